What follows belongs to an exercise in optimizing a design on an open flow for small area; a production flow would make more cautious choices. In this exercise RTL edits were held to simulation tests only and were not proved equivalent to the original. Runs are listed by start time; runs that overlapped did not see each other's results, and the first one shown may already differ from the original design. Not every run is shown, and edits may drop behaviour that the tests do not exercise. Power and IR drop assume default switching activity.

===== flow/config.mk =====
export PLATFORM = sky130hd
export DESIGN_NAME = parser_wrapper
export DESIGN_NICKNAME = parser_wrapper
export VERILOG_FILES = /design/flow/design.v
export SDC_FILE = /design/flow/constraint.sdc
export NUM_CORES = 4
export LEC_CHECK = 0
export CAP_MARGIN = 20
export CORE_AREA = 5 5 435 435
export DIE_AREA = 0 0 440 440
export SLEW_MARGIN = 20

===== flow/constraint.sdc =====
create_clock -name core_clock -period 5.0 [get_ports {CLK}]
set_input_delay 1.0000 -clock core_clock [delete_from_list [all_inputs] [get_ports {CLK}]]
set_output_delay 1.0000 -clock core_clock [all_outputs]
set_load 0.01 [all_outputs]

===== flow/design.v =====
`timescale  1ns/1ns
`default_nettype wire
module parser_wrapper #(
  parameter C_BUS_DATA_WIDTH = 512                 ,
  parameter C_BUS_KEEP_WIDTH = (C_BUS_DATA_WIDTH/8)
) (
  input  wire                        CLK              ,
  input  wire                        RST_N            ,
  input  wire [C_BUS_DATA_WIDTH-1:0] IN_PACKET_TDATA  ,
  output wire                        IN_PACKET_TREADY ,
  input  wire                        IN_PACKET_TVALID ,
  input  wire                        IN_PACKET_TLAST  ,
  input  wire [C_BUS_KEEP_WIDTH-1:0] IN_PACKET_TKEEP  ,
  output wire [C_BUS_DATA_WIDTH-1:0] OUT_PACKET_TDATA ,
  input  wire                        OUT_PACKET_TREADY,
  output wire                        OUT_PACKET_TVALID,
  output wire                        OUT_PACKET_TLAST ,
  output wire [C_BUS_KEEP_WIDTH-1:0] OUT_PACKET_TKEEP ,
  output wire                        RULE_TDATA       ,
  output wire                        RULE_TVALID
);
  assign OUT_PACKET_TDATA  = IN_PACKET_TDATA;
  assign IN_PACKET_TREADY  = OUT_PACKET_TREADY;
  assign OUT_PACKET_TVALID = IN_PACKET_TVALID;
  assign OUT_PACKET_TLAST  = IN_PACKET_TLAST;
  assign OUT_PACKET_TKEEP  = IN_PACKET_TKEEP;
  wire [7:0] B [0:63];
  genvar g;
  generate
    for (g = 0; g < 64; g = g + 1) begin : g_byte
      assign B[g] = IN_PACKET_TDATA[8*g+:8];
    end
  endgenerate
  wire [15:0] w12 = {B[12], B[13]};
  wire [15:0] w16 = {B[16], B[17]};
  wire [15:0] w20 = {B[20], B[21]};
  wire e12_v4   = w12 == 16'h0800;
  wire e12_v6   = w12 == 16'h86DD;
  wire e12_vlan = w12 == 16'h8100;
  wire e16_v4   = w16 == 16'h0800;
  wire e16_v6   = w16 == 16'h86DD;
  wire e16_vlan = w16 == 16'h8100;
  wire e20_v4   = w20 == 16'h0800;
  wire e20_v6   = w20 == 16'h86DD;
  wire [60:0] p53;
  generate
    for (g = 0; g < 61; g = g + 1) begin : g_p53
      assign p53[g] = ({B[g], B[g+1]} == 16'h0035) || ({B[g+2], B[g+3]} == 16'h0035);
    end
  endgenerate
  wire t1 = e12_v4                 && B[23] == 8'h11 && p53[34];
  wire t2 = e12_vlan && e16_v4     && B[27] == 8'h11 && p53[38];
  wire t3 = e16_vlan && e20_v4     && B[31] == 8'h11 && p53[42];
  wire t4 = e12_v6                 && B[18] == 8'h11 && p53[52];
  wire t5 = e12_vlan && e16_v6     && B[22] == 8'h11 && p53[56];
  wire t6 = e16_vlan && e20_v6     && B[26] == 8'h11 && p53[60];
  wire verdict = t1 | t2 | t3 | t4 | t5 | t6;
  wire take = IN_PACKET_TVALID & OUT_PACKET_TREADY;
  reg first;
  reg valid1;
  reg rule_valid;
  always @(posedge CLK or negedge RST_N) begin
    if(~RST_N) begin
      first      <= 1'b1;
      valid1     <= 1'b0;
      rule_valid <= 1'b0;
    end else begin
      if(take)
        first <= IN_PACKET_TLAST;
      valid1     <= take & first;
      rule_valid <= valid1;
    end
  end
  reg rule1;
  reg rule;
  always @(posedge CLK) begin
    rule1 <= verdict;
    rule  <= rule1;
  end
  assign RULE_TDATA  = rule;
  assign RULE_TVALID = rule_valid;
endmodule

===== flow/run.sh =====
#!/bin/bash
# synth_recipe.tcl (not shown) runs the flow's synth.tcl, then flattens the netlist and writes it again
# the make line also repeats each setting of config.mk as NAME=value (left out here)
make -C /OpenROAD-flow-scripts/flow DESIGN_CONFIG=/design/flow/config.mk WORK_HOME=/design/flow/orfs CLKGATE_MAP_FILE= SYNTH_SCRIPT=/design/flow/synth_recipe.tcl finish

==> insert_results.sql, run 1 <==
INSERT INTO impl_metrics (metric_group, metric, value, unit) VALUES
('status', 'run_status', 'no timing/DRC/antenna violations', ''),
('layout', 'fin_area', '0.0101', 'mm2'),
('setup_path', 'cell_type_of_the_slowest_stage_on_the_worst_timing_path', 'sky130_fd_sc_hd__a211oi_1', ''),
('setup_path', 'critical_path.max_stage_delay', '840', 'ps'),
('sta', 'layout_skew', '0.117', 'ps'),
('yosys', 'mappedNetlistNets', '1289', ''),
('layout', 'filler_cell_count', '21700', ''),
('setup_path', 'worst-endpoint-arrival', '3720', 'ps'),
('cts', 'cts_hold_buf', '0', ''),
('yosys', 'yosysSeqAreaShare', '2.17', '%'),
('yosys', 'synth_top_cell_area_share', '81.1', '%'),
('place', 'placement.io_buffers', '585', ''),
('yosys', 'yosys-mux-area-fraction', '0.210', '%'),
('cts', 'cts-root-to-sink-buffers', '2', ''),
('global_routing', 'tot_gr_track_use', '15.9', '%'),
('cts', 'clock_sinks', '5', ''),
('setup_path', 'setup.worst_path.end_class', 'flip-flop', ''),
('floorplanning', 'die_area', '0.194', 'mm2'),
('yosys', 'synth.area.top_cells', 'sky130_fd_sc_hd__buf_4 81%, sky130_fd_sc_hd__nor4b_1 3.8%, sky130_fd_sc_hd__nor4_1 3.5%, sky130_fd_sc_hd__and4b_1 2.6%, sky130_fd_sc_hd__nand4_1 2.2%', ''),
('setup_path', 'cpLargestDelayFamily', 'compound AO/OA/AOI/OAI gates', ''),
('sta', 'final-setup-viol-count', '0', ''),
('job', 'cap_viol_max_count', '0', ''),
('sta', 'max_clock_freq', '0.280', 'GHz'),
('pwr', 'cellLeakagePower', '2.59', 'nW'),
('setup_path', 'largest_driver_fanout_on_the_critical_path', '2', ''),
('sta', 'min_period_over_period', '71.5', '%'),
('pwr', 'finalPower', '0.00107', 'W'),
('cts', 'number_of_gates_given_a_new_drive_strength_after_cts', '0', ''),
('setup_path', 'timing.setup.critical_path_class', 'in2reg', ''),
('place', 'place_ws', '1270', 'ps'),
('pwr', 'power.density_cell_area', '105', 'mW/mm2'),
('sta', 'worst_pin_slew', '913', 'ps'),
('yosys', 'ys.flop_type', 'sky130_fd_sc_hd__dfxtp_1', ''),
('detailed_routing', 'wl_per_cell', '50.5', 'um'),
('detailed_routing', 'drt_first_pass_iters', '5', ''),
('sta', 'drv_slew', '0', ''),
('setup_path', 'crit_path_start_kind', 'input port', ''),
('floorplanning', 'placement_rows', '157', ''),
('yosys', 'post_synth_fa_ha_maj_area_fraction', '0', '%'),
('layout', 'drive_above_1_share', '1.80', '%'),
('yosys', 'synth-compound-area-share', '1.21', '%'),
('hold_path', 'min_delay_path_depth', '0', ''),
('cts', 'clk_latency', '240', 'ps'),
('hold_path', 'hold_path_startpoint', 'rule1$_DFF_P_', ''),
('yosys', 'synth-edff-count', '0', ''),
('yosys', 'netlist_instances', '708', ''),
('floorplanning', 'die_width', '440', 'um'),
('yosys', 'synthSimpleGateAreaFrac', '15.4', '%'),
('yosys', 'commonest_cells_in_the_synthesized_netlist', '579 x sky130_fd_sc_hd__buf_4, 30 x sky130_fd_sc_hd__nor4_1, 23 x sky130_fd_sc_hd__nor4b_1', ''),
('setup_path', 'path_cells', 'clkdlybuf4s50_1 -> nor4b_1 -> nand4_1 -> a211oi_1 -> o21ai_1 -> o311ai_2', ''),
('yosys', 'ys_types', '26', ''),
('sta', 'finalCriticalPeriod', '3580', 'ps'),
('setup_path', 'r2r_cells', '1', ''),
('yosys', 'ys_async_rst_share', '60.0', '%'),
('sta', 'slew_headroom', '38.8', '%'),
('detailed_routing', 'viasPerCell', '1.81', ''),
('setup_path', 'timing.critical_path.required', '5150', 'ps'),
('layout', 'synthToLayoutAreaGrowth', '88.8', '%'),
('yosys', 'synth_top_family_by_area', 'buffers and inverters', ''),
('cts', 'post-cts-setup-buffer-count', '0', ''),
('global_routing', 'gr-total-overflow', '0', ''),
('detailed_routing', 'first_iter_violations', '552', ''),
('place', 'total_cell_area_at_the_placement_stage', '0.00999', 'mm2'),
('sta', 'final_critical_path_setup_slack', '1420', 'ps'),
('setup_path', 'r2r-start', 'first$_DFFE_PN1P_', ''),
('layout', 'final-instance-count-excl-fill', '3209', ''),
('sta', 'fin_setup_tns', '0', 'ps'),
('pwr', 'vdd_ir_drop_max', '0.0682', 'mV'),
('global_routing', 'grt_pass1_vias', '5190', ''),
('yosys', 'yosysWarnings', '1', ''),
('layout', 'num-nets-final', '1305', '');
power by group:
group | switching, W | leakage, nW | internal (W)
registers | 0.000000771 | 0.0535 | 0.0000435
clock network | 0.0000328 | 0.0383 | 0.000106
logic | 0.000471 | 2.50 | 0.000414
total | 0.000504 | 2.59 | 0.000563
worst max path at each step:
stage	from	endpoint	slack (ps)	depth (start not counted)
floorplan	IN_PACKET_TDATA[345]	rule1$_DFF_P_	2870	5
global placement	IN_PACKET_TDATA[138]	rule1$_DFF_P_	1250	7
detailed placement	IN_PACKET_TDATA[142]	rule1$_DFF_P_	1270	7
CTS	OUT_PACKET_TREADY	IN_PACKET_TREADY	1390	2
global route	IN_PACKET_TDATA[128]	OUT_PACKET_TDATA[128]	1410	2
finish	IN_PACKET_TDATA[312]	rule1$_DFF_P_	1420	6
cell usage in the layout (no fill, tap or decap), drive strengths merged, types with 2 or more instances in the layout:
cell type        n
diode           22
dfxtp            2
a21oi            2
nor4            32
nand4           19
clkdlybuf4s50  585
a2111oi          2
buf              5
nor3             2
nand3b           2
clkbuf           4
nand3            4
nor2             6
and4b           14
a211oi           2
dfrtp            2
nand4b           2
nor4b           24
nand2            7
routing by layer:
| layer | GRT usage [%] | wire, um |
|---|---|---|
| met5 | 0.277 | 138 |
| met4 | 3.55 | 3860 |
| met3 | 19.0 | 41600 |
| met2 | 29.6 | 84500 |
| met1 | 9.14 | 31800 |
area by class of cell:
cell class	instances	area [um2]	share of cell area (%)
Antenna cell	22	55.1	0.544
Clock buffer	4	78.8	0.778
Multi-Input combinational cell	124	900	8.88
Sequential cell	5	116	1.15
Tap cell	2464	3080	30.4
Timing Repair Buffer	590	5890	58.2
sequential cells by signal (all words and copies together) (netlist names):
name	count
first	1
rule	1
rule1	1
rule_valid	1
valid1	1
kinds of logic after synthesis:
family,count (synthesis)
buffers and inverters,579
and+or+nand+nor,115
AOI/OAI and AO/OA,8
DFF,5
muxes,1
metrics by stage:
stage	utilization, %	hold WS, ps
floorplan	-	310
global placement	5.45	342
detailed placement	5.45	330
CTS	5.49	340
global route	5.51	351
finish	5.52	340
==> run 2, diff against run 1 <==
==> flow/flow/run.sh (new file) <==
#!/bin/bash
# Standard ORFS layout, with the port buffers made from the smallest buffer.
set -e
cd "$(dirname "$0")/.."
cat >> config.mk <<'CFG'
export BUFFER_PORTS_ARGS = -buffer_cell sky130_fd_sc_hd__buf_1
CFG
bash standard.sh > standard.log 2>&1
==> flow/standard.sh (new file) <==
#!/bin/bash
# synth_recipe.tcl (not shown) runs the flow's synth.tcl, then flattens the netlist and writes it again
# the make line also repeats each setting of config.mk as NAME=value (left out here)
make -C /OpenROAD-flow-scripts/flow DESIGN_CONFIG=/design/flow/config.mk WORK_HOME=/design/flow/orfs CLKGATE_MAP_FILE= SYNTH_SCRIPT=/design/flow/synth_recipe.tcl "${@:-finish}"
--- a/flow/config.mk
+++ b/flow/config.mk
@@ -9,3 +9,4 @@
 export CORE_AREA = 5 5 435 435
 export DIE_AREA = 0 0 440 440
 export SLEW_MARGIN = 20
+export BUFFER_PORTS_ARGS = -buffer_cell sky130_fd_sc_hd__buf_1
removed: flow/run.sh
==> insert_results.sql, run 2 <==
INSERT INTO impl_metrics (metric_group, metric, value, unit) VALUES
('pwr', 'power.density_cell_area', '120', 'mW/mm2'),
('yosys', 'ys.flop_type', 'sky130_fd_sc_hd__dfxtp_1', ''),
('floorplanning', 'initial_core_util', '2.92', '%'),
('setup_path', 'critical_path.max_stage_delay', '750', 'ps'),
('detailed_routing', 'drt_first_pass_iters', '7', ''),
('layout', 'finish.utilization', '3.59', '%'),
('cts', 'number_of_gates_given_a_new_drive_strength_after_cts', '0', ''),
('status', 'run_status', 'no timing/DRC/antenna violations', ''),
('sta', 'hold_violations', '0', ''),
('setup_path', 'timing.setup.critical_path_class', 'in2out', ''),
('setup_path', 'cell_type_of_the_slowest_stage_on_the_worst_timing_path', 'sky130_fd_sc_hd__buf_1', ''),
('cts', 'cts_hold_buf', '0', ''),
('sta', 'max_clock_freq', '0.340', 'GHz'),
('global_routing', 'gr-total-overflow', '0', ''),
('layout', 'num-nets-final', '1306', ''),
('floorplanning', 'core_region_area', '0.183', 'mm2'),
('cts', 'clk_latency', '240', 'ps'),
('place', 'hpwlAfterDp', '159000', 'um'),
('setup_path', 'largest_driver_fanout_on_the_critical_path', '2', ''),
('pwr', 'cellLeakagePower', '1.01', 'nW'),
('detailed_routing', 'viasPerCell', '1.93', ''),
('pwr', 'finalPower', '0.000792', 'W'),
('sta', 'worst_pin_slew', '1030', 'ps'),
('yosys', 'yosysSeqAreaShare', '2.17', '%'),
('yosys', 'avgSynthCellArea', '7.57', 'um2'),
('yosys', 'netlist_instances', '708', ''),
('global_routing', 'grt_antenna_before_repair', '116', ''),
('floorplanning', 'placement_rows', '157', ''),
('sta', 'finalCriticalPeriod', '2940', 'ps'),
('sta', 'drv_slew', '0', ''),
('floorplanning', 'die_height', '440', 'um'),
('setup_path', 'worst-endpoint-arrival', '1940', 'ps'),
('pwr', 'netSwitchingFraction', '66.8', '%'),
('detailed_routing', 'route.final.wire_length', '162000', 'um'),
('floorplanning', 'die_area', '0.194', 'mm2'),
('layout', 'most_frequent_cells_in_the_layout', '585 x sky130_fd_sc_hd__buf_1, 30 x sky130_fd_sc_hd__nor4_1, 22 x sky130_fd_sc_hd__nor4b_1', ''),
('pwr', 'relative_contribution_of_the_clock_network_to_total_power', '17.6', '%'),
('hold_path', 'hold_path.class', 'reg2reg', ''),
('cts', 'ctsHtreeMaxLevel', '1', ''),
('yosys', 'synth.area.top_cells', 'sky130_fd_sc_hd__buf_4 81%, sky130_fd_sc_hd__nor4b_1 3.8%, sky130_fd_sc_hd__nor4_1 3.5%, sky130_fd_sc_hd__and4b_1 2.6%, sky130_fd_sc_hd__nand4_1 2.2%', ''),
('sta', 'fin_setup_tns', '0', 'ps'),
('sta', 'min_period_over_period', '58.7', '%'),
('global_routing', 'grt_max_degree', '5', ''),
('sta', 'final_critical_path_setup_slack', '2060', 'ps'),
('cts', 'cts_tree', 'yes', ''),
('sta', 'layout_skew', '0.726', 'ps'),
('yosys', 'synth_top_cell_area_share', '81.1', '%'),
('cts', 'clkSlewWorstSetupHoldPaths', '30', 'ps'),
('global_routing', 'grt_pass1_wl', '172000', 'um'),
('cts', 'root_buffer', 'sky130_fd_sc_hd__clkbuf_16', ''),
('pwr', 'power.share.sequential', '5.6', '%'),
('yosys', 'mappedNetlistNets', '1289', ''),
('job', 'cap_viol_max_count', '0', ''),
('global_routing', 'grt_pass1_vias', '5193', ''),
('setup_path', 'path_cells', 'buf_1 -> buf_1', ''),
('place', 'place_ws', '1690', 'ps'),
('yosys', 'synth-seq-cells', '5', ''),
('yosys', 'post_synthesis_cell_type_with_the_largest_combined_area', 'sky130_fd_sc_hd__buf_4', ''),
('yosys', 'most_common_cell_in_the_netlist', 'sky130_fd_sc_hd__buf_4', ''),
('detailed_routing', 'first_iter_violations', '878', ''),
('place', 'globalplace.congestion', '1.03', ''),
('setup_path', 'critPathMostFrequentCell', 'sky130_fd_sc_hd__buf_1', ''),
('detailed_routing', 'wl_per_cell', '49.9', 'um'),
('detailed_routing', 'post-route-drc-count', '0', ''),
('layout', 'mostFrequentLayoutCell', 'sky130_fd_sc_hd__buf_1', ''),
('sta', 'rsz_0062_raised_after_global_routing', 'no', ''),
('sta', 'final-setup-viol-count', '0', ''),
('cts', 'post-cts-setup-buffer-count', '0', ''),
('pwr', 'comb_power_share', '76.8', '%'),
('yosys', 'ys_async_rst_share', '60.0', '%'),
('place', 'placement.io_buffers', '585', ''),
('layout', 'drive_above_1_share', '2.21', '%'),
('yosys', 'commonest_cells_in_the_synthesized_netlist', '579 x sky130_fd_sc_hd__buf_4, 30 x sky130_fd_sc_hd__nor4_1, 23 x sky130_fd_sc_hd__nor4b_1', ''),
('sta', 'slew_headroom', '31.3', '%'),
('global_routing', 'tot_gr_track_use', '15.9', '%'),
('setup_path', 'cpLargestDelayFamily', 'buffers and inverters', ''),
('setup_path', 'crit_path_start_kind', 'input port', ''),
('cts', 'tritoncts.num_buffers', '3', ''),
('pwr', 'p_sw', '0.000529', 'W'),
('layout', 'synthToLayoutAreaGrowth', '22.8', '%'),
('yosys', 'synth-edff-count', '0', ''),
('detailed_routing', 'detail-route-antenna-nets', '0', ''),
('setup_path', 'setup.worst_path.end_class', 'primary output', ''),
('yosys', 'synthesis.area', '0.00536', 'mm2'),
('setup_path', 'cp_num_buf_inv', '2', ''),
('floorplanning', 'die_width', '440', 'um'),
('cts', 'cts-root-to-sink-buffers', '2', ''),
('setup_path', 'timing.critical_path.required', '4000', 'ps'),
('pwr', 'p_int', '0.000263', 'W'),
('detailed_routing', 'dr_total_vias', '6242', ''),
('cts', 'clock_sinks', '5', ''),
('pwr', 'vdd_ir_drop_max', '0.0858', 'mV'),
('floorplanning', 'ios', '1162', ''),
('yosys', 'yosysWarnings', '1', ''),
('yosys', 'ys_types', '26', '');
## run 2: cell counts after synthesis
No cell type changed its count.
## run 2: logic make-up after synthesis
group	after synthesis	share of synthesized area (%)
AO/OA/AOI/OAI	8	1.21
buffers and inverters	579	81.1
flip-flops	5	2.17
AND/OR/NAND/NOR	115	15.4
multiplexers	1	0.210
## run 2: metrics by stage
stage	area, um2	hold slack [ps]	instances
floorplan	5360	310	708
global placement	6320	339	3181
detailed placement	6380	339	3184
CTS	6460	348	3188
global route	6520	359	3213
finish	6590	346	3240
## run 2: per-layer routing
layer  GRT usage (%)  wire, um  share of wire (%)
met4            4.83      5900                3.7
met1            8.48     28400                 18
met5            1.49       462               0.29
met3            20.0     44700                 28
met2            28.7     82200                 51
## run 2: final timing paths
kind,start,end,slack (ps),cells past startpoint
max,IN_PACKET_TDATA[468],OUT_PACKET_TDATA[468],2060,2
min reg2reg,valid1$_DFF_PN0_,rule_valid$_DFF_PN0_,350,0
min in group asynchronous,RST_N,rule_valid$_DFF_PN0_,560,1
min,valid1$_DFF_PN0_,rule_valid$_DFF_PN0_,350,0
max reg2reg,first$_DFFE_PN1P_,valid1$_DFF_PN0_,4270,1
max in group asynchronous,RST_N,first$_DFFE_PN1P_,4220,1
## run 2: cell type report
type                       instances  area (um2)
sequential                         5         116
multi-input combinational        124         910
fill                           22100      177000
clock buffer                       4        78.8
timing repair buffer             591        2270
tap                             2464        3080
antenna                           52         130
## run 2: power by group through the flow
stage | Sequential [W] | Combinational (W) | Clock, W
6_report | 0.0000442 | 0.000609 | 0.000139
5_1_grt | 0.0000444 | 0.000635 | 0.000152
4_1_cts | 0.0000442 | 0.000625 | 0.000148
3_5_place_dp | 0.0000448 | 0.000623 | 0
3_3_place_gp | 0.0000446 | 0.000618 | 0
2_1_floorplan | 0.0000448 | 0.000496 | 0
==> run 3, diff against run 2 <==
--- a/flow/design.v
+++ b/flow/design.v
@@ -56,18 +56,18 @@
   wire t6 = e16_vlan && e20_v6     && B[26] == 8'h11 && p53[60];
   wire verdict = t1 | t2 | t3 | t4 | t5 | t6;
   wire take = IN_PACKET_TVALID & OUT_PACKET_TREADY;
-  reg first;
+  reg in_pkt;
   reg valid1;
   reg rule_valid;
   always @(posedge CLK or negedge RST_N) begin
     if(~RST_N) begin
-      first      <= 1'b1;
+      in_pkt     <= 1'b0;
       valid1     <= 1'b0;
       rule_valid <= 1'b0;
     end else begin
       if(take)
-        first <= IN_PACKET_TLAST;
-      valid1     <= take & first;
+        in_pkt <= ~IN_PACKET_TLAST;
+      valid1     <= take & ~in_pkt;
       rule_valid <= valid1;
     end
   end
--- a/flow/config.mk
+++ b/flow/config.mk
@@ -6,7 +6,8 @@
 export NUM_CORES = 4
 export LEC_CHECK = 0
 export CAP_MARGIN = 20
-export CORE_AREA = 5 5 435 435
-export DIE_AREA = 0 0 440 440
+export CORE_AREA = 5 5 355 355
+export CTS_BUF_LIST = sky130_fd_sc_hd__clkbuf_1
+export DIE_AREA = 0 0 360 360
 export SLEW_MARGIN = 20
 export BUFFER_PORTS_ARGS = -buffer_cell sky130_fd_sc_hd__buf_1
==> insert_results.sql, run 3 <==
INSERT INTO impl_metrics (metric_group, metric, value, unit) VALUES
('yosys', 'synth.area.top_cells', 'sky130_fd_sc_hd__buf_4 81%, sky130_fd_sc_hd__nor4b_1 3.8%, sky130_fd_sc_hd__nor4_1 3.5%, sky130_fd_sc_hd__and4b_1 2.6%, sky130_fd_sc_hd__nand4_1 2.2%', ''),
('setup_path', 'timing.critical_path.required', '5150', 'ps'),
('floorplanning', 'initial_core_util', '4.40', '%'),
('detailed_routing', 'post-route-drc-count', '0', ''),
('global_routing', 'grt_pass1_vias', '4949', ''),
('setup_path', 'r2r-start', 'in_pkt$_DFFE_PN0P_', ''),
('floorplanning', 'placement_rows', '128', ''),
('setup_path', 'r2r_setup_slack', '4380', 'ps'),
('cts', 'tritoncts.num_buffers', '3', ''),
('yosys', 'synth-edff-count', '0', ''),
('setup_path', 'worst_setup_path_endpoint', 'rule1$_DFF_P_', ''),
('sta', 'fin_setup_tns', '0', 'ps'),
('cts', 'clkSlewWorstSetupHoldPaths', '110', 'ps'),
('global_routing', 'grt_pass1_wl', '128000', 'um'),
('pwr', 'cellLeakagePower', '0.936', 'nW'),
('place', 'placement.io_buffers', '585', ''),
('setup_path', 'rr_endpoint', 'in_pkt$_DFFE_PN0P_', ''),
('layout', 'filler_cell_count', '14700', ''),
('setup_path', 'critical_path.startpoint', 'IN_PACKET_TDATA[136]', ''),
('cts', 'cts-root-to-sink-buffers', '2', ''),
('sta', 'drv_slew', '0', ''),
('floorplanning', 'die_width', '360', 'um'),
('yosys', 'synth-seq-cells', '5', ''),
('place', 'globalplace.congestion', '0.884', ''),
('global_routing', 'grt_antenna_before_repair', '123', ''),
('floorplanning', 'die_height', '360', 'um'),
('yosys', 'yosysSeqAreaShare', '2.15', '%'),
('pwr', 'power.density_cell_area', '104', 'mW/mm2'),
('place', 'hpwlAfterDp', '113000', 'um'),
('yosys', 'ys.flop_type', 'sky130_fd_sc_hd__dfrtp_1', ''),
('detailed_routing', 'first_iter_violations', '347', ''),
('setup_path', 'setup.worst_path.end_class', 'flip-flop', ''),
('yosys', 'netlist_instances', '709', ''),
('sta', 'rsz_0062_raised_after_global_routing', 'no', ''),
('global_routing', 'gr-total-overflow', '0', ''),
('hold_path', 'hold_path.class', 'reg2reg', ''),
('global_routing', 'tot_gr_track_use', '16.7', '%'),
('floorplanning', 'die_area', '0.130', 'mm2'),
('cts', 'root_buffer', 'sky130_fd_sc_hd__clkbuf_1', ''),
('yosys', 'yosysWarnings', '1', ''),
('cts', 'cts_tree', 'yes', ''),
('status', 'run_status', 'no timing/DRC/antenna violations', ''),
('floorplanning', 'ios', '1162', ''),
('layout', 'num-nets-final', '1302', ''),
('detailed_routing', 'detail-route-antenna-nets', '0', ''),
('yosys', 'post_synthesis_cell_type_with_the_largest_combined_area', 'sky130_fd_sc_hd__buf_4', ''),
('yosys', 'avgSynthCellArea', '7.55', 'um2'),
('cts', 'ctsHtreeMaxLevel', '1', ''),
('setup_path', 'timing.setup.critical_path_class', 'in2reg', ''),
('setup_path', 'r2r_cells', '2', ''),
('detailed_routing', 'drt_first_pass_iters', '4', ''),
('global_routing', 'grt_max_degree', '5', ''),
('layout', 'most_frequent_cells_in_the_layout', '585 x sky130_fd_sc_hd__buf_1, 30 x sky130_fd_sc_hd__nor4_1, 22 x sky130_fd_sc_hd__nor4b_1', ''),
('setup_path', 'crit_path_start_kind', 'input port', ''),
('detailed_routing', 'route.final.wire_length', '115000', 'um'),
('yosys', 'mappedNetlistNets', '1290', ''),
('detailed_routing', 'viasPerCell', '2.22', ''),
('cts', 'post-cts-setup-buffer-count', '0', ''),
('job', 'cap_viol_max_count', '0', ''),
('cts', 'clk_latency', '260', 'ps'),
('sta', 'max_clock_freq', '0.328', 'GHz'),
('sta', 'hold_ws', '344', 'ps'),
('layout', 'mostFrequentLayoutCell', 'sky130_fd_sc_hd__buf_1', ''),
('cts', 'clock_sinks', '5', ''),
('sta', 'min_period_over_period', '61.0', '%'),
('sta', 'layout_skew', '0.0822', 'ps'),
('sta', 'worst_pin_slew', '1020', 'ps'),
('setup_path', 'largest_driver_fanout_on_the_critical_path', '3', ''),
('pwr', 'vdd_ir_drop_max', '0.0291', 'mV'),
('setup_path', 'worst-endpoint-arrival', '3200', 'ps'),
('yosys', 'commonest_cells_in_the_synthesized_netlist', '579 x sky130_fd_sc_hd__buf_4, 30 x sky130_fd_sc_hd__nor4_1, 23 x sky130_fd_sc_hd__nor4b_1', ''),
('sta', 'finalCriticalPeriod', '3050', 'ps'),
('yosys', 'ys_types', '24', ''),
('floorplanning', 'core_region_area', '0.122', 'mm2'),
('sta', 'final-setup-viol-count', '0', ''),
('layout', 'synthToLayoutAreaGrowth', '0.537', '%'),
('cts', 'cts_hold_buf', '0', ''),
('sta', 'hold_violations', '0', ''),
('layout', 'final-instance-count-excl-fill', '2392', ''),
('yosys', 'synthesis.area', '0.00536', 'mm2'),
('detailed_routing', 'dr_total_vias', '5314', ''),
('yosys', 'synth_top_cell_area_share', '81.1', '%'),
('yosys', 'ys_async_rst_share', '60.0', '%'),
('layout', 'finish.utilization', '4.42', '%'),
('layout', 'drive_above_1_share', '0.833', '%'),
('yosys', 'most_common_cell_in_the_netlist', 'sky130_fd_sc_hd__buf_4', ''),
('cts', 'number_of_gates_given_a_new_drive_strength_after_cts', '0', ''),
('detailed_routing', 'wl_per_cell', '48.0', 'um'),
('place', 'placed_cells', '2341', ''),
('sta', 'slew_headroom', '31.3', '%');
==> run 3: cell types whose count changed in the layout (fill, tap and decap cells not counted), moves of 3 or more <==
cell,delta
sky130_fd_sc_hd__buf_4,-3
sky130_fd_sc_hd__clkbuf_1,+3
sky130_fd_sc_hd__clkbuf_16,-3
sky130_fd_sc_hd__diode_2,-5
==> run 3: routing by layer <==
layer / GRT usage, % / share of wire [%] / up-vias
li1: - / - / 1868
met1: 14.5 / 30 / 2355
met2: 27.1 / 45 / 879
met3: 19.6 / 24 / 116
met4: 0.117 / 0.15 / 96
met5: 0 / 0.53 / -
==> run 3: report_power, final <==
group	switching, W	internal (W)
Sequential	0.000000775	0.0000421
Combinational	0.000374	0.000111
Clock	0.0000169	0.0000129
Total	0.000392	0.000166
==> run 3: metrics by stage <==
step | total power (W) | area (um2) | setup WS (ps)
floorplan | 0.000540 | 5360 | 2870
global placement | 0.000545 | 5250 | 1380
global route | 0.000585 | 5290 | 1700
CTS | 0.000583 | 5260 | 1630
detailed placement | 0.000549 | 5250 | 1330
finish | 0.000558 | 5390 | 1950
==> run 3: how the worst min path moves through the flow <==
stage                  start            to  slack (ps)  depth (start not counted)
3_5_place_dp   rule1$_DFF_P_  rule$_DFF_P_         320                          0
6_report       rule1$_DFF_P_  rule$_DFF_P_         340                          0
4_1_cts        rule1$_DFF_P_  rule$_DFF_P_         350                          0
3_3_place_gp   rule1$_DFF_P_  rule$_DFF_P_         310                          0
2_1_floorplan  rule1$_DFF_P_  rule$_DFF_P_         310                          0
5_1_grt        rule1$_DFF_P_  rule$_DFF_P_         360                          0
==> run 3: cell type report <==
cell class,instances,area [um2],area share (%)
flip-flops and latches,5,115,2.14
repair buffers,586,2200,40.9
well taps,1625,2030,37.8
clock buffers,4,15.0,0.279
multi-input cells,125,901,16.7
diodes,47,118,2.18
==> run 3: worst max-delay path, stage by stage <==
cell and delay [ps]:
sky130_fd_sc_hd__buf_1 150, sky130_fd_sc_hd__nor4_1 900, sky130_fd_sc_hd__nand4_1 340, sky130_fd_sc_hd__a211oi_1 480, sky130_fd_sc_hd__o21ai_1 180, sky130_fd_sc_hd__o311ai_2 140
==> run 3: cell families after synthesis <==
kind of cell | count (synthesis) | share of synthesized area, %
buf+inv | 579 | 81.1
simple gates | 116 | 15.4
compound gates | 9 | 1.31
flops | 5 | 2.15
==> run 4, diff against run 3 <==
==> flow/flow/run.sh (replaced) <==
#!/bin/bash
# Standard ORFS layout with two changes:
#  - the port buffers are the smallest buffer (buf_1);
#  - after the standard synthesis, the gates that compute the verdict are
#    replaced by a hand-mapped NAND/NOR netlist (flow/gen_logic.py), proven
#    equivalent with Yosys before it is used.  Registers are untouched.
set -euo pipefail
W="$(cd "$(dirname "$0")/.." && pwd)"
cd "$W"
cat >> config.mk <<'CFG'
export BUFFER_PORTS_ARGS = -buffer_cell sky130_fd_sc_hd__buf_1
CFG
bash standard.sh synth > synth.log 2>&1
R="$W/orfs/results/${FLOW_PLATFORM:-sky130hd}/parser_wrapper/base"
LIB=/OpenROAD-flow-scripts/flow/platforms/sky130hd/lib/sky130_fd_sc_hd__tt_025C_1v80.lib
cp "$R/1_2_yosys.v" "$W/synth_standard.v"
if python3 flow/remap.py "$W/synth_standard.v" "$W/synth_remap.v" verdict > remap.log 2>&1; then
  sed "s#LIBFILE#$LIB#;s#OLDNET#$W/synth_standard.v#;s#NEWNET#$W/synth_remap.v#" flow/eqv.ys > eqv_run.ys
  if yosys -q eqv_run.ys > eqv.log 2>&1; then
    echo "equivalent: using the hand-mapped netlist" >> remap.log
    cp "$W/synth_remap.v" "$R/1_2_yosys.v"
    touch "$R/1_2_yosys.v"
  else
    echo "not proven equivalent: keeping the standard netlist" >> remap.log
  fi
fi
bash standard.sh > layout.log 2>&1
==> flow/flow/areas.json (new file) <==
{"sky130_fd_sc_hd__a2111o_1": 11.2608, "sky130_fd_sc_hd__a2111o_2": 12.512, "sky130_fd_sc_hd__a2111o_4": 21.2704, "sky130_fd_sc_hd__a2111oi_0": 8.7584, "sky130_fd_sc_hd__a2111oi_1": 10.0096, "sky130_fd_sc_hd__a2111oi_2": 15.0144, "sky130_fd_sc_hd__a2111oi_4": 27.5264, "sky130_fd_sc_hd__a211o_1": 8.7584, "sky130_fd_sc_hd__a211o_2": 10.0096, "sky130_fd_sc_hd__a211o_4": 17.5168, "sky130_fd_sc_hd__a211oi_1": 7.5072, "sky130_fd_sc_hd__a211oi_2": 12.512, "sky130_fd_sc_hd__a211oi_4": 20.0192, "sky130_fd_sc_hd__a21bo_1": 10.0096, "sky130_fd_sc_hd__a21bo_2": 10.0096, "sky130_fd_sc_hd__a21bo_4": 16.2656, "sky130_fd_sc_hd__a21boi_0": 7.5072, "sky130_fd_sc_hd__a21boi_1": 7.5072, "sky130_fd_sc_hd__a21boi_2": 11.2608, "sky130_fd_sc_hd__a21boi_4": 18.768, "sky130_fd_sc_hd__a21o_1": 7.5072, "sky130_fd_sc_hd__a21o_2": 8.7584, "sky130_fd_sc_hd__a21o_4": 15.0144, "sky130_fd_sc_hd__a21oi_1": 5.0048, "sky130_fd_sc_hd__a21oi_2": 8.7584, "sky130_fd_sc_hd__a21oi_4": 16.2656, "sky130_fd_sc_hd__a221o_1": 10.0096, "sky130_fd_sc_hd__a221o_2": 11.2608, "sky130_fd_sc_hd__a221o_4": 21.2704, "sky130_fd_sc_hd__a221oi_1": 8.7584, "sky130_fd_sc_hd__a221oi_2": 15.0144, "sky130_fd_sc_hd__a221oi_4": 26.2752, "sky130_fd_sc_hd__a222oi_1": 10.0096, "sky130_fd_sc_hd__a22o_1": 8.7584, "sky130_fd_sc_hd__a22o_2": 10.0096, "sky130_fd_sc_hd__a22o_4": 17.5168, "sky130_fd_sc_hd__a22oi_1": 7.5072, "sky130_fd_sc_hd__a22oi_2": 12.512, "sky130_fd_sc_hd__a22oi_4": 21.2704, "sky130_fd_sc_hd__a2bb2o_1": 10.0096, "sky130_fd_sc_hd__a2bb2o_2": 11.2608, "sky130_fd_sc_hd__a2bb2o_4": 20.0192, "sky130_fd_sc_hd__a2bb2oi_1": 8.7584, "sky130_fd_sc_hd__a2bb2oi_2": 15.0144, "sky130_fd_sc_hd__a2bb2oi_4": 26.2752, "sky130_fd_sc_hd__a311o_1": 10.0096, "sky130_fd_sc_hd__a311o_2": 11.2608, "sky130_fd_sc_hd__a311o_4": 20.0192, "sky130_fd_sc_hd__a311oi_1": 8.7584, "sky130_fd_sc_hd__a311oi_2": 15.0144, "sky130_fd_sc_hd__a311oi_4": 26.2752, "sky130_fd_sc_hd__a31o_1": 8.7584, "sky130_fd_sc_hd__a31o_2": 8.7584, "sky130_fd_sc_hd__a31o_4": 17.5168, "sky130_fd_sc_hd__a31oi_1": 6.256, "sky130_fd_sc_hd__a31oi_2": 12.512, "sky130_fd_sc_hd__a31oi_4": 21.2704, "sky130_fd_sc_hd__a32o_1": 10.0096, "sky130_fd_sc_hd__a32o_2": 11.2608, "sky130_fd_sc_hd__a32o_4": 21.2704, "sky130_fd_sc_hd__a32oi_1": 8.7584, "sky130_fd_sc_hd__a32oi_2": 16.2656, "sky130_fd_sc_hd__a32oi_4": 27.5264, "sky130_fd_sc_hd__a41o_1": 10.0096, "sky130_fd_sc_hd__a41o_2": 11.2608, "sky130_fd_sc_hd__a41o_4": 21.2704, "sky130_fd_sc_hd__a41oi_1": 8.7584, "sky130_fd_sc_hd__a41oi_2": 16.2656, "sky130_fd_sc_hd__a41oi_4": 27.5264, "sky130_fd_sc_hd__and2_0": 6.256, "sky130_fd_sc_hd__and2_1": 6.256, "sky130_fd_sc_hd__and2_2": 7.5072, "sky130_fd_sc_hd__and2_4": 8.7584, "sky130_fd_sc_hd__and2b_1": 7.5072, "sky130_fd_sc_hd__and2b_2": 8.7584, "sky130_fd_sc_hd__and2b_4": 10.0096, "sky130_fd_sc_hd__and3_1": 6.256, "sky130_fd_sc_hd__and3_2": 7.5072, "sky130_fd_sc_hd__and3_4": 11.2608, "sky130_fd_sc_hd__and3b_1": 8.7584, "sky130_fd_sc_hd__and3b_2": 10.0096, "sky130_fd_sc_hd__and3b_4": 12.512, "sky130_fd_sc_hd__and4_1": 8.7584, "sky130_fd_sc_hd__and4_2": 10.0096, "sky130_fd_sc_hd__and4_4": 11.2608, "sky130_fd_sc_hd__and4b_1": 10.0096, "sky130_fd_sc_hd__and4b_2": 11.2608, "sky130_fd_sc_hd__and4b_4": 13.7632, "sky130_fd_sc_hd__and4bb_1": 12.512, "sky130_fd_sc_hd__and4bb_2": 12.512, "sky130_fd_sc_hd__and4bb_4": 16.2656, "sky130_fd_sc_hd__buf_1": 3.7536, "sky130_fd_sc_hd__buf_12": 20.0192, "sky130_fd_sc_hd__buf_16": 27.5264, "sky130_fd_sc_hd__buf_2": 5.0048, "sky130_fd_sc_hd__buf_4": 7.5072, "sky130_fd_sc_hd__buf_6": 11.2608, "sky130_fd_sc_hd__buf_8": 15.0144, "sky130_fd_sc_hd__bufbuf_16": 32.5312, "sky130_fd_sc_hd__bufbuf_8": 18.768, "sky130_fd_sc_hd__bufinv_16": 30.0288, "sky130_fd_sc_hd__bufinv_8": 17.5168, "sky130_fd_sc_hd__clkbuf_1": 3.7536, "sky130_fd_sc_hd__clkbuf_16": 25.024, "sky130_fd_sc_hd__clkbuf_2": 5.0048, "sky130_fd_sc_hd__clkbuf_4": 7.5072, "sky130_fd_sc_hd__clkbuf_8": 13.7632, "sky130_fd_sc_hd__clkdlybuf4s15_1": 10.0096, "sky130_fd_sc_hd__clkdlybuf4s15_2": 11.2608, "sky130_fd_sc_hd__clkdlybuf4s18_1": 10.0096, "sky130_fd_sc_hd__clkdlybuf4s18_2": 10.0096, "sky130_fd_sc_hd__clkdlybuf4s25_1": 10.0096, "sky130_fd_sc_hd__clkdlybuf4s25_2": 10.0096, "sky130_fd_sc_hd__clkdlybuf4s50_1": 10.0096, "sky130_fd_sc_hd__clkdlybuf4s50_2": 11.2608, "sky130_fd_sc_hd__clkinv_1": 3.7536, "sky130_fd_sc_hd__clkinv_16": 30.0288, "sky130_fd_sc_hd__clkinv_2": 5.0048, "sky130_fd_sc_hd__clkinv_4": 8.7584, "sky130_fd_sc_hd__clkinv_8": 16.2656, "sky130_fd_sc_hd__clkinvlp_2": 5.0048, "sky130_fd_sc_hd__clkinvlp_4": 7.5072, "sky130_fd_sc_hd__conb_1": 3.7536, "sky130_fd_sc_hd__decap_12": 15.0144, "sky130_fd_sc_hd__decap_3": 3.7536, "sky130_fd_sc_hd__decap_4": 5.0048, "sky130_fd_sc_hd__decap_6": 7.5072, "sky130_fd_sc_hd__decap_8": 10.0096, "sky130_fd_sc_hd__dfbbn_1": 32.5312, "sky130_fd_sc_hd__dfbbn_2": 35.0336, "sky130_fd_sc_hd__dfbbp_1": 32.5312, "sky130_fd_sc_hd__dfrbp_1": 28.7776, "sky130_fd_sc_hd__dfrbp_2": 30.0288, "sky130_fd_sc_hd__dfrtn_1": 25.024, "sky130_fd_sc_hd__dfrtp_1": 25.024, "sky130_fd_sc_hd__dfrtp_2": 26.2752, "sky130_fd_sc_hd__dfrtp_4": 28.7776, "sky130_fd_sc_hd__dfsbp_1": 28.7776, "sky130_fd_sc_hd__dfsbp_2": 30.0152, "sky130_fd_sc_hd__dfstp_1": 26.2752, "sky130_fd_sc_hd__dfstp_2": 26.2752, "sky130_fd_sc_hd__dfstp_4": 30.0288, "sky130_fd_sc_hd__dfxbp_1": 23.7728, "sky130_fd_sc_hd__dfxbp_2": 26.2752, "sky130_fd_sc_hd__dfxtp_1": 20.0192, "sky130_fd_sc_hd__dfxtp_2": 21.2704, "sky130_fd_sc_hd__dfxtp_4": 23.7728, "sky130_fd_sc_hd__diode_2": 2.5024, "sky130_fd_sc_hd__dlclkp_1": 17.5168, "sky130_fd_sc_hd__dlclkp_2": 18.768, "sky130_fd_sc_hd__dlclkp_4": 21.2704, "sky130_fd_sc_hd__dlrbn_1": 21.2704, "sky130_fd_sc_hd__dlrbn_2": 22.5216, "sky130_fd_sc_hd__dlrbp_1": 21.2704, "sky130_fd_sc_hd__dlrbp_2": 22.5216, "sky130_fd_sc_hd__dlrtn_1": 17.5168, "sky130_fd_sc_hd__dlrtn_2": 17.5168, "sky130_fd_sc_hd__dlrtn_4": 20.0192, "sky130_fd_sc_hd__dlrtp_1": 16.2656, "sky130_fd_sc_hd__dlrtp_2": 17.5168, "sky130_fd_sc_hd__dlrtp_4": 20.0192, "sky130_fd_sc_hd__dlxbn_1": 18.768, "sky130_fd_sc_hd__dlxbn_2": 21.2704, "sky130_fd_sc_hd__dlxbp_1": 18.768, "sky130_fd_sc_hd__dlxtn_1": 15.0144, "sky130_fd_sc_hd__dlxtn_2": 16.2656, "sky130_fd_sc_hd__dlxtn_4": 18.768, "sky130_fd_sc_hd__dlxtp_1": 15.0144, "sky130_fd_sc_hd__dlygate4sd1_1": 8.7584, "sky130_fd_sc_hd__dlygate4sd2_1": 8.7584, "sky130_fd_sc_hd__dlygate4sd3_1": 10.0096, "sky130_fd_sc_hd__dlymetal6s2s_1": 12.512, "sky130_fd_sc_hd__dlymetal6s4s_1": 12.512, "sky130_fd_sc_hd__dlymetal6s6s_1": 12.512, "sky130_fd_sc_hd__ebufn_1": 10.0096, "sky130_fd_sc_hd__ebufn_2": 11.2608, "sky130_fd_sc_hd__ebufn_4": 16.2656, "sky130_fd_sc_hd__ebufn_8": 26.2752, "sky130_fd_sc_hd__edfxbp_1": 32.5312, "sky130_fd_sc_hd__edfxtp_1": 30.0288, "sky130_fd_sc_hd__einvn_0": 5.0048, "sky130_fd_sc_hd__einvn_1": 6.256, "sky130_fd_sc_hd__einvn_2": 8.7584, "sky130_fd_sc_hd__einvn_4": 13.7632, "sky130_fd_sc_hd__einvn_8": 22.5216, "sky130_fd_sc_hd__einvp_1": 6.256, "sky130_fd_sc_hd__einvp_2": 8.7584, "sky130_fd_sc_hd__einvp_4": 13.7632, "sky130_fd_sc_hd__einvp_8": 22.5216, "sky130_fd_sc_hd__fa_1": 20.0192, "sky130_fd_sc_hd__fa_2": 22.5216, "sky130_fd_sc_hd__fa_4": 27.5264, "sky130_fd_sc_hd__fah_1": 33.7824, "sky130_fd_sc_hd__fahcin_1": 33.7824, "sky130_fd_sc_hd__fahcon_1": 33.7824, "sky130_fd_sc_hd__ha_1": 12.512, "sky130_fd_sc_hd__ha_2": 15.0144, "sky130_fd_sc_hd__ha_4": 25.024, "sky130_fd_sc_hd__inv_1": 3.7536, "sky130_fd_sc_hd__inv_12": 16.2656, "sky130_fd_sc_hd__inv_16": 20.0192, "sky130_fd_sc_hd__inv_2": 3.7536, "sky130_fd_sc_hd__inv_4": 6.256, "sky130_fd_sc_hd__inv_6": 8.7584, "sky130_fd_sc_hd__inv_8": 11.2608, "sky130_fd_sc_hd__lpflow_bleeder_1": 7.5072, "sky130_fd_sc_hd__lpflow_clkbufkapwr_1": 3.7536, "sky130_fd_sc_hd__lpflow_clkbufkapwr_16": 25.024, "sky130_fd_sc_hd__lpflow_clkbufkapwr_2": 5.0048, "sky130_fd_sc_hd__lpflow_clkbufkapwr_4": 7.5072, "sky130_fd_sc_hd__lpflow_clkbufkapwr_8": 13.7632, "sky130_fd_sc_hd__lpflow_clkinvkapwr_1": 3.7536, "sky130_fd_sc_hd__lpflow_clkinvkapwr_16": 30.0288, "sky130_fd_sc_hd__lpflow_clkinvkapwr_2": 5.0048, "sky130_fd_sc_hd__lpflow_clkinvkapwr_4": 8.7584, "sky130_fd_sc_hd__lpflow_clkinvkapwr_8": 16.2656, "sky130_fd_sc_hd__lpflow_decapkapwr_12": 15.0144, "sky130_fd_sc_hd__lpflow_decapkapwr_3": 3.7536, "sky130_fd_sc_hd__lpflow_decapkapwr_4": 5.0048, "sky130_fd_sc_hd__lpflow_decapkapwr_6": 7.5072, "sky130_fd_sc_hd__lpflow_decapkapwr_8": 10.0096, "sky130_fd_sc_hd__lpflow_inputiso0n_1": 6.256, "sky130_fd_sc_hd__lpflow_inputiso0p_1": 7.5072, "sky130_fd_sc_hd__lpflow_inputiso1n_1": 7.5072, "sky130_fd_sc_hd__lpflow_inputiso1p_1": 6.256, "sky130_fd_sc_hd__lpflow_inputisolatch_1": 13.7632, "sky130_fd_sc_hd__lpflow_isobufsrc_1": 6.256, "sky130_fd_sc_hd__lpflow_isobufsrc_16": 45.0432, "sky130_fd_sc_hd__lpflow_isobufsrc_2": 8.7584, "sky130_fd_sc_hd__lpflow_isobufsrc_4": 13.7632, "sky130_fd_sc_hd__lpflow_isobufsrc_8": 23.7728, "sky130_fd_sc_hd__lpflow_isobufsrckapwr_16": 38.7872, "sky130_fd_sc_hd__lpflow_lsbuf_lh_hl_isowell_tap_1": 35.0336, "sky130_fd_sc_hd__lpflow_lsbuf_lh_hl_isowell_tap_2": 35.0336, "sky130_fd_sc_hd__lpflow_lsbuf_lh_hl_isowell_tap_4": 40.0384, "sky130_fd_sc_hd__lpflow_lsbuf_lh_isowell_4": 40.0384, "sky130_fd_sc_hd__lpflow_lsbuf_lh_isowell_tap_1": 35.0336, "sky130_fd_sc_hd__lpflow_lsbuf_lh_isowell_tap_2": 35.0336, "sky130_fd_sc_hd__lpflow_lsbuf_lh_isowell_tap_4": 40.0384, "sky130_fd_sc_hd__macro_sparecell": 36.2848, "sky130_fd_sc_hd__maj3_1": 10.0096, "sky130_fd_sc_hd__maj3_2": 11.2608, "sky130_fd_sc_hd__maj3_4": 13.7632, "sky130_fd_sc_hd__mux2_1": 11.2608, "sky130_fd_sc_hd__mux2_2": 11.2608, "sky130_fd_sc_hd__mux2_4": 15.0144, "sky130_fd_sc_hd__mux2_8": 26.2752, "sky130_fd_sc_hd__mux2i_1": 10.0096, "sky130_fd_sc_hd__mux2i_2": 13.7632, "sky130_fd_sc_hd__mux2i_4": 22.5216, "sky130_fd_sc_hd__mux4_1": 26.2752, "sky130_fd_sc_hd__mux4_2": 22.5216, "sky130_fd_sc_hd__mux4_4": 25.024, "sky130_fd_sc_hd__nand2_1": 3.7536, "sky130_fd_sc_hd__nand2_2": 6.256, "sky130_fd_sc_hd__nand2_4": 11.2608, "sky130_fd_sc_hd__nand2_8": 20.0192, "sky130_fd_sc_hd__nand2b_1": 6.256, "sky130_fd_sc_hd__nand2b_2": 8.7584, "sky130_fd_sc_hd__nand2b_4": 13.7632, "sky130_fd_sc_hd__nand3_1": 5.0048, "sky130_fd_sc_hd__nand3_2": 10.0096, "sky130_fd_sc_hd__nand3_4": 17.5168, "sky130_fd_sc_hd__nand3b_1": 7.5072, "sky130_fd_sc_hd__nand3b_2": 11.2608, "sky130_fd_sc_hd__nand3b_4": 20.0192, "sky130_fd_sc_hd__nand4_1": 6.256, "sky130_fd_sc_hd__nand4_2": 12.512, "sky130_fd_sc_hd__nand4_4": 21.2704, "sky130_fd_sc_hd__nand4b_1": 8.7584, "sky130_fd_sc_hd__nand4b_2": 15.0144, "sky130_fd_sc_hd__nand4b_4": 23.7728, "sky130_fd_sc_hd__nand4bb_1": 11.2608, "sky130_fd_sc_hd__nand4bb_2": 16.2656, "sky130_fd_sc_hd__nand4bb_4": 27.5264, "sky130_fd_sc_hd__nor2_1": 3.7536, "sky130_fd_sc_hd__nor2_2": 6.256, "sky130_fd_sc_hd__nor2_4": 11.2608, "sky130_fd_sc_hd__nor2_8": 20.0192, "sky130_fd_sc_hd__nor2b_1": 6.256, "sky130_fd_sc_hd__nor2b_2": 8.7584, "sky130_fd_sc_hd__nor2b_4": 13.7632, "sky130_fd_sc_hd__nor3_1": 5.0048, "sky130_fd_sc_hd__nor3_2": 10.0096, "sky130_fd_sc_hd__nor3_4": 16.2656, "sky130_fd_sc_hd__nor3b_1": 7.5072, "sky130_fd_sc_hd__nor3b_2": 12.512, "sky130_fd_sc_hd__nor3b_4": 18.768, "sky130_fd_sc_hd__nor4_1": 6.256, "sky130_fd_sc_hd__nor4_2": 12.512, "sky130_fd_sc_hd__nor4_4": 21.2704, "sky130_fd_sc_hd__nor4b_1": 8.7584, "sky130_fd_sc_hd__nor4b_2": 15.0144, "sky130_fd_sc_hd__nor4b_4": 23.7728, "sky130_fd_sc_hd__nor4bb_1": 10.0096, "sky130_fd_sc_hd__nor4bb_2": 16.2656, "sky130_fd_sc_hd__nor4bb_4": 25.024, "sky130_fd_sc_hd__o2111a_1": 11.2608, "sky130_fd_sc_hd__o2111a_2": 12.512, "sky130_fd_sc_hd__o2111a_4": 20.0192, "sky130_fd_sc_hd__o2111ai_1": 8.7584, "sky130_fd_sc_hd__o2111ai_2": 15.0144, "sky130_fd_sc_hd__o2111ai_4": 26.2752, "sky130_fd_sc_hd__o211a_1": 10.0096, "sky130_fd_sc_hd__o211a_2": 10.0096, "sky130_fd_sc_hd__o211a_4": 17.5168, "sky130_fd_sc_hd__o211ai_1": 7.5072, "sky130_fd_sc_hd__o211ai_2": 12.512, "sky130_fd_sc_hd__o211ai_4": 21.2704, "sky130_fd_sc_hd__o21a_1": 7.5072, "sky130_fd_sc_hd__o21a_2": 8.7584, "sky130_fd_sc_hd__o21a_4": 15.0144, "sky130_fd_sc_hd__o21ai_0": 5.0048, "sky130_fd_sc_hd__o21ai_1": 5.0048, "sky130_fd_sc_hd__o21ai_2": 8.7584, "sky130_fd_sc_hd__o21ai_4": 16.2656, "sky130_fd_sc_hd__o21ba_1": 10.0096, "sky130_fd_sc_hd__o21ba_2": 10.0096, "sky130_fd_sc_hd__o21ba_4": 16.2656, "sky130_fd_sc_hd__o21bai_1": 7.5072, "sky130_fd_sc_hd__o21bai_2": 11.2608, "sky130_fd_sc_hd__o21bai_4": 18.768, "sky130_fd_sc_hd__o221a_1": 11.2608, "sky130_fd_sc_hd__o221a_2": 11.2608, "sky130_fd_sc_hd__o221a_4": 20.0192, "sky130_fd_sc_hd__o221ai_1": 8.7584, "sky130_fd_sc_hd__o221ai_2": 15.0144, "sky130_fd_sc_hd__o221ai_4": 26.2752, "sky130_fd_sc_hd__o22a_1": 8.7584, "sky130_fd_sc_hd__o22a_2": 10.0096, "sky130_fd_sc_hd__o22a_4": 17.5168, "sky130_fd_sc_hd__o22ai_1": 6.256, "sky130_fd_sc_hd__o22ai_2": 12.512, "sky130_fd_sc_hd__o22ai_4": 20.0192, "sky130_fd_sc_hd__o2bb2a_1": 10.0096, "sky130_fd_sc_hd__o2bb2a_2": 11.2608, "sky130_fd_sc_hd__o2bb2a_4": 20.0192, "sky130_fd_sc_hd__o2bb2ai_1": 8.7584, "sky130_fd_sc_hd__o2bb2ai_2": 15.0144, "sky130_fd_sc_hd__o2bb2ai_4": 27.5264, "sky130_fd_sc_hd__o311a_1": 10.0096, "sky130_fd_sc_hd__o311a_2": 11.2608, "sky130_fd_sc_hd__o311a_4": 21.2704, "sky130_fd_sc_hd__o311ai_0": 8.7584, "sky130_fd_sc_hd__o311ai_1": 8.7584, "sky130_fd_sc_hd__o311ai_2": 16.2656, "sky130_fd_sc_hd__o311ai_4": 26.2752, "sky130_fd_sc_hd__o31a_1": 8.7584, "sky130_fd_sc_hd__o31a_2": 10.0096, "sky130_fd_sc_hd__o31a_4": 17.5168, "sky130_fd_sc_hd__o31ai_1": 7.5072, "sky130_fd_sc_hd__o31ai_2": 12.512, "sky130_fd_sc_hd__o31ai_4": 21.2704, "sky130_fd_sc_hd__o32a_1": 10.0096, "sky130_fd_sc_hd__o32a_2": 11.2608, "sky130_fd_sc_hd__o32a_4": 22.5216, "sky130_fd_sc_hd__o32ai_1": 8.7584, "sky130_fd_sc_hd__o32ai_2": 16.2656, "sky130_fd_sc_hd__o32ai_4": 27.5264, "sky130_fd_sc_hd__o41a_1": 11.2608, "sky130_fd_sc_hd__o41a_2": 12.512, "sky130_fd_sc_hd__o41a_4": 21.2704, "sky130_fd_sc_hd__o41ai_1": 8.7584, "sky130_fd_sc_hd__o41ai_2": 16.2656, "sky130_fd_sc_hd__o41ai_4": 27.5264, "sky130_fd_sc_hd__or2_0": 6.256, "sky130_fd_sc_hd__or2_1": 6.256, "sky130_fd_sc_hd__or2_2": 6.256, "sky130_fd_sc_hd__or2_4": 8.7584, "sky130_fd_sc_hd__or2b_1": 7.5072, "sky130_fd_sc_hd__or2b_2": 8.7584, "sky130_fd_sc_hd__or2b_4": 11.2608, "sky130_fd_sc_hd__or3_1": 6.256, "sky130_fd_sc_hd__or3_2": 7.5072, "sky130_fd_sc_hd__or3_4": 11.2608, "sky130_fd_sc_hd__or3b_1": 8.7584, "sky130_fd_sc_hd__or3b_2": 8.7584, "sky130_fd_sc_hd__or3b_4": 11.2608, "sky130_fd_sc_hd__or4_1": 7.5072, "sky130_fd_sc_hd__or4_2": 8.7584, "sky130_fd_sc_hd__or4_4": 11.2608, "sky130_fd_sc_hd__or4b_1": 10.0096, "sky130_fd_sc_hd__or4b_2": 10.0096, "sky130_fd_sc_hd__or4b_4": 13.7632, "sky130_fd_sc_hd__or4bb_1": 11.2608, "sky130_fd_sc_hd__or4bb_2": 12.512, "sky130_fd_sc_hd__or4bb_4": 15.0144, "sky130_fd_sc_hd__probe_p_8": 15.0144, "sky130_fd_sc_hd__probec_p_8": 15.0144, "sky130_fd_sc_hd__sdfbbn_1": 38.7872, "sky130_fd_sc_hd__sdfbbn_2": 41.2896, "sky130_fd_sc_hd__sdfbbp_1": 38.7872, "sky130_fd_sc_hd__sdfrbp_1": 35.0336, "sky130_fd_sc_hd__sdfrbp_2": 36.2848, "sky130_fd_sc_hd__sdfrtn_1": 31.28, "sky130_fd_sc_hd__sdfrtp_1": 31.28, "sky130_fd_sc_hd__sdfrtp_2": 32.5312, "sky130_fd_sc_hd__sdfrtp_4": 35.0336, "sky130_fd_sc_hd__sdfsbp_1": 36.2848, "sky130_fd_sc_hd__sdfsbp_2": 38.7872, "sky130_fd_sc_hd__sdfstp_1": 33.7824, "sky130_fd_sc_hd__sdfstp_2": 35.0336, "sky130_fd_sc_hd__sdfstp_4": 37.536, "sky130_fd_sc_hd__sdfxbp_1": 30.0288, "sky130_fd_sc_hd__sdfxbp_2": 32.5312, "sky130_fd_sc_hd__sdfxtp_1": 26.2752, "sky130_fd_sc_hd__sdfxtp_2": 27.5264, "sky130_fd_sc_hd__sdfxtp_4": 30.0288, "sky130_fd_sc_hd__sdlclkp_1": 18.768, "sky130_fd_sc_hd__sdlclkp_2": 20.0192, "sky130_fd_sc_hd__sdlclkp_4": 22.5216, "sky130_fd_sc_hd__sedfxbp_1": 38.7872, "sky130_fd_sc_hd__sedfxbp_2": 41.2896, "sky130_fd_sc_hd__sedfxtp_1": 36.2848, "sky130_fd_sc_hd__sedfxtp_2": 37.536, "sky130_fd_sc_hd__sedfxtp_4": 40.0384, "sky130_fd_sc_hd__xnor2_1": 8.7584, "sky130_fd_sc_hd__xnor2_2": 16.2656, "sky130_fd_sc_hd__xnor2_4": 27.5264, "sky130_fd_sc_hd__xnor3_1": 22.5216, "sky130_fd_sc_hd__xnor3_2": 23.7728, "sky130_fd_sc_hd__xnor3_4": 26.2752, "sky130_fd_sc_hd__xor2_1": 8.7584, "sky130_fd_sc_hd__xor2_2": 16.2656, "sky130_fd_sc_hd__xor2_4": 27.5264, "sky130_fd_sc_hd__xor3_1": 23.7728, "sky130_fd_sc_hd__xor3_2": 25.024, "sky130_fd_sc_hd__xor3_4": 27.5264}
==> flow/flow/eqv.ys (new file) <==
read_liberty -ignore_miss_func LIBFILE
read_verilog OLDNET
rename parser_wrapper gold
read_verilog NEWNET
rename parser_wrapper gate
flatten
async2sync
opt_clean
equiv_make gold gate equiv
hierarchy -top equiv
equiv_simple
equiv_induct
equiv_status -assert
==> flow/flow/gen_logic.py (new file) <==
"""Hand-mapped sky130hd gates for the DNS verdict.

Builds the verdict of README's six terms from single-polarity NAND/NOR trees,
shared sub-terms and an a222oi/nand2 top.  Each signal carries a polarity:
'H' (1 when its condition holds) or 'L' (0 when it holds).
"""
from functools import lru_cache

AREA = {'nand2': 3.7536, 'nand3': 5.0048, 'nand4': 6.256, 'nor2': 3.7536,
        'nor3': 5.0048, 'nor4': 6.256, 'nand2b': 6.256, 'nand3b': 7.5072,
        'nand4b': 8.7584, 'nor2b': 6.256, 'nor3b': 7.5072, 'nor4b': 8.7584,
        'nor4bb': 10.0096, 'inv': 3.7536, 'o22ai': 6.256, 'a222oi': 10.0096}
CELL = {'nand2': 'nand2_1', 'nand3': 'nand3_1', 'nand4': 'nand4_1',
        'nor2': 'nor2_1', 'nor3': 'nor3_1', 'nor4': 'nor4_1',
        'nand2b': 'nand2b_1', 'nand3b': 'nand3b_1', 'nand4b': 'nand4b_1',
        'nor2b': 'nor2b_1', 'nor3b': 'nor3b_1', 'nor4b': 'nor4b_1',
        'nor4bb': 'nor4bb_1', 'inv': 'inv_1', 'o22ai': 'o22ai_1',
        'a222oi': 'a222oi_1'}
# pins: inputs in order (inverted-input pins listed first for b-variants
# taking L signals in the nand-b case and H signals in the nor-b case)
PINS = {'nand2': 'A B', 'nand3': 'A B C', 'nand4': 'A B C D',
        'nor2': 'A B', 'nor3': 'A B C', 'nor4': 'A B C D',
        'nand2b': 'A_N B', 'nand3b': 'A_N B C', 'nand4b': 'A_N B C D',
        'nor2b': 'B_N A', 'nor3b': 'C_N A B', 'nor4b': 'D_N A B C',
        'nor4bb': 'C_N D_N A B', 'inv': 'A', 'o22ai': 'A1 A2 B1 B2',
        'a222oi': 'A1 A2 B1 B2 C1 C2'}

# AND moves: (H taken, L taken, output polarity, gate); for b-variants the
# "odd" inputs come first in PINS.
MOVES = []
for k in (2, 3, 4):
    MOVES.append((k, 0, 'L', f'nand{k}'))
    MOVES.append((0, k, 'H', f'nor{k}'))
MOVES += [(1, 1, 'L', 'nand2b'), (2, 1, 'L', 'nand3b'), (3, 1, 'L', 'nand4b'),
          (1, 1, 'H', 'nor2b'), (1, 2, 'H', 'nor3b'), (1, 3, 'H', 'nor4b'),
          (2, 2, 'H', 'nor4bb')]


@lru_cache(None)
def best(h, l, p):
    if h + l == 1:
        if (h == 1) == (p == 'H'):
            return (0.0, ())
        return (AREA['inv'], ('inv',))
    res = (1e9, ())
    for ch, cl, op, g in MOVES:
        if ch <= h and cl <= l:
            nh, nl = h - ch + (op == 'H'), l - cl + (op == 'L')
            r = best(nh, nl, p)
            c = r[0] + AREA[g]
            if c < res[0] - 1e-9:
                res = (c, ((ch, cl, op, g),) + r[1])
    return res


class Net:
    def __init__(self):
        self.cells = []   # (gate, out, [ins])
        self.n = 0

    def gate(self, g, ins):
        self.n += 1
        out = f'hm_{self.n}'
        self.cells.append((g, out, list(ins)))
        return out

    def AND(self, sigs, p):
        """sigs: list of (name, pol); returns name of a signal of polarity p
        that is true iff all conditions hold."""
        H = [s for s, q in sigs if q == 'H']
        L = [s for s, q in sigs if q == 'L']
        cost, moves = best(len(H), len(L), p)
        for mv in moves:
            if mv == 'inv':
                src = H.pop(0) if H else L.pop(0)
                o = self.gate('inv', [src])
                (L if H == [] and p == 'L' else H).append(o) if False else None
                return o
            ch, cl, op, g = mv
            hs, H = H[:ch], H[ch:]
            ls, L = L[:cl], L[cl:]
            # odd inputs first: nand-b takes the L one inverted; nor-b the H ones
            if g.startswith('nand'):
                ins = ls + hs
            else:
                ins = hs + ls
            o = self.gate(g, ins)
            (H if op == 'H' else L).append(o)
        return (H + L)[0]

    def area(self):
        return sum(AREA[g] for g, _, _ in self.cells)


def bit(b, k):
    return f'IN_PACKET_TDATA[{8 * b + k}]'


def lits(b, v, skip=()):
    """conditions for byte b == v, as (signal, polarity)"""
    return [(bit(b, k), 'H' if (v >> k) & 1 else 'L') for k in range(8)
            if k not in skip]


def build(out_name='verdict'):
    N = Net()
    # shared pieces
    z13 = [(N.gate('nor4', [bit(13, k) for k in (7, 6, 5, 4)]), 'H'),
           (N.gate('nor4', [bit(13, k) for k in (3, 2, 1, 0)]), 'H')]
    z17 = [(N.gate('nor4', [bit(17, k) for k in (7, 6, 5, 4)]), 'H'),
           (N.gate('nor4', [bit(17, k) for k in (3, 2, 1, 0)]), 'H')]
    c = {b: (N.gate('nor3', [bit(b, 6), bit(b, 5), bit(b, 4)]), 'H')
         for b in (12, 16, 20)}
    C = (4, 5, 6)   # bits covered by c[b]

    def pair(i):
        sig = []
        for j in (i, i + 2):
            z = [N.gate('nor4', [bit(j, k) for k in (7, 6, 5, 4)]),
                 N.gate('nor4', [bit(j, k) for k in (3, 2, 1, 0)]),
                 N.gate('nor4', [bit(j + 1, k) for k in (7, 6, 3, 1)])]
            nz = N.gate('nand3', z)
            no = N.gate('nand4', [bit(j + 1, k) for k in (5, 4, 2, 0)])
            sig += [nz, no]
        return N.gate('o22ai', sig)   # H

    e12vl = N.AND([c[12]] + lits(12, 0x81, C) + z13, 'L')
    e16vl = N.AND([c[16]] + lits(16, 0x81, C) + z17, 'L')
    hdr = {}
    hdr[1] = N.AND([c[12]] + lits(12, 0x08, C) + z13 + lits(23, 0x11), 'H')
    hdr[4] = N.AND([c[12]] + lits(12, 0x86, C) + lits(13, 0xDD) + lits(18, 0x11), 'H')
    hdr[2] = N.AND([(e12vl, 'L'), c[16]] + lits(16, 0x08, C) + z17 + lits(27, 0x11), 'H')
    hdr[5] = N.AND([(e12vl, 'L'), c[16]] + lits(16, 0x86, C) + lits(17, 0xDD) + lits(22, 0x11), 'H')
    hdr[3] = N.AND([(e16vl, 'L'), c[20]] + lits(20, 0x08, C) + lits(21, 0x00) + lits(31, 0x11), 'H')
    hdr[6] = N.AND([(e16vl, 'L'), c[20]] + lits(20, 0x86, C) + lits(21, 0xDD) + lits(26, 0x11), 'H')
    p = {1: pair(34), 2: pair(38), 3: pair(42), 4: pair(52), 5: pair(56), 6: pair(60)}
    a = N.gate('a222oi', [p[1], hdr[1], p[2], hdr[2], p[3], hdr[3]])
    b = N.gate('a222oi', [p[4], hdr[4], p[5], hdr[5], p[6], hdr[6]])
    N.cells.append(('nand2', out_name, [a, b]))
    return N


# ---- reference and gate simulation -------------------------------------
def ref(d):
    B = lambda i: (d >> (8 * i)) & 0xff
    W = lambda i: (B(i) << 8) | B(i + 1)
    p53 = lambda i: W(i) == 0x35 or W(i + 2) == 0x35
    return int((W(12) == 0x0800 and B(23) == 0x11 and p53(34)) or
               (W(12) == 0x8100 and W(16) == 0x0800 and B(27) == 0x11 and p53(38)) or
               (W(16) == 0x8100 and W(20) == 0x0800 and B(31) == 0x11 and p53(42)) or
               (W(12) == 0x86DD and B(18) == 0x11 and p53(52)) or
               (W(12) == 0x8100 and W(16) == 0x86DD and B(22) == 0x11 and p53(56)) or
               (W(16) == 0x8100 and W(20) == 0x86DD and B(26) == 0x11 and p53(60)))


FUN = {
    'nand2': lambda A, B: 1 - (A & B), 'nand3': lambda A, B, C: 1 - (A & B & C),
    'nand4': lambda A, B, C, D: 1 - (A & B & C & D),
    'nor2': lambda A, B: 1 - (A | B), 'nor3': lambda A, B, C: 1 - (A | B | C),
    'nor4': lambda A, B, C, D: 1 - (A | B | C | D),
    'inv': lambda A: 1 - A,
    'o22ai': lambda A1, A2, B1, B2: 1 - ((A1 | A2) & (B1 | B2)),
    'a222oi': lambda A1, A2, B1, B2, C1, C2: 1 - ((A1 & A2) | (B1 & B2) | (C1 & C2)),
}
PF = {'nand2b': lambda A_N, B: 1 - ((1 - A_N) & B),
      'nand3b': lambda A_N, B, C: 1 - ((1 - A_N) & B & C),
      'nand4b': lambda A_N, B, C, D: 1 - ((1 - A_N) & B & C & D),
      'nor2b': lambda B_N, A: 1 - (A | (1 - B_N)),
      'nor3b': lambda C_N, A, B: 1 - (A | B | (1 - C_N)),
      'nor4b': lambda D_N, A, B, C: 1 - (A | B | C | (1 - D_N)),
      'nor4bb': lambda C_N, D_N, A, B: 1 - (A | B | (1 - C_N) | (1 - D_N))}
FUN.update(PF)


def sim(N, d):
    v = {}
    def get(s):
        if s.startswith('IN_PACKET_TDATA['):
            return (d >> int(s[16:-1])) & 1
        return v[s]
    for g, o, ins in N.cells:
        v[o] = FUN[g](*[get(s) for s in ins])
    return v


def emit(N, prefix='hm'):
    lines = []
    for i, (g, o, ins) in enumerate(N.cells):
        pins = PINS[g].split()
        outp = 'Y'
        conns = ', '.join(f'.{p}({s})' for p, s in zip(pins, ins))
        lines.append(f'  sky130_fd_sc_hd__{CELL[g]} {prefix}_c{i} ({conns}, .{outp}({o}));')
    wires = [o for _, o, _ in N.cells if o.startswith('hm_')]
    return wires, lines


if __name__ == '__main__':
    import random
    N = build()
    print('cells', len(N.cells), 'area', round(N.area() + 3.7536, 2))
    rnd = random.Random(1)
    hits = 0
    for t in range(200000):
        d = rnd.getrandbits(512)
        # sprinkle like the testbench so every term gets exercised
        def put16(d, i, v):
            d &= ~(0xffff << (8 * i)); return d | (((v >> 8) | ((v & 0xff) << 8)) << (8 * i))
        for s in (12, 16, 20):
            r = rnd.randrange(8)
            if r < 2: d = put16(d, s, 0x0800)
            elif r < 4: d = put16(d, s, 0x86dd)
            elif r < 6: d = put16(d, s, 0x8100)
        for i in range(3):
            if rnd.random() < .5: d = (d & ~(0xff << 8 * (23 + 4 * i))) | (0x11 << 8 * (23 + 4 * i))
            if rnd.random() < .5: d = (d & ~(0xff << 8 * (18 + 4 * i))) | (0x11 << 8 * (18 + 4 * i))
        for i in (34, 36, 38, 40, 42, 44, 52, 54, 56, 58, 60, 62):
            if rnd.random() < .25: d = put16(d, i, 0x0035)
        if rnd.random() < .5:
            d ^= 1 << rnd.randrange(96, 512)
        r = ref(d); hits += r
        if sim(N, d)['verdict'] != r:
            print('MISMATCH', hex(d)); break
    else:
        print('ok, matches', hits)
==> flow/flow/remap.py (new file) <==
"""Replace the gates that compute one net of a Yosys netlist with the
hand-mapped gates from gen_logic.py.

usage: remap.py IN.v OUT.v [NET]
The gates removed are those in NET's fan-in cone (stopping at ports and
flip-flops) that drive nothing outside it.  Prints the area removed and added.
"""
import re, sys, json, os
sys.path.insert(0, os.path.dirname(os.path.abspath(__file__)))
import gen_logic

src, dst = sys.argv[1], sys.argv[2]
net = sys.argv[3] if len(sys.argv) > 3 else 'verdict'
text = open(src).read()

# instances: "  sky130_fd_sc_hd__X name (\n    .P(n),\n ... );"
inst_re = re.compile(r'^  (sky130_fd_sc_hd__\w+) (\S+)\s*\((.*?)\);\n', re.S | re.M)
pin_re = re.compile(r'\.(\w+)\(([^()]*)\)')
OUTPINS = {'X', 'Y', 'Q', 'Q_N', 'HI', 'LO'}
insts = []
for m in inst_re.finditer(text):
    pins = {p: n.strip() for p, n in pin_re.findall(m.group(3))}
    insts.append(dict(type=m.group(1), name=m.group(2), pins=pins,
                      span=m.span()))
driver = {}
loads = {}
for i, c in enumerate(insts):
    for p, n in c['pins'].items():
        if p in OUTPINS:
            driver[n] = i
        else:
            loads.setdefault(n, []).append(i)
# assigns also read nets
assign_reads = set(re.findall(r'^\s*assign\s+\S+\s*=\s*([^;]+);', text, re.M))
seq = lambda c: 'df' in c['type'] or 'latch' in c['type'] or 'dl' in c['type'].split('__')[1][:2]

cone = set()
stack = [net]
while stack:
    n = stack.pop()
    i = driver.get(n)
    if i is None or i in cone or seq(insts[i]):
        continue
    cone.add(i)
    for p, m in insts[i]['pins'].items():
        if p not in OUTPINS:
            stack.append(m)
# keep cells whose outputs are read outside the cone
changed = True
while changed:
    changed = False
    for i in list(cone):
        outs = [n for p, n in insts[i]['pins'].items() if p in OUTPINS]
        for o in outs:
            if o == net:
                continue
            if any(j not in cone for j in loads.get(o, [])) or o in assign_reads \
                    or re.search(r'\boutput\b[^;]*\b' + re.escape(o) + r'\b', text):
                cone.discard(i); changed = True
                break
A = json.load(open(os.path.join(os.path.dirname(os.path.abspath(__file__)), 'areas.json')))
removed = sum(A[insts[i]['type']] for i in cone)

N = gen_logic.build(net)
wires, lines = gen_logic.emit(N)
added = N.area() + gen_logic.AREA['nand2']
# splice
out = []
pos = 0
for i in sorted(cone, key=lambda i: insts[i]['span'][0]):
    s, e = insts[i]['span']
    out.append(text[pos:s]); pos = e
out.append(text[pos:])
new = ''.join(out)
decl = ''.join(f'  wire {w};\n' for w in wires)
body = '\n'.join(lines) + '\n'
new = re.sub(r'\nendmodule', '\n' + body + 'endmodule', new, count=1)
# wire declarations after the port list
k = new.index(');\n', new.index('module ')) + 3
new = new[:k] + decl + new[k:]
open(dst, 'w').write(new)
print(f'removed {len(cone)} cells, {removed:.2f} um2; added {len(N.cells)} cells, {added:.2f} um2')
==> insert_results.sql, run 4 <==
INSERT INTO impl_metrics (metric_group, metric, value, unit) VALUES
('detailed_routing', 'drt_first_pass_iters', '4', ''),
('hold_path', 'hold_path.class', 'reg2reg', ''),
('hold_path', 'hold_path_startpoint', 'rule1$_DFF_P_', ''),
('yosys', 'mappedNetlistNets', '1296', ''),
('setup_path', 'setup.worst_path.end_class', 'flip-flop', ''),
('cts', 'number_of_gates_given_a_new_drive_strength_after_cts', '0', ''),
('sta', 'rsz_0062_raised_after_global_routing', 'no', ''),
('pwr', 'finalPower', '0.000542', 'W'),
('place', 'hpwlAfterDp', '115000', 'um'),
('setup_path', 'r2r_cells', '2', ''),
('layout', 'drive_above_1_share', '0.549', '%'),
('floorplanning', 'ios', '1162', ''),
('sta', 'layout_skew', '0.0384', 'ps'),
('cts', 'clock_sinks', '5', ''),
('sta', 'final-setup-viol-count', '0', ''),
('layout', 'most_frequent_cells_in_the_layout', '585 x sky130_fd_sc_hd__buf_1, 61 x sky130_fd_sc_hd__nor4_1, 27 x sky130_fd_sc_hd__nand4_1', ''),
('place', 'globalplace.congestion', '0.942', ''),
('global_routing', 'gr-total-overflow', '0', ''),
('sta', 'slew_headroom', '40.4', '%'),
('pwr', 'power.density_cell_area', '103', 'mW/mm2'),
('floorplanning', 'core_region_area', '0.122', 'mm2'),
('setup_path', 'largest_driver_fanout_on_the_critical_path', '3', ''),
('hold_path', 'min_delay_path_depth', '0', ''),
('floorplanning', 'initial_core_util', '4.30', '%'),
('detailed_routing', 'wl_per_cell', '48.7', 'um'),
('sta', 'final_critical_path_setup_slack', '1960', 'ps'),
('sta', 'hold_violations', '0', ''),
('setup_path', 'timing.critical_path.required', '5210', 'ps'),
('global_routing', 'grt_antenna_before_repair', '119', ''),
('sta', 'max_clock_freq', '0.329', 'GHz'),
('layout', 'synthToLayoutAreaGrowth', '1.03', '%'),
('setup_path', 'crit_path_start_kind', 'input port', ''),
('yosys', 'yosysWarnings', '1', ''),
('place', 'place_ws', '1230', 'ps'),
('detailed_routing', 'route.final.wire_length', '117000', 'um'),
('sta', 'fin_setup_tns', '0', 'ps'),
('setup_path', 'timing.setup.critical_path_class', 'in2reg', ''),
('pwr', 'cellLeakagePower', '0.838', 'nW'),
('floorplanning', 'die_area', '0.130', 'mm2'),
('cts', 'root_buffer', 'sky130_fd_sc_hd__clkbuf_1', ''),
('sta', 'min_period_over_period', '60.7', '%'),
('cts', 'ctsHtreeMaxLevel', '1', ''),
('detailed_routing', 'first_iter_violations', '469', ''),
('yosys', 'avgSynthCellArea', '7.32', 'um2'),
('setup_path', 'r2r_setup_slack', '4360', 'ps'),
('sta', 'drv_slew', '0', ''),
('place', 'total_cell_area_at_the_placement_stage', '0.00514', 'mm2'),
('cts', 'tritoncts.num_buffers', '3', ''),
('setup_path', 'r2r-start', 'in_pkt$_DFFE_PN0P_', ''),
('yosys', 'netlist_instances', '715', ''),
('cts', 'clkSlewWorstSetupHoldPaths', '120', 'ps'),
('layout', 'fin_area', '0.00529', 'mm2'),
('sta', 'finalCriticalPeriod', '3040', 'ps'),
('layout', 'mostFrequentLayoutCell', 'sky130_fd_sc_hd__buf_1', ''),
('detailed_routing', 'post-route-drc-count', '0', ''),
('cts', 'cts-root-to-sink-buffers', '2', ''),
('global_routing', 'tot_gr_track_use', '17.0', '%'),
('setup_path', 'rr_endpoint', 'in_pkt$_DFFE_PN0P_', ''),
('job', 'cap_viol_max_count', '0', ''),
('cts', 'cts_tree', 'yes', ''),
('global_routing', 'grt_pass1_wl', '130000', 'um'),
('cts', 'cts_hold_buf', '0', ''),
('detailed_routing', 'detail-route-antenna-nets', '0', ''),
('setup_path', 'worst-endpoint-arrival', '3250', 'ps'),
('setup_path', 'critical_path.startpoint', 'IN_PACKET_TDATA[109]', ''),
('cts', 'post-cts-setup-buffer-count', '0', ''),
('yosys', 'synthesis.area', '0.00523', 'mm2'),
('detailed_routing', 'viasPerCell', '2.29', ''),
('floorplanning', 'die_height', '360', 'um'),
('detailed_routing', 'dr_total_vias', '5498', ''),
('place', 'placement.io_buffers', '585', ''),
('layout', 'num-nets-final', '1310', ''),
('floorplanning', 'placement_rows', '128', ''),
('sta', 'worst_pin_slew', '894', 'ps'),
('floorplanning', 'die_width', '360', 'um'),
('cts', 'clk_latency', '270', 'ps'),
('global_routing', 'grt_max_degree', '5', ''),
('status', 'run_status', 'no timing/DRC/antenna violations', ''),
('pwr', 'vdd_ir_drop_max', '0.0428', 'mV'),
('hold_path', 'worstHoldEndpoint', 'rule$_DFF_P_', ''),
('global_routing', 'grt_pass1_vias', '4998', '');
## run 4: power by group
part | leakage [nW] | internal, W | switching, W
clock network | 0.00505 | 0.0000128 | 0.0000174
registers | 0.0550 | 0.0000422 | 0.00000106
logic | 0.778 | 0.000106 | 0.000363
## run 4: worst max path at each step
stage	endpoint	cells after the start
2_1_floorplan	rule1$_DFF_P_	9
3_3_place_gp	rule1$_DFF_P_	8
3_5_place_dp	rule1$_DFF_P_	8
4_1_cts	rule1$_DFF_P_	8
5_1_grt	rule1$_DFF_P_	8
6_report	rule1$_DFF_P_	8
## run 4: per-stage QoR
| step | std cells | utilization [%] | hold WS (ps) |
|---|---|---|---|
| floorplan | 715 | - | 310 |
| global placement | 2349 | 4.23 | 313 |
| detailed placement | 2349 | 4.23 | 314 |
| CTS | 2353 | 4.24 | 348 |
| global route | 2358 | 4.25 | 364 |
| finish | 2404 | 4.34 | 348 |
## run 4: cell type report
type,count,area (um2)
flip-flops and latches,5,115
multi-input cells,131,777
fillers,14700,116000
diodes,51,128
well taps,1625,2030
repair buffers,588,2220
clock buffers,4,15.0
## run 4: routing by layer
layer / track usage [%] / vias up / share of wire [%]
met2: 28.6 / 981 / 47
li1: - / 1915 / -
met1: 13.1 / 2376 / 27
met4: 0.832 / 94 / 0.73
met5: 0.908 / - / 0.64
met3: 20.8 / 132 / 25
## run 4: critical path, stage by stage
cell	delay [ps]
sky130_fd_sc_hd__buf_1	140
sky130_fd_sc_hd__nor4_1	640
sky130_fd_sc_hd__nand4_1	260
sky130_fd_sc_hd__nor2_1	160
sky130_fd_sc_hd__nand4_1	110
sky130_fd_sc_hd__nor4_1	400
sky130_fd_sc_hd__a222oi_1	320
sky130_fd_sc_hd__nand2_1	190
==> run 5, diff against run 4 <==
--- a/flow/flow/run.sh
+++ b/flow/flow/run.sh
@@ -1,15 +1,14 @@
 #!/bin/bash
 # Standard ORFS layout with two changes:
-#  - the port buffers are the smallest buffer (buf_1);
+#  - flow/extra.mk is added to config.mk: the port buffers are the smallest
+#    buffer (buf_1), and the clock tree options;
 #  - after the standard synthesis, the gates that compute the verdict are
 #    replaced by a hand-mapped NAND/NOR netlist (flow/gen_logic.py), proven
 #    equivalent with Yosys before it is used.  Registers are untouched.
 set -euo pipefail
 W="$(cd "$(dirname "$0")/.." && pwd)"
 cd "$W"
-cat >> config.mk <<'CFG'
-export BUFFER_PORTS_ARGS = -buffer_cell sky130_fd_sc_hd__buf_1
-CFG
+cat flow/extra.mk >> config.mk
 bash standard.sh synth > synth.log 2>&1
 R="$W/orfs/results/${FLOW_PLATFORM:-sky130hd}/parser_wrapper/base"
 LIB=/OpenROAD-flow-scripts/flow/platforms/sky130hd/lib/sky130_fd_sc_hd__tt_025C_1v80.lib
==> flow/flow/extra.mk (new file) <==
export BUFFER_PORTS_ARGS = -buffer_cell sky130_fd_sc_hd__buf_1
export CTS_ARGS = -root_buf sky130_fd_sc_hd__clkbuf_2 -buf_list sky130_fd_sc_hd__clkbuf_2 -dont_use_dummy_load -repair_clock_nets
--- a/flow/config.mk
+++ b/flow/config.mk
@@ -6,8 +6,9 @@
 export NUM_CORES = 4
 export LEC_CHECK = 0
 export CAP_MARGIN = 20
-export CORE_AREA = 5 5 355 355
-export CTS_BUF_LIST = sky130_fd_sc_hd__clkbuf_1
-export DIE_AREA = 0 0 360 360
+export CORE_AREA = 5 5 325 325
+export DIE_AREA = 0 0 330 330
+export GPL_TIMING_DRIVEN = 0
 export SLEW_MARGIN = 20
 export BUFFER_PORTS_ARGS = -buffer_cell sky130_fd_sc_hd__buf_1
+export CTS_ARGS = -root_buf sky130_fd_sc_hd__clkbuf_2 -buf_list sky130_fd_sc_hd__clkbuf_2 -dont_use_dummy_load -repair_clock_nets
==> insert_results.sql, run 5 <==
INSERT INTO impl_metrics (metric_group, metric, value, unit) VALUES
('setup_path', 'timing.critical_path.required', '5190', 'ps'),
('setup_path', 'cp_num_buf_inv', '1', ''),
('detailed_routing', 'dr_total_vias', '8917', ''),
('sta', 'hold_violations', '0', ''),
('setup_path', 'path_cells', 'buf_1 -> nor3_1 -> nand2_1 -> nor4_1 -> nand4_1 -> nor3_1 -> nand4_1 -> nor4_2 -> a222oi_1 -> nand2_1', ''),
('setup_path', 'cell_type_of_the_slowest_stage_on_the_worst_timing_path', 'sky130_fd_sc_hd__nor4_1', ''),
('pwr', 'p_sw', '0.000670', 'W'),
('cts', 'clkSlewWorstSetupHoldPaths', '60', 'ps'),
('layout', 'synthToLayoutAreaGrowth', '98.7', '%'),
('global_routing', 'grt_use_met3', '13.4', '%'),
('global_routing', 'grt.busiest_layer', 'met2', ''),
('setup_path', 'r2r-start', 'in_pkt$_DFFE_PN0P_', ''),
('global_routing', 'gr-total-overflow', '0', ''),
('setup_path', 'worst-endpoint-arrival', '4000', 'ps'),
('cts', 'root_buffer', 'sky130_fd_sc_hd__clkbuf_2', ''),
('pwr', 'p_int', '0.000488', 'W'),
('sta', 'finalCriticalPeriod', '3800', 'ps'),
('setup_path', 'critical_path.max_stage_delay', '600', 'ps'),
('yosys', 'yosysWarnings', '1', ''),
('setup_path', 'crit_path_start_kind', 'input port', ''),
('detailed_routing', 'detail-route-antenna-nets', '0', ''),
('place', 'globalplace.congestion', '1.04', ''),
('floorplanning', 'core_region_area', '0.102', 'mm2'),
('detailed_routing', 'first_iter_violations', '657', ''),
('floorplanning', 'die_width', '330', 'um'),
('floorplanning', 'die_height', '330', 'um'),
('place', 'hpwlAfterDp', '104000', 'um'),
('cts', 'clock_sinks', '5', ''),
('yosys', 'mappedNetlistNets', '1296', ''),
('pwr', 'relative_contribution_of_the_clock_network_to_total_power', '3.6', '%'),
('cts', 'number_of_gates_given_a_new_drive_strength_after_cts', '0', ''),
('cts', 'tritoncts.num_buffers', '3', ''),
('yosys', 'synthesis.area', '0.00523', 'mm2'),
('cts', 'ctsHtreeMaxLevel', '1', ''),
('sta', 'drv_slew', '0', ''),
('cts', 'cts_hold_buf', '0', ''),
('cts', 'clk_latency', '270', 'ps'),
('job', 'cap_viol_max_count', '0', ''),
('setup_path', 'cpLargestDelayFamily', 'simple AND/OR/NAND/NOR gates', ''),
('detailed_routing', 'wl_per_cell', '35.7', 'um'),
('global_routing', 'global_route.usage.met1', '19.2', '%'),
('pwr', 'power.density_cell_area', '111', 'mW/mm2'),
('cts', 'cts-root-to-sink-buffers', '2', ''),
('pwr', 'cellLeakagePower', '3.97', 'nW'),
('sta', 'max_clock_freq', '0.263', 'GHz'),
('layout', 'mostFrequentLayoutCell', 'sky130_fd_sc_hd__buf_1', ''),
('sta', 'worst_pin_slew', '1060', 'ps'),
('layout', 'drive_above_1_share', '37.0', '%'),
('place', 'placement.io_buffers', '873', ''),
('sta', 'rsz_0062_raised_after_global_routing', 'no', ''),
('cts', 'post-cts-setup-buffer-count', '0', ''),
('global_routing', 'grt_pass1_vias', '8560', ''),
('detailed_routing', 'route.final.wire_length', '108000', 'um'),
('cts', 'cts_tree', 'yes', ''),
('sta', 'min_period_over_period', '76.1', '%'),
('pwr', 'power.share.sequential', '3.7', '%'),
('layout', 'most_frequent_cells_in_the_layout', '873 x sky130_fd_sc_hd__buf_1, 581 x sky130_fd_sc_hd__buf_4, 58 x sky130_fd_sc_hd__nor4_1', ''),
('setup_path', 'setup.worst_path.end_class', 'flip-flop', ''),
('sta', 'final-setup-viol-count', '0', ''),
('floorplanning', 'initial_core_util', '5.14', '%'),
('global_routing', 'grt_pass1_wl', '122000', 'um'),
('floorplanning', 'placement_rows', '117', ''),
('yosys', 'avgSynthCellArea', '7.32', 'um2'),
('pwr', 'netSwitchingFraction', '57.8', '%'),
('hold_path', 'hold_path_startpoint', 'rule1$_DFF_P_', ''),
('floorplanning', 'die_area', '0.109', 'mm2'),
('detailed_routing', 'drt_first_pass_iters', '5', ''),
('detailed_routing', 'viasPerCell', '2.96', ''),
('setup_path', 'largest_driver_fanout_on_the_critical_path', '3', ''),
('global_routing', 'grt_max_degree', '5', ''),
('pwr', 'vdd_ir_drop_max', '0.0405', 'mV'),
('detailed_routing', 'post-route-drc-count', '0', ''),
('yosys', 'netlist_instances', '715', ''),
('layout', 'num-nets-final', '2177', ''),
('hold_path', 'hold_path.class', 'reg2reg', ''),
('layout', 'fin_area', '0.0104', 'mm2'),
('sta', 'layout_skew', '0.0703', 'ps'),
('status', 'run_status', 'no timing/DRC/antenna violations', ''),
('sta', 'slew_headroom', '29.0', '%'),
('global_routing', 'grt_antenna_before_repair', '95', ''),
('layout', 'finish.utilization', '10.2', '%'),
('global_routing', 'tot_gr_track_use', '18.2', '%'),
('pwr', 'comb_power_share', '92.7', '%'),
('setup_path', 'critical_path.startpoint', 'IN_PACKET_TDATA[134]', ''),
('place', 'total_cell_area_at_the_placement_stage', '0.0103', 'mm2'),
('setup_path', 'timing.setup.critical_path_class', 'in2reg', ''),
('sta', 'fin_setup_tns', '0', 'ps'),
('floorplanning', 'ios', '1162', ''),
('global_routing', 'grt.met2_usage', '28.3', '%');
## run 5: changes by cell type in the layout (fill, tap and decap cells not counted), sizes merged
cell and delta:
clkbuf -1, buf +867, diode -4
## run 5: layout make-up
cell class | instances | area (um2)
Multi-Input combinational cell | 131 | 796
Timing Repair Buffer | 876 | 3300
Sequential cell | 5 | 115
Tap cell | 1368 | 1710
Buffer | 579 | 4350
Clock buffer | 3 | 15.0
Fill cell | 12100 | 91300
Antenna cell | 47 | 118
## run 5: worst paths after layout
check	slack (ps)	endpoint	depth (start not counted)
min reg2reg	330	rule$_DFF_P_	0
min in group asynchronous	510	valid1$_DFF_PN0_	1
min	330	rule$_DFF_P_	0
max in group asynchronous	4340	rule_valid$_DFF_PN0_	1
max reg2reg	4360	in_pkt$_DFFE_PN0P_	2
max	1200	rule1$_DFF_P_	10
## run 5: power by group through the flow
stage	combinational, W	sequential [W]	clock (W)
after floorplan	0.000491	0.0000439	0
after global placement	0.00107	0.0000437	0
after detailed placement	0.00108	0.0000438	0
after CTS	0.00108	0.0000429	0.0000509
after global routing	0.00112	0.0000430	0.0000484
final	0.00107	0.0000429	0.0000422
## run 5: per-stage QoR
step | power [W] | setup WS, ps | hold WS, ps | instances
finish | 0.00116 | 1200 | 328 | 3009
CTS | 0.00118 | 1200 | 336 | 2962
global placement | 0.00112 | 437 | 315 | 2956
floorplan | 0.000534 | 2700 | 310 | 715
detailed placement | 0.00112 | 890 | 316 | 2959
global route | 0.00121 | 1050 | 351 | 2988
## run 5: worst register-to-register path, cell delays in order, from the launching register on
cell and delay, ps:
sky130_fd_sc_hd__dfrtp_1 390, sky130_fd_sc_hd__nand2_1 50, sky130_fd_sc_hd__o21ai_0 80
## run 5: layer usage
metal	wire length (um)	part of all wire (%)	up-vias
met5	658	0.61	-
met4	3730	3.5	64
met3	17800	17	214
met2	47700	44	773
met1	37700	35	4239
li1	-	-	3627
==> run 6, diff against run 5 <==
--- a/flow/config.mk
+++ b/flow/config.mk
@@ -6,9 +6,8 @@
 export NUM_CORES = 4
 export LEC_CHECK = 0
 export CAP_MARGIN = 20
-export CORE_AREA = 5 5 325 325
-export DIE_AREA = 0 0 330 330
-export GPL_TIMING_DRIVEN = 0
+export CORE_AREA = 5 5 315 315
+export DIE_AREA = 0 0 320 320
 export SLEW_MARGIN = 20
 export BUFFER_PORTS_ARGS = -buffer_cell sky130_fd_sc_hd__buf_1
 export CTS_ARGS = -root_buf sky130_fd_sc_hd__clkbuf_2 -buf_list sky130_fd_sc_hd__clkbuf_2 -dont_use_dummy_load -repair_clock_nets
==> insert_results.sql, run 6 <==
INSERT INTO impl_metrics (metric_group, metric, value, unit) VALUES
('status', 'run_status', 'aborted with a tool error', ''),
('status', 'stop_stage', '3_2_place_iop', ''),
('status', 'toolErrorMsg', '[ERROR PPL-0024] Number of IO pins (1162) exceeds maximum number of available positions (1154). Increase the die perimeter from 1280.00um to 1580.32um.', ''),
('floorplanning', 'placement_rows', '113', ''),
('yosys', 'mappedNetlistNets', '1296', ''),
('yosys', 'avgSynthCellArea', '7.32', 'um2'),
('floorplanning', 'initial_core_util', '5.50', '%'),
('yosys', 'synthesis.area', '0.00523', 'mm2'),
('floorplanning', 'die_height', '320', 'um'),
('floorplanning', 'die_width', '320', 'um'),
('yosys', 'netlist_instances', '715', ''),
('yosys', 'yosysWarnings', '1', '');
==> run 7, diff against run 6 <==
--- a/flow/config.mk
+++ b/flow/config.mk
@@ -6,8 +6,8 @@
 export NUM_CORES = 4
 export LEC_CHECK = 0
 export CAP_MARGIN = 20
-export CORE_AREA = 5 5 315 315
-export DIE_AREA = 0 0 320 320
+export CORE_AREA = 5 5 355 355
+export DIE_AREA = 0 0 360 360
 export SLEW_MARGIN = 20
 export BUFFER_PORTS_ARGS = -buffer_cell sky130_fd_sc_hd__buf_1
 export CTS_ARGS = -root_buf sky130_fd_sc_hd__clkbuf_2 -buf_list sky130_fd_sc_hd__clkbuf_2 -dont_use_dummy_load -repair_clock_nets
==> insert_results.sql, run 7 <==
INSERT INTO impl_metrics (metric_group, metric, value, unit) VALUES
('setup_path', 'crit_path_start_kind', 'input port', ''),
('setup_path', 'cpLargestDelayFamily', 'simple AND/OR/NAND/NOR gates', ''),
('cts', 'cts-root-to-sink-buffers', '2', ''),
('setup_path', 'timing.setup.critical_path_class', 'in2reg', ''),
('sta', 'min_period_over_period', '62.5', '%'),
('pwr', 'power.density_cell_area', '103', 'mW/mm2'),
('layout', 'most_frequent_cells_in_the_layout', '585 x sky130_fd_sc_hd__buf_1, 61 x sky130_fd_sc_hd__nor4_1, 27 x sky130_fd_sc_hd__nand4_1', ''),
('pwr', 'comb_power_share', '86.2', '%'),
('detailed_routing', 'drt_first_pass_iters', '5', ''),
('place', 'total_cell_area_at_the_placement_stage', '0.00514', 'mm2'),
('status', 'run_status', 'no timing/DRC/antenna violations', ''),
('cts', 'clock_sinks', '5', ''),
('pwr', 'power.share.sequential', '8.0', '%'),
('global_routing', 'grt_pass1_wl', '130000', 'um'),
('sta', 'fin_setup_tns', '0', 'ps'),
('cts', 'cts_hold_buf', '0', ''),
('layout', 'filler_cell_count', '14700', ''),
('global_routing', 'grt_pass1_vias', '4998', ''),
('floorplanning', 'placement_rows', '128', ''),
('layout', 'finish.utilization', '4.34', '%'),
('cts', 'cts_tree', 'yes', ''),
('yosys', 'mappedNetlistNets', '1296', ''),
('cts', 'ctsHtreeMaxLevel', '1', ''),
('cts', 'number_of_gates_given_a_new_drive_strength_after_cts', '0', ''),
('sta', 'worst_pin_slew', '892', 'ps'),
('sta', 'finalCriticalPeriod', '3120', 'ps'),
('sta', 'rsz_0062_raised_after_global_routing', 'no', ''),
('layout', 'mostFrequentLayoutCell', 'sky130_fd_sc_hd__buf_1', ''),
('pwr', 'cellLeakagePower', '0.846', 'nW'),
('floorplanning', 'ios', '1162', ''),
('yosys', 'yosysWarnings', '1', ''),
('detailed_routing', 'wl_per_cell', '48.7', 'um'),
('global_routing', 'tot_gr_track_use', '17.0', '%'),
('pwr', 'p_sw', '0.000379', 'W'),
('floorplanning', 'core_region_area', '0.122', 'mm2'),
('setup_path', 'cell_type_of_the_slowest_stage_on_the_worst_timing_path', 'sky130_fd_sc_hd__nor4_1', ''),
('global_routing', 'gr-total-overflow', '0', ''),
('floorplanning', 'initial_core_util', '4.30', '%'),
('global_routing', 'grt_antenna_before_repair', '119', ''),
('layout', 'multi_input_comb_area', '777', 'um2'),
('global_routing', 'grt_max_degree', '5', ''),
('detailed_routing', 'first_iter_violations', '494', ''),
('place', 'placement.io_buffers', '585', ''),
('layout', 'num-nets-final', '1310', ''),
('setup_path', 'critical_path.max_stage_delay', '670', 'ps'),
('setup_path', 'cp_num_buf_inv', '1', ''),
('sta', 'hold_violations', '0', ''),
('layout', 'synthToLayoutAreaGrowth', '1.03', '%'),
('setup_path', 'timing.critical_path.required', '5150', 'ps'),
('detailed_routing', 'viasPerCell', '2.28', ''),
('floorplanning', 'die_area', '0.130', 'mm2'),
('job', 'cap_viol_max_count', '0', ''),
('detailed_routing', 'dr_total_vias', '5476', ''),
('cts', 'post-cts-setup-buffer-count', '0', ''),
('sta', 'max_clock_freq', '0.320', 'GHz'),
('setup_path', 'worst-endpoint-arrival', '3270', 'ps'),
('cts', 'clk_latency', '220', 'ps'),
('cts', 'root_buffer', 'sky130_fd_sc_hd__clkbuf_2', ''),
('yosys', 'synthesis.area', '0.00523', 'mm2'),
('sta', 'final-setup-viol-count', '0', ''),
('setup_path', 'path_cells', 'buf_1 -> nor4_1 -> nand4_1 -> nor2_1 -> nand4_1 -> nor4_1 -> a222oi_1 -> nand2_1', ''),
('floorplanning', 'die_width', '360', 'um'),
('pwr', 'netSwitchingFraction', '69.8', '%'),
('place', 'place_ws', '1230', 'ps'),
('sta', 'layout_skew', '0.101', 'ps'),
('cts', 'tritoncts.num_buffers', '3', ''),
('floorplanning', 'die_height', '360', 'um'),
('yosys', 'avgSynthCellArea', '7.32', 'um2'),
('layout', 'seq_area', '115', 'um2'),
('sta', 'drv_slew', '0', ''),
('sta', 'slew_headroom', '40.6', '%'),
('detailed_routing', 'route.final.wire_length', '117000', 'um'),
('pwr', 'vdd_ir_drop_max', '0.0446', 'mV'),
('hold_path', 'hold_path.class', 'reg2reg', ''),
('layout', 'drive_above_1_share', '0.963', '%'),
('sta', 'hold_ws', '330', 'ps'),
('setup_path', 'setup.worst_path.end_class', 'flip-flop', ''),
('setup_path', 'largest_driver_fanout_on_the_critical_path', '3', ''),
('pwr', 'relative_contribution_of_the_clock_network_to_total_power', '5.8', '%'),
('detailed_routing', 'post-route-drc-count', '0', ''),
('cts', 'clkSlewWorstSetupHoldPaths', '50', 'ps'),
('pwr', 'p_int', '0.000164', 'W'),
('detailed_routing', 'detail-route-antenna-nets', '0', ''),
('place', 'globalplace.congestion', '0.942', ''),
('yosys', 'netlist_instances', '715', ''),
('layout', 'fin_area', '0.00529', 'mm2'),
('sta', 'final_critical_path_setup_slack', '1880', 'ps'),
('place', 'hpwlAfterDp', '115000', 'um');
==> run 7: area by class of cell <==
class | count | share of cell area [%]
antenna | 51 | 2.41
timing repair buffer | 588 | 42.0
multi-input combinational | 131 | 14.7
tap | 1625 | 38.5
clock buffer | 3 | 0.284
sequential | 5 | 2.18
==> run 7: metrics by stage <==
step,instances,total power (W)
after floorplan,715,0.000534
after global placement,2349,0.000536
after detailed placement,2349,0.000539
after CTS,2352,0.000573
after global routing,2357,0.000573
final,2403,0.000544
==> run 7: final timing paths <==
kind	startpoint	endpoint	slack, ps	cells past startpoint
setup / recovery	IN_PACKET_TDATA[111]	rule1$_DFF_P_	1880	8
hold / removal	rule1$_DFF_P_	rule$_DFF_P_	330	0
setup reg to reg	in_pkt$_DFFE_PN0P_	in_pkt$_DFFE_PN0P_	4370	2
hold reg to reg	rule1$_DFF_P_	rule$_DFF_P_	330	0
max in group asynchronous	RST_N	rule_valid$_DFF_PN0_	4260	1
min in group asynchronous	RST_N	valid1$_DFF_PN0_	580	1
==> run 7: power groups by stage <==
stage / Sequential (W) / Combinational [W] / Clock (W)
floorplan: 0.0000439 / 0.000491 / 0
global route: 0.0000432 / 0.000493 / 0.0000362
CTS: 0.0000432 / 0.000498 / 0.0000326
global placement: 0.0000437 / 0.000492 / 0
detailed placement: 0.0000438 / 0.000495 / 0
finish: 0.0000433 / 0.000469 / 0.0000314
==> run 7: metal layers <==
metal,track usage [%],share of wire (%),up-vias
met5,0.908,0.65,-
met4,0.832,0.73,96
met3,20.8,25,130
met2,28.6,47,964
met1,13.1,27,2370
li1,-,-,1916
==> run 8, diff against run 7 <==
--- a/flow/config.mk
+++ b/flow/config.mk
@@ -6,8 +6,8 @@
 export NUM_CORES = 4
 export LEC_CHECK = 0
 export CAP_MARGIN = 20
-export CORE_AREA = 5 5 355 355
-export DIE_AREA = 0 0 360 360
+export CORE_AREA = 5 5 325 325
+export DIE_AREA = 0 0 330 330
 export SLEW_MARGIN = 20
 export BUFFER_PORTS_ARGS = -buffer_cell sky130_fd_sc_hd__buf_1
 export CTS_ARGS = -root_buf sky130_fd_sc_hd__clkbuf_2 -buf_list sky130_fd_sc_hd__clkbuf_2 -dont_use_dummy_load -repair_clock_nets
==> insert_results.sql, run 8 <==
INSERT INTO impl_metrics (metric_group, metric, value, unit) VALUES
('floorplanning', 'placement_rows', '117', ''),
('setup_path', 'setup.worst_path.end_class', 'flip-flop', ''),
('pwr', 'netSwitchingFraction', '68.7', '%'),
('cts', 'clk_latency', '210', 'ps'),
('sta', 'layout_skew', '0.0611', 'ps'),
('sta', 'min_period_over_period', '68.7', '%'),
('global_routing', 'grt_pass1_vias', '5035', ''),
('detailed_routing', 'post-route-drc-count', '0', ''),
('global_routing', 'grt_pass1_wl', '118000', 'um'),
('layout', 'num-nets-final', '1309', ''),
('sta', 'drv_slew', '0', ''),
('pwr', 'p_sw', '0.000360', 'W'),
('detailed_routing', 'wl_per_cell', '50.6', 'um'),
('place', 'placement.io_buffers', '585', ''),
('cts', 'tritoncts.num_buffers', '3', ''),
('place', 'hpwlAfterDp', '105000', 'um'),
('detailed_routing', 'dr_total_vias', '5353', ''),
('detailed_routing', 'drt_first_pass_iters', '4', ''),
('sta', 'hold_violations', '0', ''),
('pwr', 'cellLeakagePower', '0.841', 'nW'),
('layout', 'drive_above_1_share', '0.826', '%'),
('place', 'globalplace.congestion', '0.957', ''),
('yosys', 'yosysWarnings', '1', ''),
('cts', 'cts_tree', 'yes', ''),
('detailed_routing', 'detail-route-antenna-nets', '0', ''),
('floorplanning', 'core_region_area', '0.102', 'mm2'),
('setup_path', 'timing.setup.critical_path_class', 'in2reg', ''),
('cts', 'clock_sinks', '5', ''),
('yosys', 'avgSynthCellArea', '7.32', 'um2'),
('status', 'run_status', 'no timing/DRC/antenna violations', ''),
('cts', 'cts-root-to-sink-buffers', '2', ''),
('layout', 'synthToLayoutAreaGrowth', '-6.31', '%'),
('setup_path', 'crit_path_start_kind', 'input port', ''),
('yosys', 'synthesis.area', '0.00523', 'mm2'),
('pwr', 'p_int', '0.000164', 'W'),
('pwr', 'relative_contribution_of_the_clock_network_to_total_power', '6.0', '%'),
('sta', 'rsz_0062_raised_after_global_routing', 'no', ''),
('cts', 'number_of_gates_given_a_new_drive_strength_after_cts', '0', ''),
('sta', 'worst_pin_slew', '1140', 'ps'),
('job', 'cap_viol_max_count', '0', ''),
('pwr', 'comb_power_share', '85.8', '%'),
('sta', 'slew_headroom', '23.3', '%'),
('layout', 'most_frequent_cells_in_the_layout', '585 x sky130_fd_sc_hd__buf_1, 61 x sky130_fd_sc_hd__nor4_1, 27 x sky130_fd_sc_hd__nand4_1', ''),
('setup_path', 'worst-endpoint-arrival', '3580', 'ps'),
('detailed_routing', 'first_iter_violations', '436', ''),
('global_routing', 'grt_antenna_before_repair', '83', ''),
('floorplanning', 'die_height', '330', 'um'),
('floorplanning', 'die_area', '0.109', 'mm2'),
('detailed_routing', 'viasPerCell', '2.52', ''),
('floorplanning', 'ios', '1162', ''),
('pwr', 'power.density_cell_area', '107', 'mW/mm2'),
('global_routing', 'grt_max_degree', '5', ''),
('global_routing', 'gr-total-overflow', '0', ''),
('cts', 'post-cts-setup-buffer-count', '0', ''),
('setup_path', 'timing.critical_path.required', '5140', 'ps'),
('sta', 'max_clock_freq', '0.291', 'GHz'),
('floorplanning', 'die_width', '330', 'um'),
('global_routing', 'tot_gr_track_use', '18.4', '%'),
('layout', 'mostFrequentLayoutCell', 'sky130_fd_sc_hd__buf_1', ''),
('yosys', 'netlist_instances', '715', ''),
('pwr', 'power.share.sequential', '8.2', '%'),
('hold_path', 'hold_path.class', 'reg2reg', ''),
('sta', 'final-setup-viol-count', '0', ''),
('cts', 'cts_hold_buf', '0', ''),
('sta', 'fin_setup_tns', '0', 'ps'),
('yosys', 'mappedNetlistNets', '1296', ''),
('pwr', 'vdd_ir_drop_max', '0.0249', 'mV'),
('layout', 'filler_cell_count', '12300', ''),
('setup_path', 'largest_driver_fanout_on_the_critical_path', '3', ''),
('sta', 'finalCriticalPeriod', '3430', 'ps'),
('cts', 'ctsHtreeMaxLevel', '1', ''),
('detailed_routing', 'route.final.wire_length', '107000', 'um'),
('cts', 'root_buffer', 'sky130_fd_sc_hd__clkbuf_2', ''),
('cts', 'clkSlewWorstSetupHoldPaths', '40', 'ps'),
('floorplanning', 'initial_core_util', '5.14', '%'),
('sta', 'hold_ws', '324', 'ps');
## run 8: final timing paths
kind | cells past startpoint | start | end | slack, ps
worst max-delay path | 11 | IN_PACKET_TDATA[134] | rule1$_DFF_P_ | 1570
worst min-delay path | 0 | rule1$_DFF_P_ | rule$_DFF_P_ | 320
worst max register to register | 2 | in_pkt$_DFFE_PN0P_ | in_pkt$_DFFE_PN0P_ | 4390
worst min register to register | 0 | rule1$_DFF_P_ | rule$_DFF_P_ | 320
max in group asynchronous | 1 | RST_N | valid1$_DFF_PN0_ | 4270
min in group asynchronous | 1 | RST_N | in_pkt$_DFFE_PN0P_ | 580
## run 8: worst max-delay path, cell delays in order
cell                       delay [ps]
sky130_fd_sc_hd__buf_1            100
sky130_fd_sc_hd__nor3_1           360
sky130_fd_sc_hd__nand2_1          100
sky130_fd_sc_hd__nor4_1           490
sky130_fd_sc_hd__nand4_1          420
sky130_fd_sc_hd__nor3_1           340
sky130_fd_sc_hd__nand4_1          120
sky130_fd_sc_hd__nor4_1           230
sky130_fd_sc_hd__buf_4            200
sky130_fd_sc_hd__a222oi_1          90
sky130_fd_sc_hd__nand2_1          120
## run 8: metal layers
metal,share of wire (%),GRT usage (%)
met2,46,30.3
met3,27,24.3
met4,0.80,1.27
met5,0.78,2.13
met1,26,13.3
## run 8: layout make-up
type,count,area (um2),share of cell area [%]
clock buffers,3,15.0,0.306
multi-input cells,131,777,15.8
repair buffers,587,2210,45.1
diodes,29,72.6,1.48
well taps,1368,1710,34.9
flip-flops and latches,5,115,2.35
## run 8: power groups by stage
stage / Combinational [W] / Sequential, W / Clock (W)
finish: 0.000450 / 0.0000432 / 0.0000314
CTS: 0.000473 / 0.0000431 / 0.0000349
floorplan: 0.000491 / 0.0000439 / 0
global placement: 0.000465 / 0.0000438 / 0
detailed placement: 0.000470 / 0.0000439 / 0
global route: 0.000471 / 0.0000433 / 0.0000365
## run 8: stage by stage
stage | power (W) | area, um2 | util [%] | instances | setup slack [ps]
floorplan | 0.000534 | 5230 | - | 715 | 2700
global placement | 0.000509 | 4810 | 4.73 | 2091 | 1590
detailed placement | 0.000514 | 4810 | 4.73 | 2091 | 1430
CTS | 0.000551 | 4830 | 4.75 | 2094 | 1640
global route | 0.000551 | 4850 | 4.77 | 2102 | 1550
finish | 0.000524 | 4900 | 4.82 | 2123 | 1570
==> run 9, diff against run 8 <==
==> flow/flow/extra.mk (replaced) <==
export BUFFER_PORTS_ARGS = -buffer_cell sky130_fd_sc_hd__buf_1
export CTS_ARGS = -root_buf sky130_fd_sc_hd__clkbuf_2 -buf_list sky130_fd_sc_hd__clkbuf_2 -dont_use_dummy_load -sink_clustering_enable -sink_clustering_size 8 -sink_clustering_max_diameter 100 -repair_clock_nets
export GPL_KEEP_OVERFLOW = 0
--- a/flow/config.mk
+++ b/flow/config.mk
@@ -10,4 +10,5 @@
 export DIE_AREA = 0 0 330 330
 export SLEW_MARGIN = 20
 export BUFFER_PORTS_ARGS = -buffer_cell sky130_fd_sc_hd__buf_1
-export CTS_ARGS = -root_buf sky130_fd_sc_hd__clkbuf_2 -buf_list sky130_fd_sc_hd__clkbuf_2 -dont_use_dummy_load -repair_clock_nets
+export CTS_ARGS = -root_buf sky130_fd_sc_hd__clkbuf_2 -buf_list sky130_fd_sc_hd__clkbuf_2 -dont_use_dummy_load -sink_clustering_enable -sink_clustering_size 8 -sink_clustering_max_diameter 100 -repair_clock_nets
+export GPL_KEEP_OVERFLOW = 0
==> insert_results.sql, run 9 <==
INSERT INTO impl_metrics (metric_group, metric, value, unit) VALUES
('job', 'cap_viol_max_count', '0', ''),
('floorplanning', 'initial_core_util', '5.14', '%'),
('layout', 'most_frequent_cells_in_the_layout', '585 x sky130_fd_sc_hd__buf_1, 60 x sky130_fd_sc_hd__nor4_1, 27 x sky130_fd_sc_hd__nand4_1', ''),
('cts', 'number_of_gates_given_a_new_drive_strength_after_cts', '0', ''),
('yosys', 'netlist_instances', '715', ''),
('setup_path', 'critPathMostFrequentCell', 'sky130_fd_sc_hd__nand2_1', ''),
('global_routing', 'gr-total-overflow', '0', ''),
('yosys', 'mappedNetlistNets', '1296', ''),
('global_routing', 'tot_gr_track_use', '18.4', '%'),
('cts', 'cts_hold_buf', '0', ''),
('global_routing', 'grt_pass1_wl', '118000', 'um'),
('place', 'placement.io_buffers', '585', ''),
('sta', 'drv_slew', '0', ''),
('place', 'globalplace.congestion', '0.956', ''),
('status', 'run_status', 'no timing/DRC/antenna violations', ''),
('hold_path', 'hold_path_startpoint', 'rule1$_DFF_P_', ''),
('setup_path', 'cell_type_of_the_slowest_stage_on_the_worst_timing_path', 'sky130_fd_sc_hd__nor4_2', ''),
('sta', 'worst_pin_slew', '1240', 'ps'),
('setup_path', 'critical_path.max_stage_delay', '540', 'ps'),
('sta', 'finalCriticalPeriod', '3290', 'ps'),
('setup_path', 'worst-endpoint-arrival', '3440', 'ps'),
('layout', 'fin_area', '0.00491', 'mm2'),
('yosys', 'yosysWarnings', '1', ''),
('pwr', 'vdd_ir_drop_max', '0.0182', 'mV'),
('setup_path', 'path_cells', 'buf_1 -> nor3_1 -> nand2_1 -> nor4_1 -> nand4_1 -> nor2_1 -> nand3_1 -> nor4_2 -> a222oi_1 -> nand2_1', ''),
('floorplanning', 'ios', '1162', ''),
('sta', 'hold_violations', '0', ''),
('floorplanning', 'placement_rows', '117', ''),
('sta', 'final-setup-viol-count', '0', ''),
('cts', 'ctsHtreeMaxLevel', '1', ''),
('sta', 'rsz_0062_raised_after_global_routing', 'no', ''),
('detailed_routing', 'first_iter_violations', '497', ''),
('layout', 'drive_above_1_share', '0.964', '%'),
('cts', 'root_buffer', 'sky130_fd_sc_hd__clkbuf_2', ''),
('detailed_routing', 'route.final.wire_length', '107000', 'um'),
('sta', 'layout_skew', '0.125', 'ps'),
('detailed_routing', 'detail-route-antenna-nets', '0', ''),
('setup_path', 'setup.worst_path.end_class', 'flip-flop', ''),
('sta', 'slew_headroom', '16.6', '%'),
('place', 'total_cell_area_at_the_placement_stage', '0.00482', 'mm2'),
('global_routing', 'grt_max_degree', '5', ''),
('sta', 'min_period_over_period', '65.9', '%'),
('sta', 'max_clock_freq', '0.304', 'GHz'),
('pwr', 'power.density_cell_area', '106', 'mW/mm2'),
('floorplanning', 'die_area', '0.109', 'mm2'),
('cts', 'post-cts-setup-buffer-count', '0', ''),
('yosys', 'synthesis.area', '0.00523', 'mm2'),
('detailed_routing', 'dr_total_vias', '5313', ''),
('setup_path', 'largest_driver_fanout_on_the_critical_path', '3', ''),
('floorplanning', 'core_region_area', '0.102', 'mm2'),
('hold_path', 'hold_path.class', 'reg2reg', ''),
('pwr', 'cellLeakagePower', '0.841', 'nW'),
('detailed_routing', 'drt_first_pass_iters', '4', ''),
('cts', 'clk_latency', '220', 'ps'),
('detailed_routing', 'viasPerCell', '2.50', ''),
('global_routing', 'grt_antenna_before_repair', '89', ''),
('setup_path', 'r2r-start', 'in_pkt$_DFFE_PN0P_', ''),
('setup_path', 'timing.critical_path.required', '5140', 'ps'),
('layout', 'num-nets-final', '1309', ''),
('place', 'hpwlAfterDp', '105000', 'um'),
('sta', 'fin_setup_tns', '0', 'ps'),
('floorplanning', 'die_height', '330', 'um'),
('setup_path', 'r2r_setup_slack', '4380', 'ps'),
('floorplanning', 'die_width', '330', 'um'),
('setup_path', 'crit_path_start_kind', 'input port', ''),
('detailed_routing', 'wl_per_cell', '50.5', 'um'),
('global_routing', 'grt_pass1_vias', '5035', ''),
('cts', 'clkSlewWorstSetupHoldPaths', '40', 'ps'),
('layout', 'mostFrequentLayoutCell', 'sky130_fd_sc_hd__buf_1', ''),
('layout', 'synthToLayoutAreaGrowth', '-6.10', '%'),
('yosys', 'avgSynthCellArea', '7.32', 'um2'),
('cts', 'cts-root-to-sink-buffers', '2', ''),
('cts', 'cts_tree', 'yes', ''),
('cts', 'clock_sinks', '5', ''),
('detailed_routing', 'post-route-drc-count', '0', ''),
('cts', 'tritoncts.num_buffers', '3', ''),
('setup_path', 'critical_path.startpoint', 'IN_PACKET_TDATA[134]', ''),
('setup_path', 'timing.setup.critical_path_class', 'in2reg', '');
==> run 9: changes by cell type in the layout (fill, tap and decap cells not counted), sizes merged <==
cell   previous run  this run
diode            29        32
==> run 9: stage by stage <==
| stage | utilization (%) | setup WS [ps] | hold WS [ps] | cells | total power [W] |
|---|---|---|---|---|---|
| after floorplan | - | 2700 | 310 | 715 | 0.000534 |
| after global placement | 4.71 | 781 | 318 | 2089 | 0.000509 |
| after detailed placement | 4.74 | 1150 | 317 | 2091 | 0.000515 |
| after CTS | 4.75 | 1360 | 329 | 2094 | 0.000551 |
| after global routing | 4.77 | 1330 | 345 | 2100 | 0.000552 |
| final | 4.83 | 1710 | 324 | 2126 | 0.000523 |
==> run 9: critical path, delay by kind of cell <==
| kind | cells | cell delay [ps] |
|---|---|---|
| compound gates | 1 | 210 |
| buf+inv | 1 | 100 |
| simple gates | 8 | 2120 |
==> run 9: routing by layer <==
layer	routed length [um]	up-vias	GRT usage [%]
met5	1020	-	3.19
met4	859	88	1.27
met3	28900	128	24.6
met2	49700	910	30.4
met1	27000	2309	13.0
li1	-	1878	-
==> run 9: cell type report <==
cell class / instances / area (um2)
sequential: 5 / 115
tap: 1368 / 1710
multi-input combinational: 131 / 783
timing repair buffer: 587 / 2210
fill: 12300 / 96800
clock buffer: 3 / 15.0
antenna: 32 / 80.1
==> run 9: where the power goes <==
part	internal [W]	total (W)	leakage [nW]	switching [W]
logic	0.000106	0.000448	0.773	0.000342
registers	0.0000423	0.0000431	0.0550	0.000000831
clock network	0.0000162	0.0000319	0.0127	0.0000157
total	0.000165	0.000523	0.841	0.000359
==> run 9: worst paths after layout <==
| check | endpoint | cells past startpoint |
|---|---|---|
| worst max-delay path | rule1$_DFF_P_ | 10 |
| worst max register to register | in_pkt$_DFFE_PN0P_ | 2 |
| max in group asynchronous | valid1$_DFF_PN0_ | 1 |
| worst min-delay path | rule$_DFF_P_ | 0 |
| min in group asynchronous | in_pkt$_DFFE_PN0P_ | 1 |
| worst min register to register | rule$_DFF_P_ | 0 |
==> run 10, diff against run 9 <==
==> flow/flow/extra.mk (replaced) <==
export BUFFER_PORTS_ARGS = -buffer_cell sky130_fd_sc_hd__buf_1
export CTS_ARGS = -root_buf sky130_fd_sc_hd__clkbuf_2 -buf_list sky130_fd_sc_hd__clkbuf_2 -dont_use_dummy_load -repair_clock_nets
export GPL_KEEP_OVERFLOW = 0
==> flow/config.mk (replaced) <==
export PLATFORM = sky130hd
export DESIGN_NAME = parser_wrapper
export DESIGN_NICKNAME = parser_wrapper
export VERILOG_FILES = /design/flow/design.v
export SDC_FILE = /design/flow/constraint.sdc
export NUM_CORES = 4
export LEC_CHECK = 0
export CAP_MARGIN = 5
export CORE_AREA = 5 5 325 325
export DIE_AREA = 0 0 330 330
export SLEW_MARGIN = 5
export BUFFER_PORTS_ARGS = -buffer_cell sky130_fd_sc_hd__buf_1
export CTS_ARGS = -root_buf sky130_fd_sc_hd__clkbuf_2 -buf_list sky130_fd_sc_hd__clkbuf_2 -dont_use_dummy_load -repair_clock_nets
export GPL_KEEP_OVERFLOW = 0
==> insert_results.sql, run 10 <==
INSERT INTO impl_metrics (metric_group, metric, value, unit) VALUES
('yosys', 'mappedNetlistNets', '1296', ''),
('detailed_routing', 'first_iter_violations', '517', ''),
('detailed_routing', 'detail-route-antenna-nets', '0', ''),
('hold_path', 'hold_path.class', 'reg2reg', ''),
('global_routing', 'grt.met2_usage', '30.3', '%'),
('layout', 'multi_input_comb_area', '783', 'um2'),
('detailed_routing', 'route.final.wire_length', '107000', 'um'),
('sta', 'max_clock_freq', '0.270', 'GHz'),
('setup_path', 'setup.worst_path.end_class', 'flip-flop', ''),
('layout', 'fin_area', '0.00491', 'mm2'),
('floorplanning', 'core_region_area', '0.102', 'mm2'),
('floorplanning', 'die_height', '330', 'um'),
('global_routing', 'grt_max_degree', '5', ''),
('layout', 'filler_cell_count', '12300', ''),
('global_routing', 'global_route.usage.met1', '13.1', '%'),
('detailed_routing', 'post-route-drc-count', '0', ''),
('pwr', 'finalPower', '0.000521', 'W'),
('place', 'total_cell_area_at_the_placement_stage', '0.00481', 'mm2'),
('sta', 'final-setup-viol-count', '0', ''),
('layout', 'mostFrequentLayoutCell', 'sky130_fd_sc_hd__buf_1', ''),
('setup_path', 'critical_path.startpoint', 'IN_PACKET_TDATA[134]', ''),
('cts', 'cts-root-to-sink-buffers', '2', ''),
('sta', 'worst_pin_slew', '1140', 'ps'),
('setup_path', 'rr_endpoint', 'in_pkt$_DFFE_PN0P_', ''),
('sta', 'finalCriticalPeriod', '3700', 'ps'),
('cts', 'cts_tree', 'yes', ''),
('sta', 'layout_skew', '0.0612', 'ps'),
('layout', 'num-nets-final', '1308', ''),
('detailed_routing', 'drt_first_pass_iters', '5', ''),
('layout', 'seq_area', '115', 'um2'),
('cts', 'post-cts-setup-buffer-count', '0', ''),
('pwr', 'relative_contribution_of_the_clock_network_to_total_power', '5.9', '%'),
('setup_path', 'crit_path_start_kind', 'input port', ''),
('pwr', 'comb_power_share', '85.8', '%'),
('layout', 'most_frequent_cells_in_the_layout', '585 x sky130_fd_sc_hd__buf_1, 60 x sky130_fd_sc_hd__nor4_1, 27 x sky130_fd_sc_hd__nand4_1', ''),
('yosys', 'avgSynthCellArea', '7.32', 'um2'),
('yosys', 'netlist_instances', '715', ''),
('pwr', 'cellLeakagePower', '0.835', 'nW'),
('cts', 'clock_sinks', '5', ''),
('floorplanning', 'initial_core_util', '5.14', '%'),
('layout', 'drive_above_1_share', '0.828', '%'),
('cts', 'root_buffer', 'sky130_fd_sc_hd__clkbuf_2', ''),
('global_routing', 'grt_pass1_vias', '5104', ''),
('hold_path', 'min_delay_path_depth', '0', ''),
('sta', 'hold_violations', '0', ''),
('global_routing', 'grt.busiest_layer', 'met2', ''),
('sta', 'fin_setup_tns', '0', 'ps'),
('setup_path', 'r2r_setup_slack', '4380', 'ps'),
('place', 'placement.io_buffers', '585', ''),
('global_routing', 'gr-total-overflow', '0', ''),
('place', 'place_ws', '829', 'ps'),
('pwr', 'power.density_cell_area', '106', 'mW/mm2'),
('sta', 'min_period_over_period', '74.0', '%'),
('global_routing', 'grt_use_met3', '24.6', '%'),
('pwr', 'p_sw', '0.000357', 'W'),
('cts', 'clkSlewWorstSetupHoldPaths', '40', 'ps'),
('setup_path', 'largest_driver_fanout_on_the_critical_path', '3', ''),
('floorplanning', 'die_width', '330', 'um'),
('sta', 'drv_slew', '0', ''),
('status', 'run_status', 'no timing/DRC/antenna violations', ''),
('global_routing', 'grt_pass1_wl', '119000', 'um'),
('cts', 'tritoncts.num_buffers', '3', ''),
('pwr', 'netSwitchingFraction', '68.4', '%'),
('job', 'cap_viol_max_count', '0', ''),
('setup_path', 'r2r_cells', '2', ''),
('floorplanning', 'die_area', '0.109', 'mm2'),
('place', 'hpwlAfterDp', '105000', 'um'),
('detailed_routing', 'viasPerCell', '2.48', ''),
('global_routing', 'grt_antenna_before_repair', '85', ''),
('cts', 'clk_latency', '210', 'ps'),
('cts', 'ctsHtreeMaxLevel', '1', ''),
('detailed_routing', 'dr_total_vias', '5266', ''),
('sta', 'slew_headroom', '23.4', '%'),
('yosys', 'yosysWarnings', '1', ''),
('detailed_routing', 'wl_per_cell', '50.5', 'um'),
('floorplanning', 'placement_rows', '117', ''),
('yosys', 'synthesis.area', '0.00523', 'mm2'),
('place', 'globalplace.congestion', '0.956', ''),
('cts', 'cts_hold_buf', '0', ''),
('setup_path', 'worst_setup_path_endpoint', 'rule1$_DFF_P_', ''),
('global_routing', 'tot_gr_track_use', '18.4', '%'),
('cts', 'number_of_gates_given_a_new_drive_strength_after_cts', '0', ''),
('pwr', 'p_int', '0.000165', 'W'),
('sta', 'rsz_0062_raised_after_global_routing', 'no', ''),
('setup_path', 'r2r-start', 'in_pkt$_DFFE_PN0P_', ''),
('floorplanning', 'ios', '1162', ''),
('setup_path', 'timing.critical_path.required', '5140', 'ps'),
('layout', 'synthToLayoutAreaGrowth', '-6.10', '%'),
('setup_path', 'timing.setup.critical_path_class', 'in2reg', ''),
('pwr', 'vdd_ir_drop_max', '0.0255', 'mV'),
('sta', 'final_critical_path_setup_slack', '1300', 'ps'),
('pwr', 'power.share.sequential', '8.3', '%'),
('setup_path', 'worst-endpoint-arrival', '3840', 'ps');
run 10: power by group through the flow:
stage / combinational [W] / sequential, W / clock (W)
floorplan: 0.000491 / 0.0000439 / 0
global placement: 0.000465 / 0.0000438 / 0
detailed placement: 0.000471 / 0.0000438 / 0
CTS: 0.000473 / 0.0000430 / 0.0000346
global route: 0.000472 / 0.0000432 / 0.0000363
finish: 0.000447 / 0.0000431 / 0.0000310
run 10: critical path, stage by stage:
cell	delay, ps
sky130_fd_sc_hd__buf_1	100
sky130_fd_sc_hd__nor3_1	340
sky130_fd_sc_hd__nand2_1	100
sky130_fd_sc_hd__nor4_1	360
sky130_fd_sc_hd__nand4_1	400
sky130_fd_sc_hd__nor3_1	340
sky130_fd_sc_hd__nand4_1	130
sky130_fd_sc_hd__nor4_1	700
sky130_fd_sc_hd__a222oi_1	230
sky130_fd_sc_hd__nand2_1	120
run 10: cell type report:
cell class	instances	share of cell area [%]
Timing Repair Buffer	586	44.8
Clock buffer	3	0.306
Sequential cell	5	2.34
Tap cell	1368	34.8
Antenna cell	34	1.73
Multi-Input combinational cell	131	15.9
run 10: metal layers:
layer	up-vias	wire length [um]	share of wire, %
li1	1877	-	-
met1	2284	27300	25
met2	883	49500	46
met3	134	28700	27
met4	88	976	0.91
met5	-	870	0.81
run 10: how the worst min path moves through the flow:
| stage | start | to |
|---|---|---|
| 2_1_floorplan | rule1$_DFF_P_ | rule$_DFF_P_ |
| 6_report | rule1$_DFF_P_ | rule$_DFF_P_ |
| 3_3_place_gp | rule1$_DFF_P_ | rule$_DFF_P_ |
| 5_1_grt | rule1$_DFF_P_ | rule$_DFF_P_ |
| 4_1_cts | rule1$_DFF_P_ | rule$_DFF_P_ |
| 3_5_place_dp | rule1$_DFF_P_ | rule$_DFF_P_ |
run 10: metrics by stage:
step,hold slack [ps],utilization [%],instances
final,324,4.83,2127
after global placement,318,4.71,2089
after floorplan,310,-,715
after detailed placement,317,4.73,2090
after CTS,329,4.75,2093
after global routing,345,4.76,2099
==> run 11, diff against run 10 <==
==> flow/config.mk (replaced) <==
export PLATFORM = sky130hd
export DESIGN_NAME = parser_wrapper
export DESIGN_NICKNAME = parser_wrapper
export VERILOG_FILES = /design/flow/design.v
export SDC_FILE = /design/flow/constraint.sdc
export NUM_CORES = 4
export LEC_CHECK = 0
export CAP_MARGIN = 20
export CORE_AREA = 5 5 355 355
export DIE_AREA = 0 0 360 360
export SLEW_MARGIN = 20
export BUFFER_PORTS_ARGS = -buffer_cell sky130_fd_sc_hd__buf_1
export CTS_ARGS = -root_buf sky130_fd_sc_hd__clkbuf_2 -buf_list sky130_fd_sc_hd__clkbuf_2 -dont_use_dummy_load -repair_clock_nets
export GPL_KEEP_OVERFLOW = 0
==> insert_results.sql, run 11 <==
INSERT INTO impl_metrics (metric_group, metric, value, unit) VALUES
('status', 'run_status', 'no timing/DRC/antenna violations', ''),
('detailed_routing', 'met2_wirelength', '55400', 'um'),
('setup_path', 'rr_endpoint', 'in_pkt$_DFFE_PN0P_', ''),
('pwr', 'p_sw', '0.000376', 'W'),
('setup_path', 'r2r-start', 'in_pkt$_DFFE_PN0P_', ''),
('pwr', 'power.density_cell_area', '102', 'mW/mm2'),
('yosys', 'netlist_instances', '715', ''),
('layout', 'seq_area', '115', 'um2'),
('cts', 'cts_tree', 'yes', ''),
('yosys', 'yosysWarnings', '1', ''),
('detailed_routing', 'detail-route-antenna-nets', '0', ''),
('detailed_routing', 'm1WireLength', '31900', 'um'),
('setup_path', 'setup.worst_path.end_class', 'flip-flop', ''),
('setup_path', 'cpLargestDelayFamily', 'simple AND/OR/NAND/NOR gates', ''),
('cts', 'tritoncts.num_buffers', '3', ''),
('layout', 'multi_input_comb_area', '783', 'um2'),
('detailed_routing', 'met3_length', '28600', 'um'),
('cts', 'clk_latency', '220', 'ps'),
('place', 'globalplace.congestion', '0.942', ''),
('pwr', 'cellLeakagePower', '0.835', 'nW'),
('floorplanning', 'placement_rows', '128', ''),
('layout', 'num-nets-final', '1308', ''),
('yosys', 'avgSynthCellArea', '7.32', 'um2'),
('cts', 'cts_hold_buf', '0', ''),
('cts', 'ctsHtreeMaxLevel', '1', ''),
('pwr', 'power.share.sequential', '8.0', '%'),
('pwr', 'vdd_ir_drop_max', '0.0404', 'mV'),
('cts', 'clock_sinks', '5', ''),
('global_routing', 'gr-total-overflow', '0', ''),
('detailed_routing', 'route.final.wire_length', '117000', 'um'),
('setup_path', 'path_cells', 'buf_1 -> nor4_2 -> nand4_1 -> nor2_1 -> nand3_1 -> nor4_1 -> a222oi_1 -> nand2_1', ''),
('detailed_routing', 'maxUsedRoutingLayer', 'met5', ''),
('setup_path', 'critical_path.max_stage_delay', '620', 'ps'),
('sta', 'min_period_over_period', '66.4', '%'),
('hold_path', 'worstHoldEndpoint', 'rule$_DFF_P_', ''),
('place', 'placement.io_buffers', '585', ''),
('hold_path', 'hold_path.class', 'reg2reg', ''),
('cts', 'clkSlewWorstSetupHoldPaths', '50', 'ps'),
('layout', 'synthToLayoutAreaGrowth', '0.909', '%'),
('pwr', 'netSwitchingFraction', '69.6', '%'),
('layout', 'mostFrequentLayoutCell', 'sky130_fd_sc_hd__buf_1', ''),
('detailed_routing', 'drt_first_pass_iters', '5', ''),
('sta', 'worst_pin_slew', '852', 'ps'),
('pwr', 'comb_power_share', '86.2', '%'),
('sta', 'max_clock_freq', '0.301', 'GHz'),
('sta', 'finalCriticalPeriod', '3320', 'ps'),
('place', 'hpwlAfterDp', '115000', 'um'),
('global_routing', 'tot_gr_track_use', '17.0', '%'),
('pwr', 'finalPower', '0.000541', 'W'),
('sta', 'final_critical_path_setup_slack', '1680', 'ps'),
('setup_path', 'timing.critical_path.required', '5140', 'ps'),
('global_routing', 'grt_antenna_before_repair', '103', ''),
('sta', 'final-setup-viol-count', '0', ''),
('place', 'place_ws', '934', 'ps'),
('pwr', 'relative_contribution_of_the_clock_network_to_total_power', '5.9', '%'),
('sta', 'rsz_0062_raised_after_global_routing', 'no', ''),
('hold_path', 'min_delay_path_depth', '0', ''),
('detailed_routing', 'first_iter_violations', '458', ''),
('cts', 'number_of_gates_given_a_new_drive_strength_after_cts', '0', ''),
('sta', 'layout_skew', '0.0814', 'ps'),
('detailed_routing', 'post-route-drc-count', '0', ''),
('floorplanning', 'core_region_area', '0.122', 'mm2'),
('layout', 'drive_above_1_share', '0.828', '%'),
('global_routing', 'grt_pass1_wl', '130000', 'um'),
('setup_path', 'timing.setup.critical_path_class', 'in2reg', ''),
('yosys', 'synthesis.area', '0.00523', 'mm2'),
('sta', 'drv_slew', '0', ''),
('sta', 'slew_headroom', '43.2', '%'),
('yosys', 'mappedNetlistNets', '1296', ''),
('floorplanning', 'initial_core_util', '4.30', '%'),
('hold_path', 'hold_path_startpoint', 'rule1$_DFF_P_', ''),
('setup_path', 'largest_driver_fanout_on_the_critical_path', '3', ''),
('cts', 'post-cts-setup-buffer-count', '0', ''),
('floorplanning', 'ios', '1162', ''),
('global_routing', 'grt_pass1_vias', '5019', ''),
('cts', 'cts-root-to-sink-buffers', '2', ''),
('floorplanning', 'die_width', '360', 'um'),
('detailed_routing', 'dr_total_vias', '5316', ''),
('sta', 'hold_violations', '0', ''),
('detailed_routing', 'viasPerCell', '2.21', ''),
('layout', 'filler_cell_count', '14800', ''),
('global_routing', 'grt_max_degree', '5', ''),
('floorplanning', 'die_height', '360', 'um'),
('floorplanning', 'die_area', '0.130', 'mm2'),
('job', 'cap_viol_max_count', '0', ''),
('detailed_routing', 'wl_per_cell', '48.6', 'um'),
('setup_path', 'crit_path_start_kind', 'input port', ''),
('pwr', 'p_int', '0.000164', 'W'),
('setup_path', 'cell_type_of_the_slowest_stage_on_the_worst_timing_path', 'sky130_fd_sc_hd__nor4_2', ''),
('setup_path', 'r2r_setup_slack', '4370', 'ps'),
('setup_path', 'cp_num_buf_inv', '1', ''),
('setup_path', 'worst-endpoint-arrival', '3460', 'ps'),
('layout', 'most_frequent_cells_in_the_layout', '585 x sky130_fd_sc_hd__buf_1, 60 x sky130_fd_sc_hd__nor4_1, 27 x sky130_fd_sc_hd__nand4_1', ''),
('cts', 'root_buffer', 'sky130_fd_sc_hd__clkbuf_2', ''),
('setup_path', 'r2r_cells', '2', '');
[run 11: cell type report]
type	count	area share, %
repair buffers	586	41.7
well taps	1625	38.5
multi-input cells	131	14.8
diodes	52	2.46
flip-flops and latches	5	2.18
clock buffers	3	0.284
[run 11: worst register-to-register path: cells and delay by family, from the launching register on]
family,cells,cell delay [ps]
flip-flops,1,370
AO/OA/AOI/OAI,1,80
AND/OR/NAND/NOR,1,50
[run 11: worst max path at each step]
stage                          from            end  slack (ps)  depth (start not counted)
6_report       IN_PACKET_TDATA[143]  rule1$_DFF_P_        1680                          8
5_1_grt        IN_PACKET_TDATA[141]  rule1$_DFF_P_        1210                          8
4_1_cts        IN_PACKET_TDATA[141]  rule1$_DFF_P_        1160                          8
3_5_place_dp   IN_PACKET_TDATA[141]  rule1$_DFF_P_         930                          8
3_3_place_gp   IN_PACKET_TDATA[141]  rule1$_DFF_P_        -150                          8
2_1_floorplan  IN_PACKET_TDATA[102]  rule1$_DFF_P_        2700                          9
[run 11: power groups by stage]
stage	combinational (W)	clock, W	sequential, W
finish	0.000466	0.0000317	0.0000432
global route	0.000494	0.0000351	0.0000431
CTS	0.000498	0.0000327	0.0000431
detailed placement	0.000495	0	0.0000438
global placement	0.000492	0	0.0000437
floorplan	0.000491	0	0.0000439
[run 11: per-stage QoR]
| step | hold slack, ps | utilization (%) | instance area, um2 | TNS, ps | instances |
|---|---|---|---|---|---|
| 4_1_cts | 340 | 4.23 | 5150 | 0 | 2350 |
| 6_report | 338 | 4.34 | 5280 | 0 | 2402 |
| 3_3_place_gp | 313 | 4.20 | 5110 | -149 | 2346 |
| 3_5_place_dp | 318 | 4.22 | 5130 | 0 | 2347 |
| 5_1_grt | 360 | 4.24 | 5160 | 0 | 2353 |
| 2_1_floorplan | 310 | - | 5230 | 0 | 715 |
[run 11: layer usage]
metal  vias up  GRT usage, %
met1      2331          12.9
met4        78         0.256
met5         -         0.726
li1       1915             -
met2       898          28.8
met3        94          21.2

## re-timing with driven ports
The results above use ideal ports. As a check the final layouts listed here were re-extracted and re-timed, cells and wires unchanged.
Step 1 (the two cells are an assumption about what drives the block):
set clk [get_ports {CLK}]
set_driving_cell -lib_cell sky130_fd_sc_hd__clkbuf_16 $clk
set_driving_cell -lib_cell sky130_fd_sc_hd__buf_2 [delete_from_list [all_inputs] $clk]
Step 2, shift: input delay + t, output delay - t, t = (earliest + latest rising clock arrival at the registers) / 2. This alone moves slack from input paths to output paths.
Slacks: no drivers / after step 1 / after step 2; pairs: no drivers / after step 1.
run	t (ns)	setup slack, ns	worst hold slack (ns)
run 1	0.333	1.423 / 1.340 / 1.148	0.340 / 0.340 / 0.340
run 2	0.321	2.063 / 1.966 / 1.835	0.346 / 0.346 / 0.346
run 3	0.296	1.952 / 1.971 / 1.675	0.344 / 0.344 / 0.344
run 4	0.317	1.963 / 1.943 / 1.626	0.348 / 0.348 / 0.348
run 5	0.317	1.196 / 1.223 / 0.907	0.328 / 0.328 / 0.328
run 7	0.268	1.875 / 1.851 / 1.583	0.330 / 0.330 / 0.330
run 8	0.253	1.565 / 1.563 / 1.310	0.324 / 0.324 / 0.324
run 9	0.256	1.706 / 1.699 / 1.443	0.324 / 0.324 / 0.324
run 10	0.252	1.298 / 1.288 / 1.036	0.324 / 0.324 / 0.324
run 11	0.265	1.679 / 1.612 / 1.347	0.338 / 0.338 / 0.338
After both steps setup and hold are still met in every run listed. For run 4, which loses most, drivers alone change the setup slack by -0.020 ns; drivers and shift together by -0.337 ns.
